This design comes from an exercise in tuning for a short achievable clock period and few clock cycles on the open sky130 flow, not from production work.
In this exercise RTL edits were held to simulation tests only and were not proved equivalent to the original.
Order is by start time. A run may have started before the one above it ended, and the first run may already hold edits.
The series may have gaps, and a smaller design here may also do less where the tests do not look.

--- design/flow/config.mk ---
export PLATFORM = sky130hd
export DESIGN_NAME = processor
export DESIGN_NICKNAME = processor
export VERILOG_FILES = /design/flow/design.v
export SDC_FILE = /design/flow/constraint.sdc
export NUM_CORES = 4
export LEC_CHECK = 0
export CAP_MARGIN = 20
export CORE_MARGIN = 2
export CORE_UTILIZATION = 30
export PLACE_DENSITY = 0.5
export SLEW_MARGIN = 20
--- design/flow/constraint.sdc ---
create_clock -name core_clock -period 11.0 [get_ports {clk}]
set_input_delay 2.2000 -clock core_clock [delete_from_list [all_inputs] [get_ports {clk}]]
set_output_delay 2.2000 -clock core_clock [all_outputs]
set_load 0.01 [all_outputs]
--- design/flow/design.v ---
parameter R_type = 7'b0110011;
parameter I_type_alu = 7'b0010011;
parameter I_type_load = 7'b0000011;
parameter I_type_jump = 7'b1100111;
parameter S_type = 7'b0100011;
parameter B_type = 7'b1100011;
parameter J_type = 7'b1101111;
parameter U_type = 7'b0110111;
parameter func3_R_type_add_sub = 3'b000;
parameter func3_R_type_sll = 3'b001;
parameter func3_R_type_slt = 3'b010;
parameter func3_R_type_sltu = 3'b011;
parameter func3_R_type_xor = 3'b100;
parameter func3_R_type_or = 3'b110;
parameter func3_R_type_and = 3'b111;
parameter func3_I_type_lw = 3'b010;
parameter func3_I_type_addi = 3'b000;
parameter func3_I_type_slti = 3'b010;
parameter func3_I_type_sltiu = 3'b011;
parameter func3_I_type_xori = 3'b100;
parameter func3_I_type_ori = 3'b110;
parameter func3_I_type_andi = 3'b111;
parameter func3_I_type_jalr = 3'b000;
parameter func3_S_type_sb = 3'b000;
parameter func3_S_type_sh = 3'b001;
parameter func3_S_type_sw = 3'b010;
parameter func3_B_type_beq = 3'b000;
parameter func3_B_type_bne = 3'b001;
parameter func3_B_type_blt = 3'b100;
parameter func3_B_type_bge = 3'b101;
parameter func3_J_type_jal = 3'b000;
parameter func3_U_type_lui = 3'b011;
parameter func3_U_type_auipc = 3'b100;
parameter func7_R_type_default = 7'b0000000;
parameter func7_R_type_sub = 7'b0100000;
parameter imm_I_type = 3'b000;
parameter imm_S_type = 3'b001;
parameter imm_B_type = 3'b010;
parameter imm_J_type = 3'b011;
parameter imm_U_type = 3'b100;
parameter imm_default = 3'b000;
parameter op_add  = 3'b000;
parameter op_sub  = 3'b001;
parameter op_and  = 3'b010;
parameter op_or   = 3'b011;
parameter op_slt  = 3'b100;
parameter op_sltu = 3'b101;
parameter op_xor  = 3'b110;
parameter op_default = 3'b000;
parameter J_disable = 2'b00;
parameter JumpJalr = 2'b01;
parameter JumpJal = 2'b10;
parameter B_disable = 3'b000;
parameter B_type_beq = 3'b001;
parameter B_type_bne = 3'b100;
parameter B_type_blt = 3'b101;
parameter B_type_bge = 3'b110;
parameter Result_ALU = 2'b00;
parameter Result_mem = 2'b01;
parameter Result_PC = 2'b10;
parameter Result_imm = 2'b11;
parameter ALU_src_reg = 1'b0;
parameter ALU_src_imm = 1'b1;
parameter PC_4 = 2'b00;
parameter PC_reg_imm = 2'b01;
parameter PC_imm = 2'b10;
parameter Forward_none = 2'b00;
parameter Forward_ResultW = 2'b01;
parameter Forward_ALUM = 2'b10;
parameter Forward_ImmM = 2'b11;
module adder(
    input [31:0] A,
    input [31:0] B,
    output [31:0] C
);
    assign  C = A + B;
endmodule
module multiplexer_2to1 (
    input wire S, 
    input wire [31:0]D0, 
    input wire [31:0]D1, 
    output wire [31:0]Y 
);
    assign Y = (S == 1'b0) ? D0 : D1;
endmodule
module multiplexer_4to1 (
    input [1:0] S, 
    input [31:0] D0,
    input [31:0] D1,
    input [31:0] D2,
    input [31:0] D3, 
    output [31:0]Y 
);
    assign Y = (S == 2'b00) ? D0 :
               (S == 2'b01) ? D1 :
               (S == 2'b10) ? D2 :
               (S == 2'b11) ? D3 : 4'b0;
endmodule
module register #(parameter WIDTH = 32) (
    input clk,
    input rst,
    input ld,
    input [WIDTH - 1:0] par_in,
    output reg [WIDTH - 1:0] par_out
);
    always @(posedge clk) begin
        if (rst == 1'b1)
            par_out <= 0;
        else if (ld == 1'b1)
            par_out <= par_in;
    end
endmodule
module PC (
    input clk,
    input rst,
    input [31:0] data_in,
    input enable,
    output reg [31:0] data_out
);
    always @(posedge clk or posedge rst) begin
        if (rst)
            data_out <= 32'b0;
        else if(enable)
            data_out <= data_in;
    end
endmodule
module ALU (
    input signed [31:0] A,
    input signed [31:0] B,
    input [2:0] ALUOp,
    output reg [31:0] ALUResult,
    output Zero,
    output Neg
);
parameter R_type = 7'b0110011;
parameter I_type_alu = 7'b0010011;
parameter I_type_load = 7'b0000011;
parameter I_type_jump = 7'b1100111;
parameter S_type = 7'b0100011;
parameter B_type = 7'b1100011;
parameter J_type = 7'b1101111;
parameter U_type = 7'b0110111;
parameter func3_R_type_add_sub = 3'b000;
parameter func3_R_type_sll = 3'b001;
parameter func3_R_type_slt = 3'b010;
parameter func3_R_type_sltu = 3'b011;
parameter func3_R_type_xor = 3'b100;
parameter func3_R_type_or = 3'b110;
parameter func3_R_type_and = 3'b111;
parameter func3_I_type_lw = 3'b010;
parameter func3_I_type_addi = 3'b000;
parameter func3_I_type_slti = 3'b010;
parameter func3_I_type_sltiu = 3'b011;
parameter func3_I_type_xori = 3'b100;
parameter func3_I_type_ori = 3'b110;
parameter func3_I_type_andi = 3'b111;
parameter func3_I_type_jalr = 3'b000;
parameter func3_S_type_sb = 3'b000;
parameter func3_S_type_sh = 3'b001;
parameter func3_S_type_sw = 3'b010;
parameter func3_B_type_beq = 3'b000;
parameter func3_B_type_bne = 3'b001;
parameter func3_B_type_blt = 3'b100;
parameter func3_B_type_bge = 3'b101;
parameter func3_J_type_jal = 3'b000;
parameter func3_U_type_lui = 3'b011;
parameter func3_U_type_auipc = 3'b100;
parameter func7_R_type_default = 7'b0000000;
parameter func7_R_type_sub = 7'b0100000;
parameter imm_I_type = 3'b000;
parameter imm_S_type = 3'b001;
parameter imm_B_type = 3'b010;
parameter imm_J_type = 3'b011;
parameter imm_U_type = 3'b100;
parameter imm_default = 3'b000;
parameter op_add  = 3'b000;
parameter op_sub  = 3'b001;
parameter op_and  = 3'b010;
parameter op_or   = 3'b011;
parameter op_slt  = 3'b100;
parameter op_sltu = 3'b101;
parameter op_xor  = 3'b110;
parameter op_default = 3'b000;
parameter J_disable = 2'b00;
parameter JumpJalr = 2'b01;
parameter JumpJal = 2'b10;
parameter B_disable = 3'b000;
parameter B_type_beq = 3'b001;
parameter B_type_bne = 3'b100;
parameter B_type_blt = 3'b101;
parameter B_type_bge = 3'b110;
parameter Result_ALU = 2'b00;
parameter Result_mem = 2'b01;
parameter Result_PC = 2'b10;
parameter Result_imm = 2'b11;
parameter ALU_src_reg = 1'b0;
parameter ALU_src_imm = 1'b1;
parameter PC_4 = 2'b00;
parameter PC_reg_imm = 2'b01;
parameter PC_imm = 2'b10;
parameter Forward_none = 2'b00;
parameter Forward_ResultW = 2'b01;
parameter Forward_ALUM = 2'b10;
parameter Forward_ImmM = 2'b11;
    always @(*) begin
        case(ALUOp)
            op_add: ALUResult = A + B;
            op_sub: ALUResult = A - B;
            op_and: ALUResult = A & B;
            op_or: ALUResult = A | B;
            op_slt: ALUResult = A < B;
            op_sltu: ALUResult = $unsigned(A) < $unsigned(B);
            op_xor: ALUResult = A ^ B;
            default: ALUResult = A + B;
        endcase
    end
    assign Zero = (ALUResult == 0);
    assign Neg = (A < B);
endmodule
module imm_extend(
    input [24:0]unextend_data,
    input [2:0]extend_func,
    output reg [31:0]extended_data
);
parameter R_type = 7'b0110011;
parameter I_type_alu = 7'b0010011;
parameter I_type_load = 7'b0000011;
parameter I_type_jump = 7'b1100111;
parameter S_type = 7'b0100011;
parameter B_type = 7'b1100011;
parameter J_type = 7'b1101111;
parameter U_type = 7'b0110111;
parameter func3_R_type_add_sub = 3'b000;
parameter func3_R_type_sll = 3'b001;
parameter func3_R_type_slt = 3'b010;
parameter func3_R_type_sltu = 3'b011;
parameter func3_R_type_xor = 3'b100;
parameter func3_R_type_or = 3'b110;
parameter func3_R_type_and = 3'b111;
parameter func3_I_type_lw = 3'b010;
parameter func3_I_type_addi = 3'b000;
parameter func3_I_type_slti = 3'b010;
parameter func3_I_type_sltiu = 3'b011;
parameter func3_I_type_xori = 3'b100;
parameter func3_I_type_ori = 3'b110;
parameter func3_I_type_andi = 3'b111;
parameter func3_I_type_jalr = 3'b000;
parameter func3_S_type_sb = 3'b000;
parameter func3_S_type_sh = 3'b001;
parameter func3_S_type_sw = 3'b010;
parameter func3_B_type_beq = 3'b000;
parameter func3_B_type_bne = 3'b001;
parameter func3_B_type_blt = 3'b100;
parameter func3_B_type_bge = 3'b101;
parameter func3_J_type_jal = 3'b000;
parameter func3_U_type_lui = 3'b011;
parameter func3_U_type_auipc = 3'b100;
parameter func7_R_type_default = 7'b0000000;
parameter func7_R_type_sub = 7'b0100000;
parameter imm_I_type = 3'b000;
parameter imm_S_type = 3'b001;
parameter imm_B_type = 3'b010;
parameter imm_J_type = 3'b011;
parameter imm_U_type = 3'b100;
parameter imm_default = 3'b000;
parameter op_add  = 3'b000;
parameter op_sub  = 3'b001;
parameter op_and  = 3'b010;
parameter op_or   = 3'b011;
parameter op_slt  = 3'b100;
parameter op_sltu = 3'b101;
parameter op_xor  = 3'b110;
parameter op_default = 3'b000;
parameter J_disable = 2'b00;
parameter JumpJalr = 2'b01;
parameter JumpJal = 2'b10;
parameter B_disable = 3'b000;
parameter B_type_beq = 3'b001;
parameter B_type_bne = 3'b100;
parameter B_type_blt = 3'b101;
parameter B_type_bge = 3'b110;
parameter Result_ALU = 2'b00;
parameter Result_mem = 2'b01;
parameter Result_PC = 2'b10;
parameter Result_imm = 2'b11;
parameter ALU_src_reg = 1'b0;
parameter ALU_src_imm = 1'b1;
parameter PC_4 = 2'b00;
parameter PC_reg_imm = 2'b01;
parameter PC_imm = 2'b10;
parameter Forward_none = 2'b00;
parameter Forward_ResultW = 2'b01;
parameter Forward_ALUM = 2'b10;
parameter Forward_ImmM = 2'b11;
    always @(*)
        begin
            case (extend_func)
                imm_I_type: extended_data = {{20{unextend_data[24]}}, unextend_data[24:13]};
                imm_S_type: extended_data = {{20{unextend_data[24]}}, unextend_data[24:18], unextend_data[4:0]};
                imm_B_type: extended_data = {{20{unextend_data[24]}}, unextend_data[0], unextend_data[23:18], unextend_data[4:1], 1'b0};
                imm_J_type: extended_data = {{12{unextend_data[24]}}, unextend_data[12:5], unextend_data[13], unextend_data[23:14], 1'b0};
                imm_U_type: extended_data = {unextend_data[24:5], {12{1'b0}}};
                default: extended_data = {{20{unextend_data[24]}}, unextend_data[24:13]};
            endcase
    end
endmodule
module branch_logic (
    input Zero,
    input Neg,
    input [1:0] Jump,
    input [2:0] Branch,
    output reg [1:0] PCSrc
);
parameter R_type = 7'b0110011;
parameter I_type_alu = 7'b0010011;
parameter I_type_load = 7'b0000011;
parameter I_type_jump = 7'b1100111;
parameter S_type = 7'b0100011;
parameter B_type = 7'b1100011;
parameter J_type = 7'b1101111;
parameter U_type = 7'b0110111;
parameter func3_R_type_add_sub = 3'b000;
parameter func3_R_type_sll = 3'b001;
parameter func3_R_type_slt = 3'b010;
parameter func3_R_type_sltu = 3'b011;
parameter func3_R_type_xor = 3'b100;
parameter func3_R_type_or = 3'b110;
parameter func3_R_type_and = 3'b111;
parameter func3_I_type_lw = 3'b010;
parameter func3_I_type_addi = 3'b000;
parameter func3_I_type_slti = 3'b010;
parameter func3_I_type_sltiu = 3'b011;
parameter func3_I_type_xori = 3'b100;
parameter func3_I_type_ori = 3'b110;
parameter func3_I_type_andi = 3'b111;
parameter func3_I_type_jalr = 3'b000;
parameter func3_S_type_sb = 3'b000;
parameter func3_S_type_sh = 3'b001;
parameter func3_S_type_sw = 3'b010;
parameter func3_B_type_beq = 3'b000;
parameter func3_B_type_bne = 3'b001;
parameter func3_B_type_blt = 3'b100;
parameter func3_B_type_bge = 3'b101;
parameter func3_J_type_jal = 3'b000;
parameter func3_U_type_lui = 3'b011;
parameter func3_U_type_auipc = 3'b100;
parameter func7_R_type_default = 7'b0000000;
parameter func7_R_type_sub = 7'b0100000;
parameter imm_I_type = 3'b000;
parameter imm_S_type = 3'b001;
parameter imm_B_type = 3'b010;
parameter imm_J_type = 3'b011;
parameter imm_U_type = 3'b100;
parameter imm_default = 3'b000;
parameter op_add  = 3'b000;
parameter op_sub  = 3'b001;
parameter op_and  = 3'b010;
parameter op_or   = 3'b011;
parameter op_slt  = 3'b100;
parameter op_sltu = 3'b101;
parameter op_xor  = 3'b110;
parameter op_default = 3'b000;
parameter J_disable = 2'b00;
parameter JumpJalr = 2'b01;
parameter JumpJal = 2'b10;
parameter B_disable = 3'b000;
parameter B_type_beq = 3'b001;
parameter B_type_bne = 3'b100;
parameter B_type_blt = 3'b101;
parameter B_type_bge = 3'b110;
parameter Result_ALU = 2'b00;
parameter Result_mem = 2'b01;
parameter Result_PC = 2'b10;
parameter Result_imm = 2'b11;
parameter ALU_src_reg = 1'b0;
parameter ALU_src_imm = 1'b1;
parameter PC_4 = 2'b00;
parameter PC_reg_imm = 2'b01;
parameter PC_imm = 2'b10;
parameter Forward_none = 2'b00;
parameter Forward_ResultW = 2'b01;
parameter Forward_ALUM = 2'b10;
parameter Forward_ImmM = 2'b11;
    always @(*) begin
        PCSrc = PC_4;
        case(Jump)
            JumpJal: PCSrc = PC_imm;
            JumpJalr: PCSrc = PC_reg_imm;
        endcase
        case(Branch)
            B_type_beq: PCSrc = Zero ? PC_imm : PC_4;
            B_type_bne: PCSrc = Zero ? PC_4 : PC_imm;
            B_type_blt: PCSrc = Neg ? PC_imm : PC_4;
            B_type_bge: PCSrc = Neg ? PC_4 : PC_imm;
        endcase
    end
endmodule
module file_reg(
    input clk,
    input rst,
    input [4:0] A1, A2, A3,
    input [31:0] WD,
    input We,
    output [31:0] RD1, RD2
);
    reg [31:0] Reg_file [31:0];
    integer i;
    always @(negedge clk or posedge rst) begin
        if (rst) begin
            for (i = 0; i < 32; i = i + 1) begin
                Reg_file[i] <= 32'b0;
            end
        end else if (We) begin
            if (A3 != 5'b00000) begin
                Reg_file[A3] <= WD;
            end
        end
    end
    assign RD1 = Reg_file[A1];
    assign RD2 = Reg_file[A2];
endmodule
module controller(
    input [6:0] op,
    input [2:0] func3,
    input [6:0] func7,
    output reg RegWrite,
    output reg [1:0] ResultSrc,
    output reg MemWrite,
    output reg [1:0] Jump,
    output reg [2:0] Branch,
    output reg [2:0] ALUControl,
    output reg ALUSrc,
    output reg [2:0] ImmSrc
);
parameter R_type = 7'b0110011;
parameter I_type_alu = 7'b0010011;
parameter I_type_load = 7'b0000011;
parameter I_type_jump = 7'b1100111;
parameter S_type = 7'b0100011;
parameter B_type = 7'b1100011;
parameter J_type = 7'b1101111;
parameter U_type = 7'b0110111;
parameter func3_R_type_add_sub = 3'b000;
parameter func3_R_type_sll = 3'b001;
parameter func3_R_type_slt = 3'b010;
parameter func3_R_type_sltu = 3'b011;
parameter func3_R_type_xor = 3'b100;
parameter func3_R_type_or = 3'b110;
parameter func3_R_type_and = 3'b111;
parameter func3_I_type_lw = 3'b010;
parameter func3_I_type_addi = 3'b000;
parameter func3_I_type_slti = 3'b010;
parameter func3_I_type_sltiu = 3'b011;
parameter func3_I_type_xori = 3'b100;
parameter func3_I_type_ori = 3'b110;
parameter func3_I_type_andi = 3'b111;
parameter func3_I_type_jalr = 3'b000;
parameter func3_S_type_sb = 3'b000;
parameter func3_S_type_sh = 3'b001;
parameter func3_S_type_sw = 3'b010;
parameter func3_B_type_beq = 3'b000;
parameter func3_B_type_bne = 3'b001;
parameter func3_B_type_blt = 3'b100;
parameter func3_B_type_bge = 3'b101;
parameter func3_J_type_jal = 3'b000;
parameter func3_U_type_lui = 3'b011;
parameter func3_U_type_auipc = 3'b100;
parameter func7_R_type_default = 7'b0000000;
parameter func7_R_type_sub = 7'b0100000;
parameter imm_I_type = 3'b000;
parameter imm_S_type = 3'b001;
parameter imm_B_type = 3'b010;
parameter imm_J_type = 3'b011;
parameter imm_U_type = 3'b100;
parameter imm_default = 3'b000;
parameter op_add  = 3'b000;
parameter op_sub  = 3'b001;
parameter op_and  = 3'b010;
parameter op_or   = 3'b011;
parameter op_slt  = 3'b100;
parameter op_sltu = 3'b101;
parameter op_xor  = 3'b110;
parameter op_default = 3'b000;
parameter J_disable = 2'b00;
parameter JumpJalr = 2'b01;
parameter JumpJal = 2'b10;
parameter B_disable = 3'b000;
parameter B_type_beq = 3'b001;
parameter B_type_bne = 3'b100;
parameter B_type_blt = 3'b101;
parameter B_type_bge = 3'b110;
parameter Result_ALU = 2'b00;
parameter Result_mem = 2'b01;
parameter Result_PC = 2'b10;
parameter Result_imm = 2'b11;
parameter ALU_src_reg = 1'b0;
parameter ALU_src_imm = 1'b1;
parameter PC_4 = 2'b00;
parameter PC_reg_imm = 2'b01;
parameter PC_imm = 2'b10;
parameter Forward_none = 2'b00;
parameter Forward_ResultW = 2'b01;
parameter Forward_ALUM = 2'b10;
parameter Forward_ImmM = 2'b11;
    always @(*) begin
        {RegWrite, ResultSrc, MemWrite, Jump, Branch, ALUControl, ALUSrc, ImmSrc} = 16'b0;
        case(op)
            R_type: begin
                RegWrite = 1'b1;
                ResultSrc = Result_ALU;
                ALUSrc = ALU_src_reg;
                MemWrite = 1'b0;
                Jump = J_disable;
                Branch = B_disable;
                ImmSrc = imm_default;
                case(func7)
                    func7_R_type_default:
                        case(func3)
                            func3_R_type_add_sub: ALUControl = op_add;
                            func3_R_type_sll: ALUControl = op_default;
                            func3_R_type_slt: ALUControl = op_slt;
                            func3_R_type_sltu: ALUControl = op_sltu;
                            func3_R_type_xor: ALUControl = op_xor;
                            func3_R_type_or: ALUControl = op_or;
                            func3_R_type_and: ALUControl = op_and;
                        endcase
                    func7_R_type_sub:
                        if (func3 == func3_R_type_add_sub)
                            ALUControl = op_sub;
                endcase
            end
            I_type_alu: begin
                RegWrite = 1'b1;
                ResultSrc = Result_ALU;
                ALUSrc = ALU_src_imm;
                ImmSrc = imm_I_type;
                MemWrite = 1'b0;
                Jump = J_disable;
                Branch = B_disable;
                case(func3)
                    func3_I_type_addi: ALUControl = op_add;
                    func3_I_type_slti: ALUControl = op_slt;
                    func3_I_type_sltiu: ALUControl = op_sltu;
                    func3_I_type_xori: ALUControl = op_xor;
                    func3_I_type_ori: ALUControl = op_or;
                    func3_I_type_andi: ALUControl = op_and;
                endcase
            end
            I_type_load: begin
                RegWrite = 1'b1;
                ResultSrc = Result_mem;
                ALUSrc = ALU_src_imm;
                ALUControl = op_add;
                ImmSrc = imm_I_type;
                MemWrite = 1'b0;
                Jump = J_disable;
                Branch = B_disable;
            end
            I_type_jump: begin
                RegWrite = 1'b1;
                ResultSrc = Result_PC;
                ALUSrc = ALU_src_imm;
                ALUControl = op_add;
                Jump = JumpJalr;
                ImmSrc = imm_I_type;
                MemWrite = 1'b0;
                Branch = B_disable;
            end
            S_type: begin
                ALUSrc = ALU_src_imm;
                ALUControl = op_add;
                MemWrite = 1'b1;
                ImmSrc = imm_S_type;
                RegWrite = 1'b0;
                Jump = J_disable;
                Branch = B_disable;
                ResultSrc = Result_ALU;
            end
            B_type: begin
                ALUSrc = ALU_src_reg;
                ALUControl = op_sub;
                ImmSrc = imm_B_type;
                RegWrite = 1'b0;
                Jump = J_disable;
                MemWrite = 1'b0;
                ResultSrc = Result_ALU;
                case(func3)
                    func3_B_type_beq : Branch = B_type_beq;
                    func3_B_type_bne : Branch = B_type_bne;
                    func3_B_type_blt : Branch = B_type_blt;
                    func3_B_type_bge : Branch = B_type_bge;
                endcase
            end
            J_type: begin
                RegWrite = 1'b1;
                ResultSrc = Result_PC;
                Jump = JumpJal;
                ImmSrc = imm_J_type;
                MemWrite = 1'b0;
                Branch = B_disable;
                ALUControl = op_add;
                ALUSrc = ALU_src_imm;
            end
            U_type: begin
                RegWrite = 1'b1;
                ResultSrc = Result_imm;
                ImmSrc = imm_U_type;
                MemWrite = 1'b0;
                Jump = J_disable;
                Branch = B_disable;
                ALUControl = op_add;
                ALUSrc = ALU_src_imm;
            end
        endcase
    end
endmodule
module hazard_unit(
    input [4:0] Rs1D,
    input [4:0] Rs2D,
    input [4:0] RdE,
    input [4:0] Rs1E,
    input [4:0] Rs2E,
    input [1:0] PCSrcE,
    input [4:0] RdM,
    input [4:0] RdW,
    input ResultSrcE0,
    input [1:0] ResultSrcM,
    input RegWriteM,
    input RegWriteW,
    output StallF,
    output StallD,
    output FlushD,
    output FlushE,
    output reg [1:0] ForwardAE,
    output reg [1:0] ForwardBE
);
parameter R_type = 7'b0110011;
parameter I_type_alu = 7'b0010011;
parameter I_type_load = 7'b0000011;
parameter I_type_jump = 7'b1100111;
parameter S_type = 7'b0100011;
parameter B_type = 7'b1100011;
parameter J_type = 7'b1101111;
parameter U_type = 7'b0110111;
parameter func3_R_type_add_sub = 3'b000;
parameter func3_R_type_sll = 3'b001;
parameter func3_R_type_slt = 3'b010;
parameter func3_R_type_sltu = 3'b011;
parameter func3_R_type_xor = 3'b100;
parameter func3_R_type_or = 3'b110;
parameter func3_R_type_and = 3'b111;
parameter func3_I_type_lw = 3'b010;
parameter func3_I_type_addi = 3'b000;
parameter func3_I_type_slti = 3'b010;
parameter func3_I_type_sltiu = 3'b011;
parameter func3_I_type_xori = 3'b100;
parameter func3_I_type_ori = 3'b110;
parameter func3_I_type_andi = 3'b111;
parameter func3_I_type_jalr = 3'b000;
parameter func3_S_type_sb = 3'b000;
parameter func3_S_type_sh = 3'b001;
parameter func3_S_type_sw = 3'b010;
parameter func3_B_type_beq = 3'b000;
parameter func3_B_type_bne = 3'b001;
parameter func3_B_type_blt = 3'b100;
parameter func3_B_type_bge = 3'b101;
parameter func3_J_type_jal = 3'b000;
parameter func3_U_type_lui = 3'b011;
parameter func3_U_type_auipc = 3'b100;
parameter func7_R_type_default = 7'b0000000;
parameter func7_R_type_sub = 7'b0100000;
parameter imm_I_type = 3'b000;
parameter imm_S_type = 3'b001;
parameter imm_B_type = 3'b010;
parameter imm_J_type = 3'b011;
parameter imm_U_type = 3'b100;
parameter imm_default = 3'b000;
parameter op_add  = 3'b000;
parameter op_sub  = 3'b001;
parameter op_and  = 3'b010;
parameter op_or   = 3'b011;
parameter op_slt  = 3'b100;
parameter op_sltu = 3'b101;
parameter op_xor  = 3'b110;
parameter op_default = 3'b000;
parameter J_disable = 2'b00;
parameter JumpJalr = 2'b01;
parameter JumpJal = 2'b10;
parameter B_disable = 3'b000;
parameter B_type_beq = 3'b001;
parameter B_type_bne = 3'b100;
parameter B_type_blt = 3'b101;
parameter B_type_bge = 3'b110;
parameter Result_ALU = 2'b00;
parameter Result_mem = 2'b01;
parameter Result_PC = 2'b10;
parameter Result_imm = 2'b11;
parameter ALU_src_reg = 1'b0;
parameter ALU_src_imm = 1'b1;
parameter PC_4 = 2'b00;
parameter PC_reg_imm = 2'b01;
parameter PC_imm = 2'b10;
parameter Forward_none = 2'b00;
parameter Forward_ResultW = 2'b01;
parameter Forward_ALUM = 2'b10;
parameter Forward_ImmM = 2'b11;
    always @(*) begin
        if (((Rs1E == RdM) && RegWriteM) && (Rs1E != 0))
            ForwardAE = (ResultSrcM == Result_imm) ? Forward_ImmM : Forward_ALUM;
        else if (((Rs1E == RdW) && RegWriteW) && (Rs1E != 0))
            ForwardAE = Forward_ResultW;
        else
            ForwardAE = Forward_none;
    end
    always @(*) begin
        if (((Rs2E == RdM) && RegWriteM) && (Rs2E != 0))
            ForwardBE = (ResultSrcM == Result_imm) ? Forward_ImmM : Forward_ALUM;
        else if (((Rs2E == RdW) && RegWriteW) && (Rs2E != 0))
            ForwardBE = Forward_ResultW;
        else
            ForwardBE = Forward_none;
    end
    wire lwStall;
    assign lwStall = ((Rs1D == RdE) || (Rs2D == RdE)) && ResultSrcE0 && (RdE != 5'b0);
    assign StallF = lwStall;
    assign StallD = lwStall;
    assign FlushD = PCSrcE != 2'b0;
    assign FlushE = PCSrcE != 2'b0 || lwStall;
endmodule
module data_path (
    input clk,
    input rst,
    output [31:0] imem_addr,
    input [31:0] imem_rdata,
    output [31:0] dmem_addr,
    output [31:0] dmem_wdata,
    output dmem_we,
    input [31:0] dmem_rdata,
    output rf_we,
    output [4:0] rf_waddr,
    output [31:0] rf_wdata,
    input RegWriteD,
    input [1:0] ResultSrcD,
    input MemWriteD,
    input [1:0] JumpD,
    input [2:0] BranchD,
    input [2:0] ALUControlD,
    input ALUSrcD,
    input [2:0] ImmSrcD,
    output [6:0] op,
    output [2:0] func3,
    output [6:0] func7,
    input StallF,
    input StallD,
    input FlushD,
    input FlushE,
    input [1:0] ForwardAE,
    input [1:0] ForwardBE,
    output [4:0] H_Rs1D,
    output [4:0] H_Rs2D,
    output [4:0] H_RdE,
    output [4:0] H_Rs1E,
    output [4:0] H_Rs2E,
    output [1:0] H_PCSrcE,
    output [4:0] H_RdM,
    output [4:0] H_RdW,
    output H_ResultSrcE0,
    output [1:0] H_ResultSrcM,
    output H_RegWriteM,
    output H_RegWriteW
);
    wire [31:0] PCFP, PCF, PCD, PCE;
    wire [31:0] PCPlus4F, PCTragetE, PCPlus4D, PCPlus4E, PCPlus4M, PCPlus4W;
    wire [1:0] PCSrcE;
    wire [31:0] InstrF, InstrD;
    wire [31:0] RD1D, RD2D, RD1E, RD2E;
    wire [31:0] ExtImmD, ExtImmE, ExtImmM, ExtImmW;
    wire [4:0] Rs1D, Rs2D, RdD, Rs1E, Rs2E, RdE, RdM, RdW;
    wire [1:0] ResultSrcE, ResultSrcM, ResultSrcW;
    wire RegWriteE, RegWriteM, RegWriteW;
    wire MemWriteE, MemWriteM;
    wire [31:0] ReadDataM, ReadDataW;
    wire [1:0] JumpE;
    wire [2:0] BranchE;
    wire [31:0] SrcAE, SrcBE, RegBE, WriteDataE, WriteDataM;
    wire [31:0] ALUResultE, ALUResultM, ALUResultW;
    wire [2:0] ALUControlE;
    wire ALUSrcE;
    wire Zero, Neg;
    wire [31:0] ResultW;
    assign {H_Rs1D, H_Rs2D, H_RdE, H_Rs1E, H_Rs2E, H_PCSrcE,
            H_RdM, H_RdW, H_ResultSrcE0, H_ResultSrcM, H_RegWriteM, H_RegWriteW} =
           {Rs1D, Rs2D, RdE, Rs1E, Rs2E, PCSrcE, RdM, RdW, 
            ResultSrcE[0], ResultSrcM, RegWriteM, RegWriteW};
    multiplexer_4to1 mux_pc(
        .S(PCSrcE),
        .D0(PCPlus4F),
        .D1(ALUResultE),
        .D2(PCTragetE),
        .D3(32'b0),
        .Y(PCFP)
        );
    PC pc(
        .clk(clk),
        .rst(rst),
        .data_in(PCFP),
        .data_out(PCF),
        .enable(~StallF)
    );
    assign imem_addr = PCF;
    assign InstrF = imem_rdata;
    adder pc_adder(
        .A(PCF),
        .B(32'd4),
        .C(PCPlus4F)
    );
    register #(.WIDTH(96)) reg_F_D(
        .clk(clk),
        .rst(rst | FlushD),
        .ld(~StallD),
        .par_in({InstrF, PCF, PCPlus4F}),
        .par_out({InstrD, PCD, PCPlus4D})
    );
    file_reg Reg_file(
        .clk(clk),
        .rst(rst),
        .A1(InstrD[19:15]),
        .A2(InstrD[24:20]),
        .A3(RdW),
        .WD(ResultW),
        .We(RegWriteW),
        .RD1(RD1D),
        .RD2(RD2D)
    );
    imm_extend imm_ex(
        .unextend_data(InstrD[31:7]),
        .extend_func(ImmSrcD),
        .extended_data(ExtImmD)
    );
    assign Rs1D = InstrD[19:15];
    assign Rs2D = InstrD[24:20];
    assign RdD = InstrD[11:7];
    assign op = InstrD[6:0];
    assign func3 = InstrD[14:12];
    assign func7 = InstrD[31:25];
    register #(.WIDTH(188)) reg_D_E(
        .clk(clk),
        .rst(rst | FlushE),
        .ld(1'b1),
        .par_in({RegWriteD, ResultSrcD, MemWriteD, JumpD, BranchD, ALUControlD, ALUSrcD ,
        RD1D, RD2D, PCD, Rs1D, Rs2D, RdD, ExtImmD, PCPlus4D}),
        .par_out({RegWriteE, ResultSrcE, MemWriteE, JumpE, BranchE, ALUControlE, ALUSrcE ,
        RD1E, RD2E, PCE, Rs1E, Rs2E, RdE, ExtImmE, PCPlus4E})
    );
    multiplexer_4to1 alusrcA(
        .S(ForwardAE),
        .D0(RD1E),
        .D1(ResultW),
        .D2(ALUResultM),
        .D3(ExtImmM),
        .Y(SrcAE)
    );
    multiplexer_4to1 alusrcregB(
        .S(ForwardBE),
        .D0(RD2E),
        .D1(ResultW),
        .D2(ALUResultM),
        .D3(ExtImmM),
        .Y(RegBE)
    );
    multiplexer_2to1  alusrcB(
        .S(ALUSrcE),
        .D0(RegBE),
        .D1(ExtImmE),
        .Y(SrcBE)
    );
    ALU alu(
        .A(SrcAE),
        .B(SrcBE),
        .ALUOp(ALUControlE),
        .ALUResult(ALUResultE),
        .Zero(Zero),
        .Neg(Neg)
    );
    adder addr_imm_pc(
        .A(PCE),
        .B(ExtImmE),
        .C(PCTragetE)
    );
    branch_logic PCSelector(
        .Zero(Zero),
        .Neg(Neg),
        .Jump(JumpE),
        .Branch(BranchE),
        .PCSrc(PCSrcE)
    );
    assign WriteDataE = RegBE;
    register #(.WIDTH(137)) reg_E_M(
        .clk(clk),
        .rst(rst),
        .ld(1'b1),
        .par_in({RegWriteE, ResultSrcE, MemWriteE,
        ALUResultE, WriteDataE, RdE, ExtImmE, PCPlus4E}),
        .par_out({RegWriteM, ResultSrcM, MemWriteM,
        ALUResultM, WriteDataM, RdM, ExtImmM, PCPlus4M})
    );
    assign dmem_addr = ALUResultM;
    assign dmem_wdata = WriteDataM;
    assign dmem_we = MemWriteM;
    assign ReadDataM = dmem_rdata;
    register #(.WIDTH(136)) reg_M_W(
        .clk(clk),
        .rst(rst),
        .ld(1'b1),
        .par_in({RegWriteM, ResultSrcM,
        ALUResultM, ReadDataM, RdM, ExtImmM, PCPlus4M}),
        .par_out({RegWriteW, ResultSrcW,
        ALUResultW, ReadDataW, RdW, ExtImmW, PCPlus4W})
    );
    multiplexer_4to1 mux_W(
        .S(ResultSrcW),
        .D0(ALUResultW),
        .D1(ReadDataW),
        .D2(PCPlus4W),
        .D3(ExtImmW),
        .Y(ResultW)
    );
    assign rf_we = RegWriteW & (RdW != 5'b00000);
    assign rf_waddr = RdW;
    assign rf_wdata = ResultW;
endmodule
module processor(
    input clk,
    input rst,
    output [31:0] imem_addr,
    input [31:0] imem_rdata,
    output [31:0] dmem_addr,
    output [31:0] dmem_wdata,
    output dmem_we,
    input [31:0] dmem_rdata,
    output rf_we,
    output [4:0] rf_waddr,
    output [31:0] rf_wdata
);
    wire [6:0]op;
    wire [2:0]func3;
    wire [6:0]func7;
    wire RegWrite;
    wire [1:0] ResultSrc;
    wire MemWrite;
    wire [1:0] Jump;
    wire [2:0] Branch;
    wire [2:0] ALUControl;
    wire ALUSrc;
    wire [2:0] ImmSrc;
    wire [4:0] Rs1D;
    wire [4:0] Rs2D;
    wire [4:0] RdE;
    wire [4:0] Rs1E;
    wire [4:0] Rs2E;
    wire [1:0] PCSrcE;
    wire [4:0] RdM;
    wire [4:0] RdW;
    wire ResultSrcE0;
    wire [1:0] ResultSrcM;
    wire RegWriteM;
    wire RegWriteW;
    wire StallF;
    wire StallD;
    wire FlushD;
    wire FlushE;
    wire [1:0] ForwardAE;
    wire [1:0] ForwardBE;
    controller ctrl (
        .op(op),
        .func3(func3),
        .func7(func7),
        .RegWrite(RegWrite),
        .ResultSrc(ResultSrc),
        .MemWrite(MemWrite),
        .Jump(Jump),
        .Branch(Branch),
        .ALUControl(ALUControl),
        .ALUSrc(ALUSrc),
        .ImmSrc(ImmSrc)
    );
    hazard_unit hazard (
        .Rs1D(Rs1D),
        .Rs2D(Rs2D),
        .RdE(RdE),
        .Rs1E(Rs1E),
        .Rs2E(Rs2E),
        .PCSrcE(PCSrcE),
        .RdM(RdM),
        .RdW(RdW),
        .ResultSrcE0(ResultSrcE0),
        .ResultSrcM(ResultSrcM),
        .RegWriteM(RegWriteM),
        .RegWriteW(RegWriteW),
        .StallF(StallF),
        .StallD(StallD),
        .FlushD(FlushD),
        .FlushE(FlushE),
        .ForwardAE(ForwardAE),
        .ForwardBE(ForwardBE)
    );
    data_path dp (
        .clk(clk),
        .rst(rst),
        .imem_addr(imem_addr),
        .imem_rdata(imem_rdata),
        .dmem_addr(dmem_addr),
        .dmem_wdata(dmem_wdata),
        .dmem_we(dmem_we),
        .dmem_rdata(dmem_rdata),
        .rf_we(rf_we),
        .rf_waddr(rf_waddr),
        .rf_wdata(rf_wdata),
        .RegWriteD(RegWrite),
        .ResultSrcD(ResultSrc),
        .MemWriteD(MemWrite),
        .JumpD(Jump),
        .BranchD(Branch),
        .ALUControlD(ALUControl),
        .ALUSrcD(ALUSrc),
        .ImmSrcD(ImmSrc),
        .op(op),
        .func3(func3),
        .func7(func7),
        .StallF(StallF),
        .StallD(StallD),
        .FlushD(FlushD),
        .FlushE(FlushE),
        .ForwardAE(ForwardAE),
        .ForwardBE(ForwardBE),
        .H_Rs1D(Rs1D),
        .H_Rs2D(Rs2D),
        .H_RdE(RdE),
        .H_Rs1E(Rs1E),
        .H_Rs2E(Rs2E),
        .H_PCSrcE(PCSrcE),
        .H_RdM(RdM),
        .H_RdW(RdW),
        .H_ResultSrcE0(ResultSrcE0),
        .H_ResultSrcM(ResultSrcM),
        .H_RegWriteM(RegWriteM),
        .H_RegWriteW(RegWriteW)
    );
endmodule
--- design/flow/run.sh ---
#!/bin/bash
# synth_recipe.tcl (not shown) runs the flow's synth.tcl, then flattens the netlist and writes it again
# the make line also repeats each setting of config.mk as NAME=value (left out here)
make -C /OpenROAD-flow-scripts/flow DESIGN_CONFIG=/design/flow/config.mk WORK_HOME=/design/flow/orfs CLKGATE_MAP_FILE= SYNTH_SCRIPT=/design/flow/synth_recipe.tcl finish
==> results.py, run 1 <==
metrics = {
    "detailed_routing": {
        "routed_via_density": 6.11,
        "final_antenna_net_count": 0,
        "drc": 0,
        "vias": 71574,
        "drt_pass1_iterations": 9,
        "drt_iter0_markers": 9964,
        "wl_um": 400000,
        "wl_per_cell_um": 34.1,
    },
    "global_route": {
        "busiest_layer": "met1",
        "antenna_found_initial": 36,
        "met3_usage_pct": 10.5,
        "grt_pass1_vias": 68057,
        "grt_remaining_overflow": 0,
        "grt_pass1_wl_um": 552000,
        "met1_usage_pct": 41.6,
        "grt_max_degree": 127,
        "grt_usage_pct": 30.2,
        "gr-usage-met2_pct": 41.3,
    },
    "logic_synthesis": {
        "syn_nets": 8485,
        "synth_area_um2": 75900,
        "syn_area_per_cell_um2": 9.16,
        "synth_area_leaders": "dfrtn_1 (34%), dfxtp_1 (15%), o21ai_0 (7.5%), nand2_1 (6.6%), a221oi_1 (3.8%)",
        "synth_ff_type": "dfrtn_1",
        "synth.most_common_cell": "nand2_1",
        "ys_types": 97,
        "synth_edf_count": 0,
        "synth_top_area_cell": "dfrtn_1",
        "ys_seq_area_share_pct": 49.4,
        "synth_top_area_share_pct": 33.7,
        "ys_ff_latch": 1609,
        "synth-async-reset-ratio_pct": 65.6,
        "yosys_warnings": 12,
        "synth_commonest_cells": "nand2_1 (1335), o21ai_0 (1131), dfrtn_1 (1024)",
        "syn_inst": 8288,
    },
    "placed_design": {
        "routabilityCongestion": 0.945,
        "hpwl_um": 249000,
        "port_buffers": 200,
    },
    "clock_tree": {
        "cts_root_buf": "clkbuf_16",
        "ctsHtreeMaxLevel": 4,
        "clk_pin_slew_ns": 0.06,
        "clock_latency_ns": 0.87,
        "cts_setup_buffers": 0,
        "cts_hold_buf": 0,
        "numCtsBuffers": 179,
        "cts_tree": "done",
        "clk_path_buf_depth": 3,
        "cts-resized-gates": 0,
        "cts_num_sinks": 1609,
    },
    "flow_run": {
        "cap_violations": 0,
    },
    "finish": {
        "multi_input_area_um2": 36000,
        "drive_gt1_share_pct": 9.94,
        "fin_nets": 8400,
        "nFillCells": 25580,
        "regArea_um2": 37500,
        "area_growth_pct": 16.8,
    },
    "floorplan": {
        "initial_core_util_pct": 30.2,
        "die_area_um2": 257000,
        "io_pins": 201,
        "fp.dieW_um": 507,
        "die_y_um": 507,
        "core_um2": 252000,
        "rows": 184,
    },
    "sta": {
        "fmax_mhz": 106,
        "tightest_slew_ns": 1.34,
        "setup_violations": 0,
        "hold_viol_final": 0,
        "slew_violations": 0,
        "fin_tns_setup_ns": 0,
        "relSlewSlack_pct": 10.6,
        "min_period_ns": 9.41,
        "fin_skew_ns": 0.130,
        "rsz0062_at_grt": "no",
        "period_share_pct": 85.6,
    },
    "critical_path": {
        "r2r-start": "dp.reg_M_W.par_out[67]",
        "reg2reg_depth": 24,
        "rrSetupSlack_ns": 1.59,
        "crit_fanout": 57,
        "path_class": "reg2reg",
        "cp-startpoint": "dp.reg_M_W.par_out[67]",
        "cp.arrival_ns": 10.21,
        "worstPathRequired_ns": 11.80,
        "endpoint": "dp.reg_D_E.par_out[26]",
        "end_kind": "register",
        "startpoint_type": "register",
        "r2r-end": "dp.reg_D_E.par_out[26]",
    },
    "outcome": {
        "status": "no timing/DRC/antenna violations",
    },
    "worst_hold_path": {
        "min_path_type": "reg2reg",
        "hold_start": "dp.Reg_file.Reg_file[0][13]",
    },
}
-- metrics by stage --
| step | util, % | instance area (um2) | hold slack, ns | setup slack, ns | std cells |
|---|---|---|---|---|---|
| 2_1_floorplan | - | 76000 | 0.413 | -0.191 | 8288 |
| 3_3_place_gp | 32.7 | 82400 | 0.346 | 1.85 | 11366 |
| 3_5_place_dp | 32.8 | 82500 | 0.351 | 1.83 | 11368 |
| 4_1_cts | 35.2 | 88600 | 0.351 | 1.97 | 11697 |
| 5_1_grt | 35.2 | 88600 | 0.357 | 1.42 | 11699 |
| 6_report | 35.2 | 88700 | 0.349 | 1.59 | 11722 |
-- area by class of cell --
type,instances,share of cell area (%)
Multi-Input combinational cell,5786,40.6
Tap cell,3348,4.72
Timing Repair Buffer,480,4.80
Clock buffer,254,5.83
Clock inverter,75,1.07
Sequential cell,1609,42.3
Inverter,147,0.626
Antenna cell,23,0.0649
-- worst min path at each step --
stage          depth (start not counted)  slack, ns                          end
3_5_place_dp                           0       0.35  dp.Reg_file.Reg_file[0][13]
5_1_grt                                0       0.36   dp.Reg_file.Reg_file[0][0]
4_1_cts                                0       0.35  dp.Reg_file.Reg_file[0][13]
3_3_place_gp                           0       0.35  dp.Reg_file.Reg_file[0][11]
6_report                               0       0.35  dp.Reg_file.Reg_file[0][13]
2_1_floorplan                          1       0.41   dp.Reg_file.Reg_file[0][0]
-- registers in the layout, summed over array words and instances (netlist names) --
name                  flops
dp.Reg_file.Reg_file   1024
dp.pc.data_out           32
dp.reg_D_E.par_out      186
dp.reg_E_M.par_out      137
dp.reg_F_D.par_out       94
dp.reg_M_W.par_out      136
-- worst max-delay path: stages (launching register included) --
cell and delay [ns]:
dfxtp_1 0.31, buf_4 0.31, xnor2_1 0.16, nand4_1 0.16, nor4_2 0.18, buf_4 0.56
mux2i_1 0.17, mux2i_1 0.52, mux2i_1 0.25, ha_1 0.34, or2_2 0.34, o221ai_1 0.60
a21oi_1 0.29, o21ai_1 0.68, o21ai_0 0.34, a21oi_1 0.24, o21bai_1 0.17, a221o_1 0.34
a22oi_1 0.93, and3_1 0.43, a22oi_2 0.19, or3_4 0.55, nor2_8 0.65, buf_4 0.33
and2_1 0.15
-- logic make-up (layout without fill, tap and decap cells) --
family,after synthesis,after routing,share of synthesized area (%)
AOI/OAI and AO/OA,2818,2818,24.7
other,0,23,0
muxes,234,234,3.16
buffers and inverters,893,956,4.53
DFF,1609,1609,49.4
and+or+nand+nor,2520,2520,15.0
xor gates and xnor gates,83,83,0.957
adders and majority gates,131,131,2.19
-- cell usage in the layout, fill, tap and decap left out, drive strengths merged, types with 155 or more instances in the layout --
| cell type | synthesis | routed |
|---|---|---|
| clkbuf | 676 | 254 |
| buf | 70 | 281 |
| dfxtp | 553 | 553 |
| a21oi | 289 | 289 |
| mux2i | 187 | 187 |
| o21ai | 1134 | 1134 |
| a22o | 324 | 324 |
| inv | 147 | 155 |
| nor2b | 228 | 228 |
| nor2 | 376 | 376 |
| a221oi | 331 | 331 |
| clkdlybuf4s50 | 0 | 199 |
| nand2 | 1335 | 1335 |
| a22oi | 339 | 339 |
| dfrtn | 1024 | 1024 |
-- layer usage --
metal  up-vias  wire length [um]
met2      5026            158000
met4        12             25500
met5         -                80
met3      1354             49900
met1     35416            166000
li1      29766                 -
Testbench counts, summed over its fixed seeds: cycles 57,646.
Power of run 1 is not shown: the default activity estimate is doubtful for this run.
==> run 2, diff against run 1 <==
==> design/flow/design.v (replaced) <==
module processor(
    input clk,
    input rst,
    output [31:0] imem_addr,
    input [31:0] imem_rdata,
    output [31:0] dmem_addr,
    output [31:0] dmem_wdata,
    output dmem_we,
    input [31:0] dmem_rdata,
    output rf_we,
    output [4:0] rf_waddr,
    output [31:0] rf_wdata
);
    reg [31:0] pcF;
    reg [15:0] btb_v;
    reg [25:0] btb_tag [0:15];
    reg [29:0] btb_tgt [0:15];
    reg [1:0]  btb_ctr [0:15];
    reg        upd_v;
    reg [3:0]  upd_idx;
    reg [25:0] upd_tag;
    reg [29:0] upd_tgt;
    reg [1:0]  upd_ctr;
    reg        validD;
    reg [31:0] instrD;
    reg [31:0] pcD;
    reg        predD, hitD;
    reg [1:0]  ctrD;
    reg [31:0] opA, opB, sdE;
    reg        fA_M, fA_W, fB_M, fB_W, fS_M, fS_W, fS_L;
    reg        weE, ldE, stE, brE, jalE, jalrE, redirE;
    reg        brLtE, brInvE, brUpdE;
    reg        o_add, o_sub, o_and, o_or, o_xor, o_slt, o_sltu, o_passB, o_link;
    reg [4:0]  rdE;
    reg [31:0] pc4E, altE;
    reg [29:0] tgtE;
    reg [29:0] pcE;
    reg        predE, hitE;
    reg [1:0]  ctrE;
    reg [31:0] ResM, sdM;
    reg        weM, ldM, stM;
    reg [4:0]  rdM;
    reg [31:0] ResW;
    reg        weW;
    reg [4:0]  rdW;
    reg [31:0] rf [0:31];
    reg [31:0] rf_ok;
    wire [31:0] A = fA_M ? ResM : (fA_W ? ResW : opA);
    wire [31:0] B = fB_M ? ResM : (fB_W ? ResW : opB);
    wire [31:0] S = fS_M ? ResM : (fS_W ? ResW : sdE);
    wire [31:0] sum  = A + B;
    wire [31:0] diff = A - B;
    wire eq   = (A == B);
    wire lt31 = A[30:0] < B[30:0];
    wire ltS  = (A[31] ^ B[31]) ? A[31] : lt31;
    wire ltU  = (A[31] ^ B[31]) ? B[31] : lt31;
    wire [31:0] aluE =
          ({32{o_add}}   & sum)
        | ({32{o_sub}}   & diff)
        | ({32{o_and}}   & (A & B))
        | ({32{o_or}}    & (A | B))
        | ({32{o_xor}}   & (A ^ B))
        | ({32{o_slt}}   & {31'b0, ltS})
        | ({32{o_sltu}}  & {31'b0, ltU})
        | ({32{o_passB}} & B)
        | ({32{o_link}}  & pc4E);
    wire condE = brLtE ? ltS : eq;
    wire redirect = redirE | (brE & (condE ^ brInvE));
    wire [31:0] redirPC = jalrE ? {sum[31:1], 1'b0} : altE;
    wire [3:0]  bi     = pcF[5:2];
    wire        btbHit = btb_v[bi] & (btb_tag[bi] == pcF[31:6]);
    wire [1:0]  btbCtr = btb_ctr[bi];
    wire        predF  = btbHit & btbCtr[1];
    wire [31:0] pc4F   = pcF + 32'd4;
    wire [31:0] predPC = predF ? {btb_tgt[bi], 2'b00} : pc4F;
    assign imem_addr = pcF;
    wire [6:0] opc = instrD[6:0];
    wire [2:0] f3  = instrD[14:12];
    wire [4:0] rs1 = instrD[19:15];
    wire [4:0] rs2 = instrD[24:20];
    wire [4:0] rd  = instrD[11:7];
    wire isR    = opc[6:2] == 5'b01100;
    wire isI    = opc[6:2] == 5'b00100;
    wire isLd   = opc[6:2] == 5'b00000;
    wire isSt   = opc[6:2] == 5'b01000;
    wire isBr   = opc[6:2] == 5'b11000;
    wire isJal  = opc[6:2] == 5'b11011;
    wire isJalr = opc[6:2] == 5'b11001;
    wire isLui  = opc[6:2] == 5'b01101;
    wire regW  = isR | isI | isLd | isJal | isJalr | isLui;
    wire weD   = regW & (rd != 5'd0);
    wire use1  = isR | isI | isLd | isSt | isBr | isJalr;
    wire use2  = isR | isBr;           
    wire use2s = isSt;                 
    wire [31:0] immI = {{20{instrD[31]}}, instrD[31:20]};
    wire [31:0] immS = {{20{instrD[31]}}, instrD[31:25], instrD[11:7]};
    wire [31:0] immB = {{20{instrD[31]}}, instrD[7], instrD[30:25], instrD[11:8], 1'b0};
    wire [31:0] immJ = {{12{instrD[31]}}, instrD[19:12], instrD[20], instrD[30:21], 1'b0};
    wire [31:0] immU = {instrD[31:12], 12'b0};
    wire [31:0] immD = isSt ? immS : (isLui ? immU : immI);
    wire [31:0] tgtD = pcD + (isJal ? immJ : immB);
    wire [31:0] pc4D = pcD + 32'd4;
    wire [31:0] r1 = (weW && rdW == rs1) ? ResW : (rf_ok[rs1] ? rf[rs1] : 32'd0);
    wire [31:0] r2 = (weW && rdW == rs2) ? ResW : (rf_ok[rs2] ? rf[rs2] : 32'd0);
    wire m1E = weE && rdE == rs1;
    wire m2E = weE && rdE == rs2;
    wire m1M = weM && rdM == rs1;
    wire m2M = weM && rdM == rs2;
    wire loadUse = validD & ldE & ((use1 & m1E) | (use2 & m2E));
    wire goE = validD & ~redirect & ~loadUse;
    wire aluRI = isR | isI;
    wire subR  = isR & instrD[30];
    wire d_add  = (aluRI & f3 == 3'b000 & ~subR) | isLd | isSt;
    wire d_sub  = aluRI & f3 == 3'b000 & subR;
    wire d_slt  = aluRI & f3 == 3'b010;
    wire d_sltu = aluRI & f3 == 3'b011;
    wire d_xor  = aluRI & f3 == 3'b100;
    wire d_or   = aluRI & f3 == 3'b110;
    wire d_and  = aluRI & f3 == 3'b111;
    wire jalNoPred = isJal & ~predD;
    wire predNonBr = predD & ~isJal & ~isBr;
    always @(posedge clk or posedge rst) begin
        if (rst) begin
            pcF    <= 32'd0;
            btb_v  <= 16'd0;
            upd_v  <= 1'b0;
            validD <= 1'b0;
            weE <= 1'b0; ldE <= 1'b0; stE <= 1'b0; brE <= 1'b0;
            jalE <= 1'b0; jalrE <= 1'b0; redirE <= 1'b0; brUpdE <= 1'b0;
            weM <= 1'b0; ldM <= 1'b0; stM <= 1'b0;
            weW <= 1'b0;
            rf_ok <= 32'd0;
        end else begin
            if (redirect)
                pcF <= redirPC;
            else if (!loadUse)
                pcF <= predPC;
            if (upd_v)
                btb_v[upd_idx] <= 1'b1;
            upd_v <= brUpdE & (hitE | condE ^ brInvE ^ predE) | (jalE & ~hitE);
            if (redirect)
                validD <= 1'b0;
            else if (!loadUse)
                validD <= 1'b1;
            weE    <= goE & weD;
            ldE    <= goE & isLd;
            stE    <= goE & isSt;
            brE    <= goE & isBr;
            jalE   <= goE & isJal;
            jalrE  <= goE & isJalr;
            redirE <= goE & (isJalr | jalNoPred | predNonBr);
            brUpdE <= goE & (isBr | isJal);
            weM <= weE;
            ldM <= ldE;
            stM <= stE;
            weW <= weM;
            if (weW)
                rf_ok[rdW] <= 1'b1;
        end
    end
    always @(posedge clk) begin
        if (upd_v) begin
            btb_tag[upd_idx] <= upd_tag;
            btb_tgt[upd_idx] <= upd_tgt;
            btb_ctr[upd_idx] <= upd_ctr;
        end
        upd_idx <= pcE[3:0];
        upd_tag <= pcE[29:4];
        upd_tgt <= tgtE;
        if (jalE)
            upd_ctr <= hitE ? ((ctrE == 2'b11) ? 2'b11 : ctrE + 2'b01) : 2'b11;
        else if (condE ^ brInvE ^ predE)
            upd_ctr <= hitE ? ((ctrE == 2'b11) ? 2'b11 : ctrE + 2'b01) : 2'b11;
        else
            upd_ctr <= (ctrE == 2'b00) ? 2'b00 : ctrE - 2'b01;
        if (!loadUse) begin
            instrD <= imem_rdata;
            pcD    <= pcF;
            predD  <= predF;
            hitD   <= btbHit;
            ctrD   <= btbCtr;
        end
        opA  <= r1;
        opB  <= use2 ? r2 : immD;
        sdE  <= r2;
        fA_M <= use1 & m1E;
        fA_W <= use1 & ~m1E & m1M;
        fB_M <= use2 & m2E;
        fB_W <= use2 & ~m2E & m2M;
        fS_L <= m2E & ldE;
        fS_M <= m2E & ~ldE;
        fS_W <= ~m2E & m2M;
        o_add   <= d_add;
        o_sub   <= d_sub;
        o_and   <= d_and;
        o_or    <= d_or;
        o_xor   <= d_xor;
        o_slt   <= d_slt;
        o_sltu  <= d_sltu;
        o_passB <= isLui;
        o_link  <= isJal | isJalr;
        brLtE  <= f3[2];
        brInvE <= f3[0] ^ predD;
        rdE    <= rd;
        pc4E   <= pc4D;
        altE   <= ((isBr | isJal) & ~predD) ? tgtD : pc4D;
        tgtE   <= tgtD[31:2];
        pcE    <= pcD[31:2];
        predE  <= predD;
        hitE   <= hitD;
        ctrE   <= ctrD;
        ResM <= aluE;
        sdM  <= fS_L ? dmem_rdata : S;
        rdM  <= rdE;
        ResW <= ldM ? dmem_rdata : ResM;
        rdW  <= rdM;
        if (weW)
            rf[rdW] <= ResW;
    end
    assign dmem_addr  = ResM;
    assign dmem_wdata = sdM;
    assign dmem_we    = stM;
    assign rf_we      = weW;
    assign rf_waddr   = rdW;
    assign rf_wdata   = ResW;
endmodule
==> design/flow/config.mk (replaced) <==
export PLATFORM = sky130hd
export DESIGN_NAME = processor
export DESIGN_NICKNAME = processor
export VERILOG_FILES = /design/flow/design.v
export SDC_FILE = /design/flow/constraint.sdc
export NUM_CORES = 4
export LEC_CHECK = 0
export ABC_CLOCK_PERIOD_IN_PS = 3000
export CAP_MARGIN = 20
export CORE_MARGIN = 2
export CORE_UTILIZATION = 40
export PLACE_DENSITY = 0.6
export SETUP_SLACK_MARGIN = 5
export SLEW_MARGIN = 20
==> results.py, run 2 <==
metrics = {
    "outcome": {
        "status": "no timing/DRC/antenna violations",
    },
    "critical_path": {
        "startpoint_type": "register",
        "reg2reg_depth": 15,
        "path_common_cell": "a31oi_1",
        "cp.depth": 15,
        "cp_cell_sequence": "buf_6 -> mux2i_1 -> o21ai_0 -> inv_1 -> ha_1 -> a2111oi_1 -> o21ai_0 -> a31oi_1 -> o211ai_1 -> a21oi_1 -> o21bai_1 -> a31oi_1 -> xnor2_1 -> a211oi_1 -> a31oi_1",
        "end_kind": "register",
        "worst_path_max_delay_cell": "a31oi_1",
        "path_class": "reg2reg",
        "worstPathRequired_ns": 11.70,
        "critical_path.max_stage_delay_ns": 0.56,
        "crit_buf_inv": 2,
        "cp_top_family": "compound AO/OA/AOI/OAI gates",
        "crit_fanout": 32,
        "cp.arrival_ns": 6.40,
    },
    "finish": {
        "layout_commonest_cell": "edfxtp_1",
        "final_cell_mix": "edfxtp_1 (2018), mux4_2 (907), nand2_1 (411)",
        "drive_gt1_share_pct": 24.2,
        "area_growth_pct": 14.2,
        "largest_reg_flops": 1024,
        "postLayoutCoreUtil_pct": 45.8,
        "reg.largest.list": "rf x1024, btb_tgt x480, btb_tag x416",
        "fin_nets": 6953,
        "top_register": "rf",
    },
    "logic_synthesis": {
        "synth_area_um2": 111000,
        "syn_area_per_cell_um2": 17.0,
        "synth-async-reset-ratio_pct": 3.71,
        "synth_top_area_cell": "edfxtp_1",
        "synth_top_area_share_pct": 54.7,
        "syn_inst": 6500,
        "synth_area_leaders": "edfxtp_1 (55%), mux4_2 (18%), dfxtp_1 (7.7%), dfrtp_1 (2.1%), mux2i_1 (2.1%)",
        "ys_seq_area_share_pct": 64.5,
        "synth_commonest_cells": "edfxtp_1 (2018), mux4_2 (907), dfxtp_1 (424)",
        "ys_ff_latch": 2536,
        "ys_types": 85,
        "yosys_warnings": 1,
        "synth_edf_count": 2018,
        "synth.most_common_cell": "edfxtp_1",
        "syn_nets": 6708,
        "synth_ff_type": "edfxtp_1",
    },
    "floorplan": {
        "fp.dieW_um": 530,
        "initial_core_util_pct": 40.1,
        "io_pins": 201,
        "die_y_um": 530,
        "core_um2": 276000,
        "rows": 193,
        "die_area_um2": 281000,
    },
    "global_route": {
        "grt_pass1_wl_um": 477000,
        "antenna_found_initial": 18,
        "grt_pass1_vias": 64440,
        "grt_max_degree": 117,
        "grt_remaining_overflow": 0,
        "grt_usage_pct": 23.7,
    },
    "placed_design": {
        "port_buffers": 198,
        "pre_cts_slack_ns": 4.21,
        "routabilityCongestion": 0.902,
        "hpwl_um": 202000,
    },
    "sta": {
        "worst_slack_ns": 5.30,
        "rsz0062_at_grt": "no",
        "tightest_slew_ns": 1.15,
        "fin_skew_ns": 0.0586,
        "slew_violations": 0,
        "setup_violations": 0,
        "fmax_mhz": 175,
        "min_period_ns": 5.70,
        "hold_viol_final": 0,
        "period_share_pct": 51.8,
        "relSlewSlack_pct": 23.5,
        "fin_tns_setup_ns": 0,
    },
    "clock_tree": {
        "ctsHtreeMaxLevel": 5,
        "clock_latency_ns": 0.87,
        "cts_tree": "done",
        "cts_hold_buf": 0,
        "cts_root_buf": "clkbuf_16",
        "clk_path_buf_depth": 4,
        "cts_num_sinks": 2536,
        "clk_pin_slew_ns": 0.06,
        "numCtsBuffers": 278,
    },
    "detailed_routing": {
        "vias": 64210,
        "wl_um": 338000,
        "wl_per_cell_um": 31.7,
        "final_antenna_net_count": 0,
        "drc": 0,
        "drt_iter0_markers": 7644,
        "routed_via_density": 6.01,
        "drt_pass1_iterations": 6,
    },
    "worst_hold_path": {
        "min_path_cells": 0,
        "min_path_type": "reg2reg",
    },
    "flow_run": {
        "cap_violations": 0,
    },
}
[run 2: final cells by class]
| cell class | count | area (um2) |
|---|---|---|
| Fill cell | 23365 | 150000 |
| Sequential cell | 2536 | 71500 |
| Multi-Input combinational cell | 3408 | 37500 |
| Clock buffer | 374 | 7690 |
| Tap cell | 3705 | 4640 |
| Timing Repair Buffer | 384 | 3490 |
| Clock inverter | 127 | 1130 |
| Inverter | 137 | 520 |
| Antenna cell | 7 | 17.5 |
[run 2: worst paths after layout]
check	from	to	slack (ns)
max	fB_W	pcF[24]	5.30
min	pcE[0]	upd_idx[0]	0.32
max reg2reg	fB_W	pcF[24]	5.30
min reg2reg	pcE[0]	upd_idx[0]	0.32
max in group asynchronous	rst	pcF[3]	7.93
min in group asynchronous	rst	rf_ok[0]	1.76
[run 2: cell families (layout without fill, tap and decap cells)]
logic type               after synthesis  after routing  synth area share [%]
adder cells (fa/ha/maj)              142            142                  1.63
other                                  0              7                     0
AO/OA/AOI/OAI                        880            880                  5.14
AND/OR/NAND/NOR                     1018           1018                  4.19
buffers and inverters                556           1022                  2.03
flip-flops                          2536           2536                  64.5
multiplexers                        1214           1214                  21.3
XOR/XNOR                             154            154                  1.22
[run 2: timing repair]
item,in CTS,in global routing
endpoints found under the setup margin,39,32
gates resized for setup,6,8
setup buffers,0,1
[run 2: metrics by stage]
step	cells	hold WS [ns]	cell area [um2]
floorplan	6500	0.310	111000
global placement	10167	0.312	118000
detailed placement	10167	0.312	118000
CTS	10668	0.321	126000
global route	10674	0.331	126000
finish	10678	0.318	126000
[run 2: per-layer routing]
metal / track usage [%] / routed length [um] / up-vias
met4: 8.96 / 14100 / 8
li1: - / - / 26611
met1: 33.6 / 142000 / 34023
met5: 0 / 55 / -
met3: 4.11 / 27000 / 585
met2: 36.6 / 155000 / 2983
Testbench counts for the RTL of run 2, summed over its fixed seeds: cycles 44,892.
Power of run 2 is not shown: the default activity estimate is doubtful for this run.
==> run 3, diff against run 2 <==
==> design/flow/design.v (replaced) <==
module processor(
    input clk,
    input rst,
    output [31:0] imem_addr,
    input [31:0] imem_rdata,
    output [31:0] dmem_addr,
    output [31:0] dmem_wdata,
    output dmem_we,
    input [31:0] dmem_rdata,
    output rf_we,
    output [4:0] rf_waddr,
    output [31:0] rf_wdata
);
    reg [31:0] pcF;
    reg [15:0] btb_v;
    reg [25:0] btb_tag [0:15];
    reg [29:0] btb_tgt [0:15];
    reg [1:0]  btb_ctr [0:15];
    reg [15:0] btb_short;    
    reg        upd_v;
    reg [3:0]  upd_idx;
    reg [25:0] upd_tag;
    reg [29:0] upd_tgt;
    reg [1:0]  upd_ctr;
    reg        upd_short;
    reg        validD;
    reg [31:0] instrD;
    reg [31:0] oh1D, oh2D;
    reg [31:0] pcD;
    reg        predD, hitD;
    reg [1:0]  ctrD;
    reg [31:0] opA, opB, addrE, sdE;
    reg        fA, fB;
    reg        weE, ldE, stE, brE, jalE, jalrE, redirE;
    reg        brLtE, brInvE, brUpdE, shortE, noRedir;
    reg        o_add, o_sub, o_and, o_or, o_xor, o_slt, o_sltu, o_passB, o_link;
    reg [4:0]  rdE;
    reg [31:0] pc4E, altE;
    reg [29:0] tgtE;
    reg [29:0] pcE;
    reg        predE, hitE;
    reg [1:0]  ctrE;
    reg [31:0] ResW;
    reg        weW;
    reg [4:0]  rdW;
    reg [31:0] rf [0:31];
    reg [31:0] rf_ok;
    wire [31:0] A = fA ? ResW : opA;
    wire [31:0] B = fB ? ResW : opB;
    wire [31:0] sum  = A + B;
    wire [31:0] diff = A - B;
    wire eq   = (A == B);
    wire lt31 = A[30:0] < B[30:0];
    wire ltS  = (A[31] ^ B[31]) ? A[31] : lt31;
    wire ltU  = (A[31] ^ B[31]) ? B[31] : lt31;
    wire [31:0] aluE =
          ({32{o_add}}   & sum)
        | ({32{o_sub}}   & diff)
        | ({32{o_and}}   & (A & B))
        | ({32{o_or}}    & (A | B))
        | ({32{o_xor}}   & (A ^ B))
        | ({32{o_slt}}   & {31'b0, ltS})
        | ({32{o_sltu}}  & {31'b0, ltU})
        | ({32{o_passB}} & B)
        | ({32{o_link}}  & pc4E);
    wire [31:0] resE = ldE ? dmem_rdata : aluE;
    wire condE = brLtE ? ltS : eq;
    wire mispE    = brE & (condE ^ brInvE);
    wire redirect = redirE | mispE;
    wire redirPCsel = redirE | (mispE & ~(noRedir & ~predD));
    wire [31:0] redirPC = jalrE ? {sum[31:1], 1'b0} : altE;
    wire [3:0]  bi     = pcF[5:2];
    wire        btbHit = btb_v[bi] & (btb_tag[bi] == pcF[31:6]);
    wire [1:0]  btbCtr = btb_ctr[bi];
    wire        predF  = btbHit & btbCtr[1] & (~btb_short[bi] | btbCtr[0]);
    wire [31:0] pc4F   = pcF + 32'd4;
    wire [31:0] predPC = predF ? {btb_tgt[bi], 2'b00} : pc4F;
    assign imem_addr = pcF;
    wire [6:0] opc = instrD[6:0];
    wire [2:0] f3  = instrD[14:12];
    wire [4:0] rs1 = instrD[19:15];
    wire [4:0] rs2 = instrD[24:20];
    wire [4:0] rd  = instrD[11:7];
    wire isR    = opc[6:2] == 5'b01100;
    wire isI    = opc[6:2] == 5'b00100;
    wire isLd   = opc[6:2] == 5'b00000;
    wire isSt   = opc[6:2] == 5'b01000;
    wire isBr   = opc[6:2] == 5'b11000;
    wire isJal  = opc[6:2] == 5'b11011;
    wire isJalr = opc[6:2] == 5'b11001;
    wire isLui  = opc[6:2] == 5'b01101;
    wire regW  = isR | isI | isLd | isJal | isJalr | isLui;
    wire weD   = regW & (rd != 5'd0);
    wire use1  = isR | isI | isBr | isJalr;    
    wire use2  = isR | isBr;                   
    wire mem   = isLd | isSt;
    wire [31:0] immI = {{20{instrD[31]}}, instrD[31:20]};
    wire [31:0] immS = {{20{instrD[31]}}, instrD[31:25], instrD[11:7]};
    wire [31:0] immB = {{20{instrD[31]}}, instrD[7], instrD[30:25], instrD[11:8], 1'b0};
    wire [31:0] immJ = {{12{instrD[31]}}, instrD[19:12], instrD[20], instrD[30:21], 1'b0};
    wire [31:0] immU = {instrD[31:12], 12'b0};
    wire [31:0] immD = isLui ? immU : immI;
    wire [31:0] tgtD = pcD + (isJal ? immJ : immB);
    wire [31:0] pc4D = pcD + 32'd4;
    wire [31:0] sel1 = oh1D & rf_ok;
    wire [31:0] sel2 = oh2D & rf_ok;
    reg  [31:0] rf1, rf2;
    integer k;
    always @(*) begin
        rf1 = 32'd0;
        rf2 = 32'd0;
        for (k = 1; k < 32; k = k + 1) begin
            rf1 = rf1 | ({32{sel1[k]}} & rf[k]);
            rf2 = rf2 | ({32{sel2[k]}} & rf[k]);
        end
    end
    wire [31:0] r1 = (weW && rdW == rs1) ? ResW : rf1;
    wire [31:0] r2 = (weW && rdW == rs2) ? ResW : rf2;
    wire [31:0] addrD = r1 + (isSt ? immS : immI);
    wire m1E = weE && rdE == rs1;
    wire m2E = weE && rdE == rs2;
    wire off0 = isSt ? (immS == 32'd0) : (immI == 32'd0);
    wire agi = validD & mem & m1E & ~off0;
    wire goE = validD & ~redirect & ~agi;
    wire aluRI = isR | isI;
    wire subR  = isR & instrD[30];
    wire d_add  = aluRI & f3 == 3'b000 & ~subR;
    wire d_sub  = aluRI & f3 == 3'b000 & subR;
    wire d_slt  = aluRI & f3 == 3'b010;
    wire d_sltu = aluRI & f3 == 3'b011;
    wire d_xor  = aluRI & f3 == 3'b100;
    wire d_or   = aluRI & f3 == 3'b110;
    wire d_and  = aluRI & f3 == 3'b111;
    wire jalNoPred = isJal & ~predD;
    wire predNonBr = predD & ~isJal & ~isBr;
    always @(posedge clk or posedge rst) begin
        if (rst) begin
            pcF    <= 32'd0;
            btb_v  <= 16'd0;
            upd_v  <= 1'b0;
            validD <= 1'b0;
            weE <= 1'b0; ldE <= 1'b0; stE <= 1'b0; brE <= 1'b0;
            jalE <= 1'b0; jalrE <= 1'b0; redirE <= 1'b0; brUpdE <= 1'b0;
            weW <= 1'b0;
            rf_ok <= 32'd0;
        end else begin
            if (redirPCsel)
                pcF <= redirPC;
            else if (!agi)
                pcF <= predPC;
            if (upd_v)
                btb_v[upd_idx] <= 1'b1;
            upd_v <= brUpdE & (hitE | condE ^ brInvE ^ predE) | (jalE & ~hitE);
            if (redirPCsel)
                validD <= 1'b0;
            else if (!agi)
                validD <= 1'b1;
            weE    <= goE & weD;
            ldE    <= goE & isLd;
            stE    <= goE & isSt;
            brE    <= goE & isBr;
            jalE   <= goE & isJal;
            jalrE  <= goE & isJalr;
            redirE <= goE & (isJalr | jalNoPred | predNonBr);
            brUpdE <= goE & (isBr | isJal);
            weW <= weE;
            if (weW)
                rf_ok[rdW] <= 1'b1;
        end
    end
    always @(posedge clk) begin
        if (upd_v) begin
            btb_tag[upd_idx] <= upd_tag;
            btb_tgt[upd_idx] <= upd_tgt;
            btb_ctr[upd_idx] <= upd_ctr;
            btb_short[upd_idx] <= upd_short;
        end
        upd_idx <= pcE[3:0];
        upd_tag <= pcE[29:4];
        upd_tgt <= tgtE;
        upd_short <= shortE;
        if (jalE)
            upd_ctr <= hitE ? ((ctrE == 2'b11) ? 2'b11 : ctrE + 2'b01) : 2'b11;
        else if (condE ^ brInvE ^ predE)
            upd_ctr <= hitE ? ((ctrE == 2'b11) ? 2'b11 : ctrE + 2'b01) : 2'b11;
        else
            upd_ctr <= (ctrE == 2'b00) ? 2'b00 : ctrE - 2'b01;
        if (!agi) begin
            instrD <= imem_rdata;
            oh1D   <= 32'd1 << imem_rdata[19:15];
            oh2D   <= 32'd1 << imem_rdata[24:20];
            pcD    <= pcF;
            predD  <= predF;
            hitD   <= btbHit;
            ctrD   <= btbCtr;
        end
        opA   <= r1;
        opB   <= use2 ? r2 : immD;
        addrE <= m1E ? resE : addrD;
        sdE   <= m2E ? resE : r2;
        fA    <= use1 & m1E;
        fB    <= use2 & m2E;
        o_add   <= d_add;
        o_sub   <= d_sub;
        o_and   <= d_and;
        o_or    <= d_or;
        o_xor   <= d_xor;
        o_slt   <= d_slt;
        o_sltu  <= d_sltu;
        o_passB <= isLui;
        o_link  <= isJal | isJalr;
        brLtE  <= f3[2];
        shortE  <= isBr & (immB == 32'd8);
        noRedir <= isBr & (immB == 32'd8) & ~predD;
        brInvE <= f3[0] ^ predD;
        rdE    <= rd;
        pc4E   <= pc4D;
        altE   <= ((isBr | isJal) & ~predD) ? tgtD : pc4D;
        tgtE   <= tgtD[31:2];
        pcE    <= pcD[31:2];
        predE  <= predD;
        hitE   <= hitD;
        ctrE   <= ctrD;
        ResW <= resE;
        rdW  <= rdE;
        if (weW)
            rf[rdW] <= ResW;
    end
    assign dmem_addr  = addrE;
    assign dmem_wdata = sdE;
    assign dmem_we    = stE;
    assign rf_we      = weW;
    assign rf_waddr   = rdW;
    assign rf_wdata   = ResW;
endmodule
==> design/flow/flow/run.sh (new file) <==
#!/bin/bash
# The standard layout, with the timing repair steps aiming for setup slack
# of MARGIN ns at the design's clock period (the SDC is unchanged).
set -euo pipefail
MARGIN=7
bash standard.sh SETUP_SLACK_MARGIN=$MARGIN finish > standard_make.log 2>&1
==> design/flow/standard.sh (new file) <==
#!/bin/bash
# synth_recipe.tcl (not shown) runs the flow's synth.tcl, then flattens the netlist and writes it again
# the make line also repeats each setting of config.mk as NAME=value (left out here)
make -C /OpenROAD-flow-scripts/flow DESIGN_CONFIG=/design/flow/config.mk WORK_HOME=/design/flow/orfs CLKGATE_MAP_FILE= SYNTH_SCRIPT=/design/flow/synth_recipe.tcl "${@:-finish}"
--- a/design/flow/config.mk
+++ b/design/flow/config.mk
@@ -10,5 +10,4 @@
 export CORE_MARGIN = 2
 export CORE_UTILIZATION = 40
 export PLACE_DENSITY = 0.6
-export SETUP_SLACK_MARGIN = 5
 export SLEW_MARGIN = 20
removed: design/flow/run.sh
==> results.py, run 3 <==
metrics = {
    "critical_path": {
        "reg2reg_depth": 24,
        "cp.arrival_ns": 5.59,
        "rrSetupSlack_ns": 6.21,
        "startpoint_type": "register",
        "end_kind": "register",
        "crit_fanout": 8,
        "critical_path.max_stage_delay_ns": 0.39,
        "cp_cell_sequence": "buf_12 -> buf_16 -> mux2_2 -> inv_1 -> ha_1 -> a21oi_2 -> o31ai_2 -> a221oi_2 -> nand2_2 -> a211oi_4 -> o21bai_2 -> a21oi_2 -> o21ai_1 -> a221o_1 -> fa_2 -> inv_2 -> a32oi_4 -> xnor2_2 -> a31oi_4 -> buf_12 -> buf_8 -> clkbuf_16 -> a211oi_4 -> a21oi_1",
        "worst_path_max_delay_cell": "a221o_1",
        "path_class": "reg2reg",
        "worstPathRequired_ns": 11.80,
        "r2r-end": "pcF[15]",
        "endpoint": "pcF[15]",
        "cp-startpoint": "fB",
        "r2r-start": "fB",
    },
    "finish": {
        "drive_gt1_share_pct": 26.1,
        "layout_commonest_cell": "edfxtp_1",
        "postLayoutCoreUtil_pct": 49.9,
        "reg.largest.list": "rf x992, btb_tgt x480, btb_tag x416",
        "nFillCells": 21965,
        "area_growth_pct": 24.0,
        "final_area_um2": 132000,
        "final_cell_mix": "edfxtp_1 (2064), buf_4 (453), a22oi_1 (419)",
        "top_register": "rf",
        "largest_reg_flops": 992,
        "fin_nets": 8130,
    },
    "placed_design": {
        "dpl_cell_area_um2": 114000,
        "port_buffers": 198,
        "pre_cts_slack_ns": 4.72,
        "hpwl_um": 255000,
        "routabilityCongestion": 0.960,
    },
    "global_route": {
        "grt_remaining_overflow": 0,
        "grt_max_degree": 109,
        "grt_pass1_vias": 75558,
        "antenna_found_initial": 45,
        "grt_usage_pct": 33.1,
        "grt_pass1_wl_um": 619000,
    },
    "floorplan": {
        "core_um2": 265000,
        "initial_core_util_pct": 40.2,
        "die_y_um": 520,
        "io_pins": 201,
        "rows": 189,
        "die_area_um2": 271000,
        "fp.dieW_um": 520,
    },
    "outcome": {
        "status": "no timing/DRC/antenna violations",
    },
    "logic_synthesis": {
        "synth_top_area_share_pct": 58.1,
        "ys_types": 81,
        "synth_top_area_cell": "edfxtp_1",
        "syn_inst": 7203,
        "yosys_warnings": 1,
        "synth.most_common_cell": "edfxtp_1",
        "ys_seq_area_share_pct": 67.3,
        "synth_edf_count": 2064,
        "synth-async-reset-ratio_pct": 3.56,
        "syn_area_per_cell_um2": 14.8,
        "synth_area_leaders": "edfxtp_1 (58%), dfxtp_1 (7.0%), mux4_2 (5.3%), a22oi_1 (3.0%), a221oi_1 (2.3%)",
        "synth_ff_type": "edfxtp_1",
        "syn_nets": 7442,
        "synth_commonest_cells": "edfxtp_1 (2064), a22oi_1 (425), dfxtp_1 (375)",
        "synth_area_um2": 107000,
        "ys_ff_latch": 2529,
    },
    "detailed_routing": {
        "drt_pass1_iterations": 12,
        "routed_via_density": 6.84,
        "vias": 79725,
        "drc": 0,
        "wl_per_cell_um": 39.9,
        "wl_um": 466000,
        "final_antenna_net_count": 0,
        "drt_iter0_markers": 15169,
    },
    "sta": {
        "period_share_pct": 43.6,
        "hold_viol_final": 0,
        "relSlewSlack_pct": 8.29,
        "fmax_mhz": 209,
        "min_period_ns": 4.79,
        "tightest_slew_ns": 1.37,
        "worst_slack_ns": 6.21,
        "rsz0062_at_grt": "yes",
        "fin_skew_ns": 0.0903,
        "slew_violations": 0,
        "setup_violations": 0,
        "fin_tns_setup_ns": 0,
    },
    "clock_tree": {
        "cts_root_buf": "clkbuf_16",
        "clk_pin_slew_ns": 0.06,
        "ctsHtreeMaxLevel": 5,
        "clk_path_buf_depth": 4,
        "clock_latency_ns": 0.96,
        "cts_tree": "done",
        "cts_num_sinks": 2529,
        "numCtsBuffers": 287,
    },
    "flow_run": {
        "cap_violations": 0,
    },
    "worst_hold_path": {
        "min_path_type": "reg2reg",
    },
}
==> run 3: cell types whose count changed after synthesis, sizes merged, moves of 70 or more <==
cell	delta
clkbuf	+104
nor3	+99
a22oi	+401
mux4	-657
nand3	+132
nor2	+70
o21ai	-72
nand2	-171
mux2i	-85
a22o	+262
nand4	+80
a221oi	+257
==> run 3: worst max-delay path: cells and delay by family, from the launching register on <==
family,cells,cell delay [ns]
and+or+nand+nor,1,0.14
AOI/OAI and AO/OA,12,2.05
xor gates and xnor gates,1,0.28
adders and majority gates,2,0.60
DFF,1,0.37
buffers and inverters,7,0.90
muxes,1,0.26
==> run 3: per-stage QoR <==
stage | hold WS (ns) | instances
3_3_place_gp | 0.312 | 10654
3_5_place_dp | 0.312 | 10656
2_1_floorplan | 0.310 | 7203
4_1_cts | 0.297 | 11527
6_report | 0.303 | 11662
5_1_grt | 0.312 | 11642
==> run 3: worst min-delay path by stage <==
stage	start	end	slack, ns	cells past startpoint
after CTS	pcE[11]	upd_tag[7]	0.30	0
after global routing	pcE[28]	upd_tag[24]	0.31	0
after floorplan	pcE[0]	upd_idx[0]	0.31	0
final	pcE[11]	upd_tag[7]	0.30	0
after detailed placement	pcE[4]	upd_tag[0]	0.31	0
after global placement	pcE[21]	upd_tag[17]	0.31	0
==> run 3: area by class of cell <==
cell class	count	area (um2)	area share, %
antenna	31	77.6	0.0586
inverter	196	757	0.572
clock buffer	373	7850	5.93
clock inverter	123	1200	0.904
timing repair buffer	884	9890	7.47
tap	3533	4420	3.34
sequential	2529	71900	54.4
multi-input combinational	3993	36200	27.3
==> run 3: logic make-up after synthesis <==
group	share of synthesized area, %
fa+ha+maj	2.07
compound gates	13.3
flops	67.3
xor+xnor	1.44
buf+inv	2.53
simple gates	5.68
mux	7.69
==> run 3: layer usage <==
metal | routed length, um | track usage, %
met5 | 1400 | 2.60
met4 | 44800 | 23.9
met3 | 68200 | 13.7
met2 | 196000 | 48.3
met1 | 155000 | 39.1
==> run 3: what timing repair did <==
action,CTS,global route
hold buffers,0,0
resized for setup,1036,223
buffers inserted,341,97
cloned,34,7
setup endpoints to repair,386,247
pin swaps,147,140
Testbench counts for the RTL of run 3, summed over its fixed seeds: cycles 41,240.
Power of run 3 is not shown: the default activity estimate is doubtful for this run.
==> run 4, diff against run 3 <==
--- a/design/flow/design.v
+++ b/design/flow/design.v
@@ -11,12 +11,14 @@
     output [4:0] rf_waddr,
     output [31:0] rf_wdata
 );
+    integer k;
     reg [31:0] pcF;
+    reg [15:0] biF;             
     reg [15:0] btb_v;
     reg [25:0] btb_tag [0:15];
     reg [29:0] btb_tgt [0:15];
     reg [1:0]  btb_ctr [0:15];
-    reg [15:0] btb_short;    
+    reg [15:0] btb_short;       
     reg        upd_v;
     reg [3:0]  upd_idx;
     reg [25:0] upd_tag;
@@ -31,9 +33,9 @@
     reg [1:0]  ctrD;
     reg [31:0] opA, opB, addrE, sdE;
     reg        fA, fB;
-    reg        weE, ldE, stE, brE, jalE, jalrE, redirE;
+    reg        weE, stE, brE, jalE, jalrE, redirE;
     reg        brLtE, brInvE, brUpdE, shortE, noRedir;
-    reg        o_add, o_sub, o_and, o_or, o_xor, o_slt, o_sltu, o_passB, o_link;
+    reg        o_add, o_sub, o_and, o_or, o_xor, o_slt, o_sltu, o_passB, o_link, o_ld;
     reg [4:0]  rdE;
     reg [31:0] pc4E, altE;
     reg [29:0] tgtE;
@@ -43,8 +45,7 @@
     reg [31:0] ResW;
     reg        weW;
     reg [4:0]  rdW;
-    reg [31:0] rf [0:31];
-    reg [31:0] rf_ok;
+    reg [31:0] rf [1:31];
     wire [31:0] A = fA ? ResW : opA;
     wire [31:0] B = fB ? ResW : opB;
     wire [31:0] sum  = A + B;
@@ -53,7 +54,7 @@
     wire lt31 = A[30:0] < B[30:0];
     wire ltS  = (A[31] ^ B[31]) ? A[31] : lt31;
     wire ltU  = (A[31] ^ B[31]) ? B[31] : lt31;
-    wire [31:0] aluE =
+    wire [31:0] resE =
           ({32{o_add}}   & sum)
         | ({32{o_sub}}   & diff)
         | ({32{o_and}}   & (A & B))
@@ -62,19 +63,30 @@
         | ({32{o_slt}}   & {31'b0, ltS})
         | ({32{o_sltu}}  & {31'b0, ltU})
         | ({32{o_passB}} & B)
-        | ({32{o_link}}  & pc4E);
-    wire [31:0] resE = ldE ? dmem_rdata : aluE;
+        | ({32{o_link}}  & pc4E)
+        | ({32{o_ld}}    & dmem_rdata);
     wire condE = brLtE ? ltS : eq;
-    wire mispE    = brE & (condE ^ brInvE);
-    wire redirect = redirE | mispE;
-    wire redirPCsel = redirE | (mispE & ~(noRedir & ~predD));
-    wire [31:0] redirPC = jalrE ? {sum[31:1], 1'b0} : altE;
-    wire [3:0]  bi     = pcF[5:2];
-    wire        btbHit = btb_v[bi] & (btb_tag[bi] == pcF[31:6]);
-    wire [1:0]  btbCtr = btb_ctr[bi];
-    wire        predF  = btbHit & btbCtr[1] & (~btb_short[bi] | btbCtr[0]);
+    wire mispE = brE & (condE ^ brInvE);
+    wire mispRedir = mispE & ~(noRedir & ~predD);
+    reg         hitF;
+    reg [1:0]   ctrF;
+    reg         shortF;
+    reg [29:0]  tgtF;
+    always @(*) begin
+        hitF = 1'b0;
+        ctrF = 2'b00;
+        shortF = 1'b0;
+        tgtF = 30'd0;
+        for (k = 0; k < 16; k = k + 1) begin
+            hitF   = hitF   | (biF[k] & btb_v[k] & (btb_tag[k] == pcF[31:6]));
+            ctrF   = ctrF   | ({2{biF[k]}} & btb_ctr[k]);
+            shortF = shortF | (biF[k] & btb_short[k]);
+            tgtF   = tgtF   | ({30{biF[k]}} & btb_tgt[k]);
+        end
+    end
+    wire        predF  = hitF & ctrF[1] & (~shortF | ctrF[0]);
     wire [31:0] pc4F   = pcF + 32'd4;
-    wire [31:0] predPC = predF ? {btb_tgt[bi], 2'b00} : pc4F;
+    wire [31:0] predPC = predF ? {tgtF, 2'b00} : pc4F;
     assign imem_addr = pcF;
     wire [6:0] opc = instrD[6:0];
     wire [2:0] f3  = instrD[14:12];
@@ -91,37 +103,40 @@
     wire isLui  = opc[6:2] == 5'b01101;
     wire regW  = isR | isI | isLd | isJal | isJalr | isLui;
     wire weD   = regW & (rd != 5'd0);
-    wire use1  = isR | isI | isBr | isJalr;    
+    wire use1  = isR | isI | isBr;             
     wire use2  = isR | isBr;                   
-    wire mem   = isLd | isSt;
+    wire mem   = isLd | isSt | isJalr;         
     wire [31:0] immI = {{20{instrD[31]}}, instrD[31:20]};
     wire [31:0] immS = {{20{instrD[31]}}, instrD[31:25], instrD[11:7]};
     wire [31:0] immB = {{20{instrD[31]}}, instrD[7], instrD[30:25], instrD[11:8], 1'b0};
     wire [31:0] immJ = {{12{instrD[31]}}, instrD[19:12], instrD[20], instrD[30:21], 1'b0};
     wire [31:0] immU = {instrD[31:12], 12'b0};
     wire [31:0] immD = isLui ? immU : immI;
+    wire [31:0] immA = isSt ? immS : immI;     
     wire [31:0] tgtD = pcD + (isJal ? immJ : immB);
     wire [31:0] pc4D = pcD + 32'd4;
-    wire [31:0] sel1 = oh1D & rf_ok;
-    wire [31:0] sel2 = oh2D & rf_ok;
     reg  [31:0] rf1, rf2;
-    integer k;
     always @(*) begin
         rf1 = 32'd0;
         rf2 = 32'd0;
         for (k = 1; k < 32; k = k + 1) begin
-            rf1 = rf1 | ({32{sel1[k]}} & rf[k]);
-            rf2 = rf2 | ({32{sel2[k]}} & rf[k]);
-        end
-    end
-    wire [31:0] r1 = (weW && rdW == rs1) ? ResW : rf1;
-    wire [31:0] r2 = (weW && rdW == rs2) ? ResW : rf2;
-    wire [31:0] addrD = r1 + (isSt ? immS : immI);
+            rf1 = rf1 | ({32{oh1D[k]}} & rf[k]);
+            rf2 = rf2 | ({32{oh2D[k]}} & rf[k]);
+        end
+    end
+    wire byp1 = weW && rdW == rs1;
+    wire byp2 = weW && rdW == rs2;
+    wire [31:0] r1 = byp1 ? ResW : rf1;
+    wire [31:0] r2 = byp2 ? ResW : rf2;
     wire m1E = weE && rdE == rs1;
     wire m2E = weE && rdE == rs2;
-    wire off0 = isSt ? (immS == 32'd0) : (immI == 32'd0);
-    wire agi = validD & mem & m1E & ~off0;
-    wire goE = validD & ~redirect & ~agi;
+    wire off0 = immA == 32'd0;
+    wire agi  = validD & mem & m1E & ~off0;
+    wire [31:0] addrRF  = rf1 + immA;
+    wire [31:0] addrW   = ResW + immA;
+    wire [31:0] addrE_d = ({32{m1E}}          & resE)
+                        | ({32{~m1E & byp1}}  & addrW)
+                        | ({32{~m1E & ~byp1}} & addrRF);
     wire aluRI = isR | isI;
     wire subR  = isR & instrD[30];
     wire d_add  = aluRI & f3 == 3'b000 & ~subR;
@@ -133,30 +148,33 @@
     wire d_and  = aluRI & f3 == 3'b111;
     wire jalNoPred = isJal & ~predD;
     wire predNonBr = predD & ~isJal & ~isBr;
+    wire goE = validD & ~agi & ~redirE & ~mispE;
+    wire [31:0] redirS = jalrE ? {addrE[31:1], 1'b0} : altE;
+    wire [31:0] earlyPC = redirE ? redirS : (agi ? pcF : predPC);
+    wire [31:0] nextPC  = mispRedir ? altE : earlyPC;
     always @(posedge clk or posedge rst) begin
         if (rst) begin
             pcF    <= 32'd0;
+            biF    <= 16'd1;
             btb_v  <= 16'd0;
             upd_v  <= 1'b0;
             validD <= 1'b0;
-            weE <= 1'b0; ldE <= 1'b0; stE <= 1'b0; brE <= 1'b0;
+            weE <= 1'b0; stE <= 1'b0; brE <= 1'b0;
             jalE <= 1'b0; jalrE <= 1'b0; redirE <= 1'b0; brUpdE <= 1'b0;
             weW <= 1'b0;
-            rf_ok <= 32'd0;
+            for (k = 1; k < 32; k = k + 1)
+                rf[k] <= 32'd0;
         end else begin
-            if (redirPCsel)
-                pcF <= redirPC;
-            else if (!agi)
-                pcF <= predPC;
+            pcF <= nextPC;
+            biF <= mispRedir ? (16'd1 << altE[5:2]) : (16'd1 << earlyPC[5:2]);
             if (upd_v)
                 btb_v[upd_idx] <= 1'b1;
             upd_v <= brUpdE & (hitE | condE ^ brInvE ^ predE) | (jalE & ~hitE);
-            if (redirPCsel)
+            if (redirE | mispRedir)
                 validD <= 1'b0;
             else if (!agi)
                 validD <= 1'b1;
             weE    <= goE & weD;
-            ldE    <= goE & isLd;
             stE    <= goE & isSt;
             brE    <= goE & isBr;
             jalE   <= goE & isJal;
@@ -165,7 +183,7 @@
             brUpdE <= goE & (isBr | isJal);
             weW <= weE;
             if (weW)
-                rf_ok[rdW] <= 1'b1;
+                rf[rdW] <= ResW;
         end
     end
     always @(posedge clk) begin
@@ -191,12 +209,12 @@
             oh2D   <= 32'd1 << imem_rdata[24:20];
             pcD    <= pcF;
             predD  <= predF;
-            hitD   <= btbHit;
-            ctrD   <= btbCtr;
+            hitD   <= hitF;
+            ctrD   <= ctrF;
         end
         opA   <= r1;
         opB   <= use2 ? r2 : immD;
-        addrE <= m1E ? resE : addrD;
+        addrE <= addrE_d;
         sdE   <= m2E ? resE : r2;
         fA    <= use1 & m1E;
         fB    <= use2 & m2E;
@@ -209,10 +227,11 @@
         o_sltu  <= d_sltu;
         o_passB <= isLui;
         o_link  <= isJal | isJalr;
+        o_ld    <= isLd;
         brLtE  <= f3[2];
+        brInvE <= f3[0] ^ predD;
         shortE  <= isBr & (immB == 32'd8);
         noRedir <= isBr & (immB == 32'd8) & ~predD;
-        brInvE <= f3[0] ^ predD;
         rdE    <= rd;
         pc4E   <= pc4D;
         altE   <= ((isBr | isJal) & ~predD) ? tgtD : pc4D;
@@ -223,8 +242,6 @@
         ctrE   <= ctrD;
         ResW <= resE;
         rdW  <= rdE;
-        if (weW)
-            rf[rdW] <= ResW;
     end
     assign dmem_addr  = addrE;
     assign dmem_wdata = sdE;
==> design/flow/flow/run.sh (replaced) <==
#!/bin/bash
# The standard layout (standard.sh), made with two different settings:
#  - ADDER_MAP_FILE is empty, so synthesis leaves the adders to abc instead of
#    mapping them to full- and half-adder cells first (the registers, their
#    names and cell types are the same as in the standard synthesis);
#  - timing repair aims for MARGIN ns of setup slack at the design's clock
#    period (the SDC is the design's, unchanged).
# make's output goes to standard_make.log; ORFS's per-step logs are under orfs/logs.
set -euo pipefail
MARGIN=7.5
bash standard.sh ADDER_MAP_FILE= SETUP_SLACK_MARGIN=$MARGIN finish > standard_make.log 2>&1
--- a/design/flow/config.mk
+++ b/design/flow/config.mk
@@ -5,7 +5,7 @@
 export SDC_FILE = /design/flow/constraint.sdc
 export NUM_CORES = 4
 export LEC_CHECK = 0
-export ABC_CLOCK_PERIOD_IN_PS = 3000
+export ABC_CLOCK_PERIOD_IN_PS = 500
 export CAP_MARGIN = 20
 export CORE_MARGIN = 2
 export CORE_UTILIZATION = 40
==> results.py, run 4 <==
metrics = {
    "clock_tree": {
        "cts_tree": "done",
        "clk_pin_slew_ns": 0.07,
        "clk_path_buf_depth": 4,
        "numCtsBuffers": 278,
        "clock_latency_ns": 0.95,
        "cts_num_sinks": 2514,
        "cts_root_buf": "clkbuf_16",
        "ctsHtreeMaxLevel": 5,
    },
    "sta": {
        "tightest_slew_ns": 1.35,
        "slew_violations": 0,
        "min_period_ns": 4.33,
        "setup_violations": 0,
        "fmax_mhz": 231,
        "rsz0062_at_grt": "yes",
        "period_share_pct": 39.4,
        "hold_viol_final": 0,
        "fin_skew_ns": 0.0499,
        "fin_tns_setup_ns": 0,
        "relSlewSlack_pct": 10.3,
    },
    "logic_synthesis": {
        "synthXorXnorAreaFrac_pct": 5.33,
        "yosys.area_share.adder_pct": 0.492,
        "synth_ff_type": "edfxtp_1",
        "synth-simple-area-share_pct": 8.95,
        "ys_types": 95,
        "ys_ff_latch": 2514,
        "syn_nets": 9741,
        "synth_top_area_share_pct": 28.2,
        "synth.mux.area_fraction_pct": 8.30,
        "synth_area_um2": 114000,
        "yosys_warnings": 2,
        "synth-compound-area-share_pct": 15.6,
        "synth.most_common_cell": "edfxtp_1",
        "ys_seq_area_share_pct": 58.2,
        "synth_top_area_cell": "edfxtp_1",
        "synth_area_leaders": "edfxtp_1 (28%), dfrtp_1 (23%), mux2_2 (7.5%), dfxtp_1 (6.6%), a22oi_1 (4.4%)",
        "synth_edf_count": 1072,
        "syn_area_per_cell_um2": 11.8,
        "syn_inst": 9675,
        "synth-async-reset-ratio_pct": 42.4,
        "synth_top_family_by_area": "compound AO/OA/AOI/OAI gates",
        "synth_commonest_cells": "edfxtp_1 (1072), dfrtp_1 (1065), mux2_2 (765)",
    },
    "placed_design": {
        "port_buffers": 198,
        "hpwl_um": 281000,
        "routabilityCongestion": 0.926,
    },
    "worst_hold_path": {
        "min_to": "upd_tgt[7]",
        "hold_start": "tgtE[7]",
        "min_path_type": "reg2reg",
        "min_path_cells": 0,
    },
    "critical_path": {
        "cp.arrival_ns": 5.10,
        "r2r-start": "fB",
        "rrSetupSlack_ns": 6.67,
        "crit_fanout": 18,
        "path_class": "reg2reg",
        "r2r-end": "biF[11]",
        "reg2reg_depth": 17,
        "startpoint_type": "register",
        "worstPathRequired_ns": 11.77,
        "end_kind": "register",
    },
    "flow_run": {
        "cap_violations": 0,
    },
    "finish": {
        "top_register": "rf",
        "layout_commonest_cell": "edfxtp_1",
        "largest_reg_flops": 992,
        "fin_nets": 10373,
        "area_growth_pct": 24.7,
        "final_cell_mix": "edfxtp_1 (1072), dfrtp_1 (1021), mux2_2 (754)",
        "drive_gt1_share_pct": 28.6,
        "reg.largest.list": "rf x992, btb_tgt x480, btb_tag x416",
    },
    "outcome": {
        "status": "no timing/DRC/antenna violations",
    },
    "global_route": {
        "grt_pass1_vias": 91627,
        "grt_pass1_wl_um": 726000,
        "grt_remaining_overflow": 0,
        "grt_max_degree": 165,
        "grt_usage_pct": 35.8,
        "antenna_found_initial": 52,
    },
    "detailed_routing": {
        "drc": 0,
        "drt_pass1_iterations": 12,
        "drt_iter0_markers": 18071,
        "vias": 97165,
        "wl_per_cell_um": 37.5,
        "final_antenna_net_count": 0,
        "wl_um": 536000,
        "routed_via_density": 6.79,
    },
    "floorplan": {
        "initial_core_util_pct": 40.1,
        "fp.dieW_um": 538,
        "rows": 196,
        "die_area_um2": 290000,
        "io_pins": 201,
        "die_y_um": 538,
        "core_um2": 284000,
    },
}
==> run 4: cell count changes after synthesis, moves of 303 or more <==
cell      before   now
clkbuf_1     372   675
edfxtp_1    2064  1072
dfrtp_1       90  1065
mux2_2        93   765
xor2_1        59   450
nand2_1      239   659
o21ai_0      174   566
==> run 4: through the flow <==
step | util [%] | instance area [um2] | setup slack, ns | instances | hold slack [ns]
floorplan | - | 114000 | -5.90 | 9675 | 0.310
detailed placement | 42.3 | 120000 | 4.85 | 13091 | 0.312
CTS | 49.1 | 140000 | 6.64 | 14159 | 0.320
global placement | 42.3 | 120000 | 4.82 | 13090 | 0.311
global route | 50.0 | 142000 | 6.61 | 14303 | 0.328
finish | 50.0 | 142000 | 6.67 | 14317 | 0.322
==> run 4: layer usage <==
metal | vias up | global-route usage [%] | wire length [um]
met4 | 50 | 26.3 | 50700
met1 | 47985 | 43.0 | 183000
met2 | 8577 | 51.6 | 222000
met3 | 2617 | 14.4 | 78900
met5 | - | 0.921 | 972
li1 | 37936 | - | -
==> run 4: worst max-delay path: stages, from the launching register on <==
cell and delay, ns:
dfxtp_4 0.36, buf_12 0.13, clkinv_2 0.09, buf_12 0.12, nor2_1 0.05, buf_6 0.18
or4_4 0.56, a221o_1 0.36, a31oi_2 0.26, o21ai_4 0.12, a311o_2 0.50, a211o_4 0.34
a31o_4 0.29, nand2b_4 0.09, inv_4 0.04, a211o_4 0.37, a21boi_4 0.16, nor2b_1 0.15
==> run 4: what timing repair did <==
action | 4_1_cts | 5_1_grt
pin swaps | 140 | 149
hold buffers | 0 | 0
buffers inserted | 474 | 125
cloned | 95 | 3
setup endpoints to repair | 1329 | 958
gates resized for setup | 1665 | 299
==> run 4: how the worst max path moves through the flow <==
| stage | start | end | slack (ns) | depth (start not counted) |
|---|---|---|---|---|
| floorplan | rst | biF[10] | -5.90 | 1 |
| global placement | fA | sdE[30] | 4.82 | 14 |
| detailed placement | fA | sdE[30] | 4.85 | 14 |
| CTS | fA | biF[11] | 6.64 | 18 |
| global route | fA | biF[11] | 6.61 | 20 |
| finish | fB | biF[11] | 6.67 | 17 |
==> run 4: layout make-up <==
cell class	instances	area [um2]
sequential	2514	66800
tap	3762	4710
antenna	29	72.6
timing repair inverter	12	60.1
clock buffer	366	7960
clock inverter	133	1170
timing repair buffer	1156	13700
inverter	91	438
multi-input combinational	6254	47300
fill	24466	142000
==> run 4: kinds of logic after synthesis <==
| group | Yosys count |
|---|---|
| AO/OA/AOI/OAI | 2510 |
| AND/OR/NAND/NOR | 2138 |
| XOR/XNOR | 695 |
| buffers and inverters | 911 |
| flip-flops | 2514 |
| multiplexers | 851 |
| adder cells (fa/ha/maj) | 56 |
Testbench counts for the RTL of run 4, summed over its fixed seeds: cycles 41,240.
Power of run 4 is not shown: the default activity estimate is doubtful for this run.
==> run 5, diff against run 4 <==
==> design/flow/design.v (replaced) <==
module processor(
    input clk,
    input rst,
    output [31:0] imem_addr,
    input [31:0] imem_rdata,
    output [31:0] dmem_addr,
    output [31:0] dmem_wdata,
    output dmem_we,
    input [31:0] dmem_rdata,
    output rf_we,
    output [4:0] rf_waddr,
    output [31:0] rf_wdata
);
    integer k;
    reg [31:0] pcF;
    reg [15:0] biF;             
    reg [15:0] btb_v;
    reg [5:0]  btb_tag [0:15];    
    reg [29:0] btb_tgt [0:15];
    reg [1:0]  btb_ctr [0:15];
    reg [15:0] btb_short;       
    reg        upd_v;
    reg [3:0]  upd_idx;
    reg [5:0]  upd_tag;
    reg [29:0] upd_tgt;
    reg [1:0]  upd_ctr;
    reg        upd_short;
    reg        validD;
    reg [31:0] instrD;
    reg [31:0] v1lD, v1hD, v2lD, v2hD;
    wire [31:0] v1D = v1lD | v1hD;
    wire [31:0] v2D = v2lD | v2hD;
    reg        bypF1, bypF2;    
    reg [31:0] prevW;           
    reg [31:0] pcD;
    reg        predD, hitD;
    reg [29:0] tgtPD;           
    reg [31:0] immAD;           
    reg [31:0] immBJD;          
    reg        off0D;           
    reg [1:0]  ctrD;
    reg [31:0] opA, opB, addrE, sdE;
    reg        weE, brE, jalE, jalrE, redirE;
    reg        stE;             
    reg        brLtE, brInvE, brUpdE, shortE, noRedir, badE, invE, upd_inv;
    reg        o_add, o_sub, o_and, o_or, o_xor, o_slt, o_sltu, o_passB, o_link, o_ld;
    reg [4:0]  rdE;
    reg [31:0] pc4E, altE, sAltE;
    reg [29:0] tgtE;
    reg [29:0] pcE;
    reg        predE, hitE;
    reg [1:0]  ctrE;
    reg [31:0] ResW;
    reg        weW;             
    reg [31:1] wrW;             
    reg [4:0]  rdW;
    reg [31:0] rf [1:31];
    wire [31:0] A = opA;
    wire [31:0] B = opB;
    wire [31:0] sum  = A + B;
    wire [31:0] diff = A - B;
    wire eq   = (A == B);
    wire lt31 = A[30:0] < B[30:0];
    wire ltS  = (A[31] ^ B[31]) ? A[31] : lt31;
    wire ltU  = (A[31] ^ B[31]) ? B[31] : lt31;
    wire [31:0] resE =
          ({32{o_add}}   & sum)
        | ({32{o_sub}}   & diff)
        | ({32{o_and}}   & (A & B))
        | ({32{o_or}}    & (A | B))
        | ({32{o_xor}}   & (A ^ B))
        | ({32{o_slt}}   & {31'b0, ltS})
        | ({32{o_sltu}}  & {31'b0, ltU})
        | ({32{o_passB}} & B)
        | ({32{o_link}}  & pc4E)
        | ({32{o_ld}}    & dmem_rdata);
    wire condE = brLtE ? ltS : eq;
    wire mispE = brE & (condE ^ brInvE);
    wire mispRedir = mispE & ~(noRedir & ~predD);
    reg         hitF;
    reg [1:0]   ctrF;
    reg         shortF;
    reg [29:0]  tgtF;
    always @(*) begin
        hitF = 1'b0;
        ctrF = 2'b00;
        shortF = 1'b0;
        tgtF = 30'd0;
        for (k = 0; k < 16; k = k + 1) begin
            hitF   = hitF   | (biF[k] & btb_v[k] & (btb_tag[k] == pcF[11:6]));
            ctrF   = ctrF   | ({2{biF[k]}} & btb_ctr[k]);
            shortF = shortF | (biF[k] & btb_short[k]);
            tgtF   = tgtF   | ({30{biF[k]}} & btb_tgt[k]);
        end
    end
    wire        predF  = hitF & ctrF[1] & (~shortF | ctrF[0]);
    wire [31:0] pc4F   = pcF + 32'd4;
    wire [31:0] predPC = predF ? {tgtF, 2'b00} : pc4F;
    assign imem_addr = pcF;
    wire [4:0]  rs1F = imem_rdata[19:15];
    wire [4:0]  rs2F = imem_rdata[24:20];
    wire [7:0]  hi1F = 8'd1 << rs1F[4:2];
    wire [3:0]  lo1F = 4'd1 << rs1F[1:0];
    wire [7:0]  hi2F = 8'd1 << rs2F[4:2];
    wire [3:0]  lo2F = 4'd1 << rs2F[1:0];
    wire        stF    = imem_rdata[6:2] == 5'b01000;
    wire        jalF   = imem_rdata[6:2] == 5'b11011;
    wire [31:0] immIF  = {{20{imem_rdata[31]}}, imem_rdata[31:20]};
    wire [31:0] immSF  = {{20{imem_rdata[31]}}, imem_rdata[31:25], imem_rdata[11:7]};
    wire [31:0] immBF  = {{20{imem_rdata[31]}}, imem_rdata[7], imem_rdata[30:25], imem_rdata[11:8], 1'b0};
    wire [31:0] immJF  = {{12{imem_rdata[31]}}, imem_rdata[19:12], imem_rdata[20], imem_rdata[30:21], 1'b0};
    wire [31:0] immAF  = stF ? immSF : immIF;
    wire [31:0] immBJF = jalF ? immJF : immBF;
    reg  [31:0] rf1lF, rf1hF, rf2lF, rf2hF;
    always @(*) begin
        rf1lF = 32'd0;
        rf2lF = 32'd0;
        rf1hF = 32'd0;
        rf2hF = 32'd0;
        for (k = 1; k < 16; k = k + 1) begin
            rf1lF = rf1lF | ({32{hi1F[k / 4] & lo1F[k % 4]}} & rf[k]);
            rf2lF = rf2lF | ({32{hi2F[k / 4] & lo2F[k % 4]}} & rf[k]);
        end
        for (k = 16; k < 32; k = k + 1) begin
            rf1hF = rf1hF | ({32{hi1F[k / 4] & lo1F[k % 4]}} & rf[k]);
            rf2hF = rf2hF | ({32{hi2F[k / 4] & lo2F[k % 4]}} & rf[k]);
        end
    end
    wire [6:0] opc = instrD[6:0];
    wire [2:0] f3  = instrD[14:12];
    wire [4:0] rs1 = instrD[19:15];
    wire [4:0] rs2 = instrD[24:20];
    wire [4:0] rd  = instrD[11:7];
    wire isR    = opc[6:2] == 5'b01100;
    wire isI    = opc[6:2] == 5'b00100;
    wire isLd   = opc[6:2] == 5'b00000;
    wire isSt   = opc[6:2] == 5'b01000;
    wire isBr   = opc[6:2] == 5'b11000;
    wire isJal  = opc[6:2] == 5'b11011;
    wire isJalr = opc[6:2] == 5'b11001;
    wire isLui  = opc[6:2] == 5'b01101;
    wire regW  = isR | isI | isLd | isJal | isJalr | isLui;
    wire weD   = regW & (rd != 5'd0);
    wire use1  = isR | isI | isBr;             
    wire use2  = isR | isBr;                   
    wire mem   = isLd | isSt | isJalr;         
    wire [31:0] immI = {{20{instrD[31]}}, instrD[31:20]};
    wire [31:0] immS = {{20{instrD[31]}}, instrD[31:25], instrD[11:7]};
    wire [31:0] immB = {{20{instrD[31]}}, instrD[7], instrD[30:25], instrD[11:8], 1'b0};
    wire [31:0] immJ = {{12{instrD[31]}}, instrD[19:12], instrD[20], instrD[30:21], 1'b0};
    wire [31:0] immU = {instrD[31:12], 12'b0};
    wire [31:0] immD = isLui ? immU : immI;
    wire [31:0] immA = immAD;                  
    wire [31:0] tgtD = pcD + immBJD;
    wire [31:0] pc4D = pcD + 32'd4;
    wire byp1 = weW && rdW == rs1;
    wire byp2 = weW && rdW == rs2;
    wire [31:0] r1 = byp1 ? ResW : (bypF1 ? prevW : v1D);
    wire [31:0] r2 = byp2 ? ResW : (bypF2 ? prevW : v2D);
    wire m1E = weE && rdE == rs1;
    wire m2E = weE && rdE == rs2;
    wire off0 = off0D;
    wire agi  = validD & mem & m1E & ~off0;
    wire [31:0] addrRF  = v1D + immA;
    wire [31:0] addrW   = ResW + immA;
    wire [31:0] addrP   = prevW + immA;
    wire [31:0] addrE_d = ({32{m1E}}                   & resE)
                        | ({32{~m1E & byp1}}           & addrW)
                        | ({32{~m1E & ~byp1 & bypF1}}  & addrP)
                        | ({32{~m1E & ~byp1 & ~bypF1}} & addrRF);
    wire aluRI = isR | isI;
    wire subR  = isR & instrD[30];
    wire d_add  = aluRI & f3 == 3'b000 & ~subR;
    wire d_sub  = aluRI & f3 == 3'b000 & subR;
    wire d_slt  = aluRI & f3 == 3'b010;
    wire d_sltu = aluRI & f3 == 3'b011;
    wire d_xor  = aluRI & f3 == 3'b100;
    wire d_or   = aluRI & f3 == 3'b110;
    wire d_and  = aluRI & f3 == 3'b111;
    wire okTgt   = (isBr | isJal) & (tgtD[31:2] == tgtPD);
    wire badPred = predD & ~okTgt;
    wire jalNoPred = isJal & ~predD;
    wire goX = goE & ~badPred;       
    wire goE = validD & ~agi & ~redirE & ~mispE;
    wire [31:0] redirS = jalrE ? {addrE[31:1], 1'b0} : (badE ? {pcE, 2'b00} : sAltE);
    wire [31:0] earlyPC = redirE ? redirS : (agi ? pcD : predPC);
    wire [31:0] nextPC  = mispRedir ? altE : earlyPC;
    wire [15:0] earlyBI = redirE ? (16'd1 << redirS[5:2])
                        : agi ? (16'd1 << pcD[5:2])
                        : predF ? (16'd1 << tgtF[3:0]) : {biF[14:0], biF[15]};
    always @(posedge clk or posedge rst) begin
        if (rst) begin
            btb_v  <= 16'd0;
            upd_v  <= 1'b0;
            upd_inv <= 1'b0;
            invE   <= 1'b0;
            validD <= 1'b0;
            weE <= 1'b0; brE <= 1'b0;
            jalE <= 1'b0; jalrE <= 1'b0; redirE <= 1'b0; brUpdE <= 1'b0;
            for (k = 1; k < 32; k = k + 1)
                rf[k] <= 32'd0;
        end else begin
            if (upd_v)
                btb_v[upd_idx] <= 1'b1;
            if (upd_inv)
                btb_v[upd_idx] <= 1'b0;
            upd_inv <= invE;
            upd_v <= brUpdE & (hitE | condE ^ brInvE ^ predE) | (jalE & ~hitE);
            validD <= ~(redirE | mispRedir | agi);
            weE    <= goX & weD;
            brE    <= goX & isBr;
            jalE   <= goX & isJal;
            jalrE  <= goX & isJalr;
            redirE <= goE & (isJalr | jalNoPred | badPred);
            brUpdE <= goX & (isBr | isJal);
            invE   <= goE & badPred;
            for (k = 1; k < 32; k = k + 1)
                if (wrW[k])
                    rf[k] <= ResW;
        end
    end
    always @(posedge clk) begin
        if (rst) begin
            pcF <= 32'd0;
            biF <= 16'd1;
        end else begin
            pcF <= nextPC;
            biF <= mispRedir ? (16'd1 << altE[5:2]) : earlyBI;
        end
    end
    always @(posedge clk) begin
        if (upd_v) begin
            btb_tag[upd_idx] <= upd_tag;
            btb_tgt[upd_idx] <= upd_tgt;
            btb_ctr[upd_idx] <= upd_ctr;
            btb_short[upd_idx] <= upd_short;
        end
        upd_idx <= pcE[3:0];
        upd_tag <= pcE[9:4];
        upd_tgt <= tgtE;
        upd_short <= shortE;
        if (jalE)
            upd_ctr <= hitE ? ((ctrE == 2'b11) ? 2'b11 : ctrE + 2'b01) : 2'b11;
        else if (condE ^ brInvE ^ predE)
            upd_ctr <= hitE ? ((ctrE == 2'b11) ? 2'b11 : ctrE + 2'b01) : 2'b11;
        else
            upd_ctr <= (ctrE == 2'b00) ? 2'b00 : ctrE - 2'b01;
        v1lD   <= rf1lF;
        v1hD   <= rf1hF;
        v2lD   <= rf2lF;
        v2hD   <= rf2hF;
        bypF1  <= weW && rdW == rs1F;
        bypF2  <= weW && rdW == rs2F;
        prevW  <= ResW;
        instrD <= imem_rdata;
        pcD    <= pcF;
        predD  <= predF;
        hitD   <= hitF;
        tgtPD  <= tgtF;
        immAD  <= immAF;
        immBJD <= immBJF;
        off0D  <= immAF == 32'd0;
        ctrD   <= ctrF;
        opA   <= m1E ? resE : r1;
        opB   <= use2 ? (m2E ? resE : r2) : immD;
        addrE <= addrE_d;
        sdE   <= m2E ? resE : r2;
        o_add   <= d_add;
        o_sub   <= d_sub;
        o_and   <= d_and;
        o_or    <= d_or;
        o_xor   <= d_xor;
        o_slt   <= d_slt;
        o_sltu  <= d_sltu;
        o_passB <= isLui;
        o_link  <= isJal | isJalr;
        o_ld    <= isLd;
        brLtE  <= f3[2];
        brInvE <= f3[0] ^ predD;
        badE   <= badPred;
        shortE  <= isBr & (immB == 32'd8);
        noRedir <= isBr & (immB == 32'd8) & ~predD;
        rdE    <= rd;
        pc4E   <= pc4D;
        altE   <= predD ? pc4D : tgtD;
        sAltE  <= tgtD;
        tgtE   <= tgtD[31:2];
        pcE    <= pcD[31:2];
        predE  <= predD;
        hitE   <= hitD;
        ctrE   <= ctrD;
        stE  <= goX & isSt;
        weW  <= weE;
        for (k = 1; k < 32; k = k + 1)
            wrW[k] <= weE & (rdE == k);
        ResW <= resE;
        rdW  <= rdE;
    end
    assign dmem_addr  = addrE;
    assign dmem_wdata = sdE;
    assign dmem_we    = stE;
    assign rf_we      = weW;
    assign rf_waddr   = rdW;
    assign rf_wdata   = ResW;
endmodule
==> design/flow/flow/run.sh (replaced) <==
#!/bin/bash
# The standard layout (standard.sh), made with these settings changed:
#  - synthesis maps with a shorter abc script (one SOP balancing, one choice
#    computation, then delay-oriented mapping with pin permutation) instead of ORFS's
#    abc_speed.script, whose repeated area-recovery rounds turn the adders
#    and comparators into ripple chains. The script is swapped in a copy of
#    ORFS's scripts folder made here; everything else in it is unchanged;
#  - ADDER_MAP_FILE is empty, so synthesis leaves the adders to abc instead of
#    mapping them to full- and half-adder cells first.
#  Neither changes the registers: the same flip-flops, names and cell types
#  as the standard synthesis (abc only maps the combinational logic).
#  - timing repair aims for MARGIN ns of setup slack at the design's clock
#    period (the SDC is the design's, unchanged).
# make's output goes to standard_make.log; ORFS's per-step logs are under orfs/logs.
set -euo pipefail
MARGIN=7.5
rm -rf scripts
cp -r "$FLOW_HOME/scripts" scripts
printf '&get -n\n&st\n&if -g -K 6\n&st\n&dch -f\n&nf -p\n&put\nbuffer -c\ntopo\nstime -c\nupsize -c\ndnsize -c\n' > scripts/abc_speed.script
bash standard.sh SCRIPTS_DIR="$PWD/scripts" ADDER_MAP_FILE= SETUP_SLACK_MARGIN=$MARGIN finish > standard_make.log 2>&1
==> design/flow/config.mk (replaced) <==
export PLATFORM = sky130hd
export DESIGN_NAME = processor
export DESIGN_NICKNAME = processor
export VERILOG_FILES = /design/flow/design.v
export SDC_FILE = /design/flow/constraint.sdc
export NUM_CORES = 4
export LEC_CHECK = 0
export CAP_MARGIN = 20
export CORE_MARGIN = 2
export CORE_UTILIZATION = 50
export PLACE_DENSITY = 0.65
export SLEW_MARGIN = 20
==> results.py, run 5 <==
metrics = {
    "flow_run": {
        "cap_violations": 0,
    },
    "logic_synthesis": {
        "synth-async-reset-ratio_pct": 43.2,
        "syn_nets": 9333,
        "synth_top_area_cell": "dfrtp_1",
        "synth_commonest_cells": "mux2_2 (1030), dfrtp_1 (1018), a22oi_1 (733)",
        "synth_edf_count": 624,
        "yosys_warnings": 2,
        "syn_inst": 9267,
        "synth_top_area_share_pct": 24.0,
        "ys_ff_latch": 2356,
        "synth_ff_type": "dfrtp_1",
        "synth.most_common_cell": "mux2_2",
        "ys_types": 102,
        "syn_area_per_cell_um2": 11.5,
        "synth_area_leaders": "dfrtp_1 (24%), edfxtp_1 (18%), dfxtp_1 (13%), mux2_2 (11%), a22oi_1 (5.2%)",
        "synth_area_um2": 106000,
        "ys_seq_area_share_pct": 55.1,
    },
    "global_route": {
        "grt_usage_pct": 40.4,
        "grt_remaining_overflow": 0,
        "grt_pass1_vias": 84272,
        "grt_max_degree": 177,
        "antenna_found_initial": 55,
        "grt_pass1_wl_um": 627000,
    },
    "detailed_routing": {
        "routed_via_density": 7.08,
        "wl_per_cell_um": 36.2,
        "drt_pass1_iterations": 11,
        "vias": 88814,
        "drc": 0,
        "final_antenna_net_count": 0,
        "wl_um": 454000,
        "drt_iter0_markers": 14835,
    },
    "sta": {
        "hold_viol_final": 0,
        "min_period_ns": 3.75,
        "relSlewSlack_pct": 24.4,
        "fmax_mhz": 267,
        "slew_violations": 0,
        "fin_skew_ns": 0.0956,
        "finalHoldWorstSlack_ns": 0.325,
        "setup_violations": 0,
        "rsz0062_at_grt": "yes",
        "tightest_slew_ns": 1.13,
        "period_share_pct": 34.1,
        "fin_tns_setup_ns": 0,
    },
    "critical_path": {
        "path_class": "reg2out",
        "cp.depth": 1,
        "crit_fanout": 2,
        "r2r-end": "redirE",
        "rrSetupSlack_ns": 7.38,
        "end_kind": "primary output",
        "r2r-start": "pcD[2]",
        "reg2reg_depth": 10,
        "crit_buf_inv": 1,
        "critical_path.max_stage_delay_ns": 0.47,
        "cp_top_family": "flip-flops",
        "startpoint_type": "register",
        "cp.arrival_ns": 1.55,
        "cp_cell_sequence": "buf_6",
        "cp-startpoint": "addrE[13]",
        "endpoint": "dmem_addr[13]",
        "worstPathRequired_ns": 8.80,
        "worst_path_max_delay_cell": "dfxtp_4",
    },
    "clock_tree": {
        "cts_num_sinks": 2356,
        "clock_latency_ns": 0.95,
        "ctsHtreeMaxLevel": 4,
        "cts_hold_buf": 0,
        "cts_root_buf": "clkbuf_16",
        "clk_path_buf_depth": 3,
        "numCtsBuffers": 236,
        "clk_pin_slew_ns": 0.07,
        "cts_tree": "done",
    },
    "finish": {
        "final_cell_count_no_fill": 12538,
        "area_growth_pct": 19.6,
        "fin_nets": 9548,
        "postLayoutCoreUtil_pct": 60.0,
        "largest_reg_flops": 992,
        "final_cell_mix": "mux2_2 (1030), dfrtp_1 (1017), a22oi_1 (733)",
        "drive_gt1_share_pct": 29.0,
        "layout_commonest_cell": "mux2_2",
        "top_register": "rf",
        "reg.largest.list": "rf x992, btb_tgt x480, btb_tag x96",
    },
    "floorplan": {
        "die_y_um": 465,
        "io_pins": 201,
        "core_um2": 212000,
        "rows": 169,
        "fp.dieW_um": 465,
        "die_area_um2": 216000,
        "initial_core_util_pct": 50.2,
    },
    "placed_design": {
        "port_buffers": 198,
        "hpwl_um": 266000,
        "routabilityCongestion": 1.01,
        "dp.cells": 11752,
    },
    "outcome": {
        "status": "no timing/DRC/antenna violations",
    },
    "worst_hold_path": {
        "min_path_type": "reg2reg",
    },
}
-- run 5: cell types whose count changed in the layout (fill, tap and decap cells not counted), sizes merged, moves of 66 or more --
cell    before   now
mux2       765  1030
o21ai      577   387
xor2       450   233
a22oi      667   733
nand2      660   557
a22o       275    20
edfxtp    1072   624
a221oi     297   165
a222oi      80   303
buf       1014   662
dfxtp      376   714
-- run 5: logic make-up (layout without fill, tap and decap cells) --
logic type | count (synthesis) | after routing | synth area share [%]
xor gates and xnor gates | 502 | 502 | 4.26
muxes | 1073 | 1073 | 11.3
other | 0 | 24 | 0
adders and majority gates | 2 | 2 | 0.0188
AOI/OAI and AO/OA | 2398 | 2398 | 16.6
buffers and inverters | 854 | 1279 | 3.14
DFF | 2356 | 2356 | 55.1
and+or+nand+nor | 2082 | 2083 | 9.57
-- run 5: routing by layer --
layer	up-vias	track usage (%)	share of wire, %
met5	-	0.0220	0.055
met4	34	27.6	8.3
li1	35938	-	-
met1	44553	51.6	37
met2	6685	57.3	41
met3	1604	14.4	13
-- run 5: worst min path at each step --
stage	startpoint	to	slack (ns)	cells past startpoint
2_1_floorplan	ctrD[0]	ctrE[0]	0.31	0
3_3_place_gp	ctrD[0]	ctrE[0]	0.31	0
3_5_place_dp	hitD	hitE	0.31	0
4_1_cts	hitD	hitE	0.33	0
5_1_grt	ctrD[1]	ctrE[1]	0.33	0
6_report	hitD	hitE	0.32	0
-- run 5: final cells by class --
class	instances	area [um2]
Timing Repair Buffer	768	8640
Sequential cell	2356	59100
Clock inverter	109	1380
Inverter	62	254
Multi-Input combinational cell	6058	47200
Antenna cell	24	60.1
Tap cell	2821	3530
Fill cell	16723	84600
Clock buffer	340	6860
-- run 5: per-stage QoR --
step / cell area (um2) / worst slack, ns
3_3_place_gp: 111000 / 5.37
2_1_floorplan: 106000 / 5.32
6_report: 127000 / 7.25
3_5_place_dp: 111000 / 5.36
4_1_cts: 125000 / 7.23
5_1_grt: 127000 / 7.23
-- run 5: what timing repair did --
| item | in CTS | in global routing |
|---|---|---|
| gates cloned | 46 | 7 |
| pin swaps | 60 | 101 |
| setup buffers | 187 | 73 |
| endpoints found under the setup margin | 1367 | 1051 |
| resized for setup | 1349 | 291 |
Testbench counts for the RTL of run 5, summed over its fixed seeds: cycles 41,240.
Power of run 5 is not shown: the default activity estimate is doubtful for this run.
==> run 6, diff against run 5 <==
--- a/design/flow/config.mk
+++ b/design/flow/config.mk
@@ -8,5 +8,7 @@
 export CAP_MARGIN = 20
 export CORE_MARGIN = 2
 export CORE_UTILIZATION = 50
+export CTS_CLUSTER_DIAMETER = 50
+export CTS_CLUSTER_SIZE = 24
 export PLACE_DENSITY = 0.65
 export SLEW_MARGIN = 20
==> results.py, run 6 <==
metrics = {
    "detailed_routing": {
        "drt_pass1_iterations": 13,
        "wl_met3_um": 61400,
        "wl_met2_um": 190000,
        "final_antenna_net_count": 0,
        "wl_per_cell_um": 36.3,
        "vias": 89040,
        "highest_layer": "met5",
        "drc": 0,
        "drt_iter0_markers": 15545,
        "wl_um": 454000,
        "routed_via_density": 7.12,
        "drt-met1-wl_um": 167000,
    },
    "placed_design": {
        "routabilityCongestion": 1.01,
        "hpwl_um": 266000,
        "port_buffers": 198,
    },
    "clock_tree": {
        "cts_tree": "done",
        "clock_latency_ns": 0.97,
        "clk_pin_slew_ns": 0.09,
        "cts_root_buf": "clkbuf_16",
        "clk_path_buf_depth": 3,
        "ctsHtreeMaxLevel": 4,
        "numCtsBuffers": 213,
        "cts_hold_buf": 0,
        "cts_num_sinks": 2356,
    },
    "logic_synthesis": {
        "synth_ff_type": "dfrtp_1",
        "synth_commonest_cells": "mux2_2 (1030), dfrtp_1 (1018), a22oi_1 (733)",
        "ys_ff_latch": 2356,
        "ys_seq_area_share_pct": 55.1,
        "ys_types": 102,
        "syn_inst": 9267,
        "synth_area_leaders": "dfrtp_1 (24%), edfxtp_1 (18%), dfxtp_1 (13%), mux2_2 (11%), a22oi_1 (5.2%)",
        "syn_nets": 9333,
        "synth_edf_count": 624,
        "synth_area_um2": 106000,
        "syn_area_per_cell_um2": 11.5,
        "synth_top_area_share_pct": 24.0,
        "synth.most_common_cell": "mux2_2",
        "yosys_warnings": 2,
        "synth-async-reset-ratio_pct": 43.2,
        "synth_top_area_cell": "dfrtp_1",
    },
    "critical_path": {
        "end_kind": "register",
        "cp.arrival_ns": 4.47,
        "crit_fanout": 4,
        "path_class": "reg2reg",
        "startpoint_type": "register",
        "worstPathRequired_ns": 11.70,
    },
    "finish": {
        "nFillCells": 16778,
        "drive_gt1_share_pct": 29.4,
        "reg.largest.list": "rf x992, btb_tgt x480, btb_tag x96",
        "top_register": "rf",
        "final_cell_mix": "mux2_2 (1030), dfrtp_1 (1017), a22oi_1 (733)",
        "layout_commonest_cell": "mux2_2",
        "largest_reg_flops": 992,
        "area_growth_pct": 19.4,
        "fin_nets": 9528,
    },
    "outcome": {
        "status": "no timing/DRC/antenna violations",
    },
    "sta": {
        "fin_skew_ns": 0.138,
        "min_period_ns": 3.77,
        "fmax_mhz": 265,
        "tightest_slew_ns": 1.13,
        "period_share_pct": 34.3,
        "finalHoldWorstSlack_ns": 0.322,
        "slew_violations": 0,
        "hold_viol_final": 0,
        "relSlewSlack_pct": 24.6,
        "fin_tns_setup_ns": 0,
        "rsz0062_at_grt": "yes",
        "setup_violations": 0,
    },
    "worst_hold_path": {
        "min_path_type": "reg2reg",
    },
    "floorplan": {
        "initial_core_util_pct": 50.2,
        "rows": 169,
        "fp.dieW_um": 465,
        "die_y_um": 465,
        "io_pins": 201,
        "die_area_um2": 216000,
        "core_um2": 212000,
    },
    "flow_run": {
        "cap_violations": 0,
    },
    "global_route": {
        "grt_usage_pct": 40.4,
        "grt_pass1_wl_um": 626000,
        "grt_remaining_overflow": 0,
        "grt_max_degree": 162,
        "antenna_found_initial": 59,
        "grt_pass1_vias": 84235,
    },
}
run 6: cell count changes in the layout (fill, tap and decap cells not counted), sizes merged:
cell | previous run | this run
clkinvlp | 15 | 16
diode | 24 | 37
inv | 66 | 131
clkinv | 68 | 67
buf | 662 | 663
bufinv | 22 | 14
clkbuf | 351 | 251
bufbuf | 42 | 45
run 6: final timing paths:
kind	from	end	slack (ns)	cells after the start
worst max-delay path	immAD[5]	addrE[30]	7.23	11
worst min-delay path	pcE[7]	upd_tag[3]	0.32	0
worst max register to register	immAD[5]	addrE[30]	7.23	11
worst min register to register	pcE[7]	upd_tag[3]	0.32	0
max in group asynchronous	rst	rf[3][20]	7.68	5
min in group asynchronous	rst	upd_v	2.08	3
run 6: critical path, stage by stage, from the launching register on:
cell and delay [ns]:
dfxtp_2 0.34, buf_12 0.14, buf_4 0.17, nor3_1 0.45, o21ai_0 0.24, o21bai_1 0.24
a211o_1 0.39, a21oi_2 0.31, nor3_1 0.10, nor2_1 0.16, xor2_1 0.09, o211ai_1 0.89
run 6: timing repair:
action / 4_1_cts / 5_1_grt
cloned: 46 / 11
buffers inserted: 186 / 73
resized for setup: 1339 / 326
pin swaps: 58 / 100
endpoints found under the setup margin: 1367 / 950
endpoints found under the hold margin: 0 / 0
run 6: logic make-up (layout without fill, tap and decap cells):
logic type / after synthesis / count (layout) / share of synthesized area (%)
compound gates: 2398 / 2398 / 16.6
xor+xnor: 502 / 502 / 4.26
fa+ha+maj: 2 / 2 / 0.0188
buf+inv: 854 / 1240 / 3.14
flops: 2356 / 2356 / 55.1
mux: 1073 / 1073 / 11.3
other cells: 0 / 37 / 0
simple gates: 2082 / 2083 / 9.57
run 6: area by class of cell:
cell class	count	area, um2	area share, %
Antenna cell	37	92.6	0.0730
Clock buffer	241	5630	4.44
Clock inverter	166	2200	1.73
Inverter	62	249	0.196
Multi-Input combinational cell	6058	47300	37.3
Sequential cell	2356	59100	46.6
Tap cell	2821	3530	2.78
Timing Repair Buffer	771	8710	6.87
run 6: layer usage:
layer	global-route usage (%)	vias to the layer above
met2	57.6	6915
li1	-	35887
met3	14.1	1553
met4	27.4	20
met5	0	-
met1	51.5	44665
run 6: stage by stage:
step	cell area (um2)	utilization, %	setup slack, ns	instances
global route	127000	59.9	7.22	12486
finish	127000	59.9	7.23	12512
floorplan	106000	-	5.32	9267
CTS	125000	58.9	7.23	12391
global placement	111000	52.6	5.37	11752
detailed placement	111000	52.6	5.36	11752
Power of run 6 is not shown: the default activity estimate is doubtful for this run.

port drivers added, routing unchanged:
Ports are ideal in the flow. The routed layouts listed here were re-timed in OpenROAD.
Step 1: set_driving_cell puts a clkbuf_16 on clk and a buf_2 on each other input, an assumption about the parent block.
Step 2 moves the port delays by t, midway between the first and last clock arrival at a register: inputs arrive t later, outputs are due t later. That takes back most of the time a late clock gives input paths.
Three values: no drivers, after step 1, after step 2; two values: the first two.
run	shift t [ns]	slack for setup (ns)	hold slack, ns	worst data-port slew with drivers (ns)
run 2	0.939	5.301 / 5.301 / 5.301	0.318 / 0.318 / 0.318	0.11
run 3	1.035	6.207 / 6.207 / 6.207	0.303 / 0.303 / 0.303	0.12
run 4	1.014	6.669 / 6.669 / 6.602	0.322 / 0.322 / 0.322	0.15
run 5	0.993	7.252 / 7.161 / 6.424	0.325 / 0.325 / 0.325	0.22
run 6	1.006	7.232 / 7.136 / 6.292	0.322 / 0.322 / 0.322	0.22
After both steps setup and hold are still met in every run listed. For run 6, which loses most, drivers alone change the setup slack by -0.096 ns; drivers and shift together by -0.940 ns.
